Context: an optimization exercise on an open-source flow, tuned for small area. The choices shown serve that exercise and are no tape-out recipe.
RTL that was checked went through simulation tests only; none was proved equivalent to the original.
Runs are listed by start time; runs that overlapped did not see each other's results, and the first one shown may already differ from the original design.
Not every run is shown, and edits may drop behaviour that the tests do not exercise.
No functional check of the RTL was part of runs 1 and 2.
Power is estimated from default activity; no workload was simulated.

==> design.v <==
module source (
  input  wire         wr_en,        
  input  wire         rd_en,     
  input  wire  [32-1:0] wr_data,     
  input  wire         rstn,   
  input  wire         clk,
  input wire         source_ready,
  output reg [32-1:0]  source_data,
  output reg          source_valid,
  output wire         fifo_full,    
  output wire         fifo_empty);   
  integer i ;
  	reg  [32-1:0] fifo [32-1:0]; 
  	reg  [5-1:0] rd_addr,wr_addr;
	reg  [5-1:0] cnt;
  	always @ (posedge clk or negedge rstn)
    begin : cnt_judge
      if (rstn == 1'b0) begin
        cnt <= 'b0;
	  end
      else if(wr_en && !fifo_full && !(rd_en && !fifo_empty && source_ready)) begin
        cnt <= cnt +1;
      end
      else if(!(wr_en && !fifo_full) && rd_en && !fifo_empty && source_ready) begin
        cnt <= cnt -1;
      end
      else begin
        cnt <= cnt;
      end
    end                                      
  	always @ (posedge clk or negedge rstn)
    begin : write
      if (rstn == 1'b0) begin
	    for(i=0;i<32;i=i+1) fifo[i] <= 'b0;
        wr_addr <= 1'b0;
	  end
      else if (wr_en && !fifo_full) begin
	      fifo[wr_addr] <= wr_data;
          wr_addr <= wr_addr + 1;
      end
      else begin
	  	  wr_addr <= wr_addr;
	      fifo[wr_addr] <= fifo[wr_addr];
	  end
    end                         
    always @ (posedge clk or negedge rstn)
    begin : read
      if (rstn == 1'b0) begin
        rd_addr <= 1'b0;
	    source_valid <= 0; 
	  end
      else if (rd_en && !fifo_empty && source_ready) begin
	      source_data <= fifo[rd_addr];
	      rd_addr <= rd_addr + 1;
	      source_valid <= 1;
      end
      else begin
	  	  rd_addr <= rd_addr;
	      source_valid <= source_valid && !source_ready;
	  end
    end
   	assign fifo_full = (cnt==32-1)? 1 : 0;
  	assign fifo_empty = (cnt==0)? 1 : 0;
endmodule
module terminal (
  input  wire         wr_en,        
  input  wire         rd_en,     
  input  wire  [32-1:0] wr_data, 
  input  wire 	 	  terminal_valid,
  input  wire         rstn,   
  input  wire         clk,
  output reg [32-1:0]  rd_data,       
  output wire   	  terminal_ready,
  output wire         fifo_full,      
  output wire         fifo_empty);     
  integer i ;
  	reg  [32-1:0] fifo [32-1:0]; 
  	reg  [5-1:0] rd_addr,wr_addr;
	reg  [5-1:0] cnt;
  	always @ (posedge clk or negedge rstn)
    begin : cnt_judge
      if (rstn == 1'b0) begin
        cnt <= 'b0;
	  end
      else if(wr_en && terminal_valid && !fifo_full && !(rd_en && !fifo_empty)) begin
        cnt <= cnt +1;
      end
      else if(!(wr_en && terminal_valid && !fifo_full) && rd_en && !fifo_empty) begin
        cnt <= cnt -1;
      end
      else begin
        cnt <= cnt;
      end
    end                                      
  	always @ (posedge clk or negedge rstn)
    begin : write
      if (rstn == 1'b0) begin
	    for(i=0;i<32;i=i+1) fifo[i] <= 'b0;
        wr_addr <= 1'b0;
	  end
      else if (wr_en && terminal_valid && !fifo_full) begin
	      fifo[wr_addr] <= wr_data;
          wr_addr <= wr_addr + 1;
      end
      else begin
	  	  wr_addr <= wr_addr;
	      fifo[wr_addr] <= fifo[wr_addr];
	  end
    end                         
    always @ (posedge clk or negedge rstn)
    begin : read
      if (rstn == 1'b0) begin
        rd_addr <= 1'b0;
	  end
      else if (rd_en && !fifo_empty) begin
	      rd_data <= fifo[rd_addr];
          rd_addr <= rd_addr + 1;
      end
      else begin
	  	  rd_addr <= rd_addr;
	  end
    end
   	assign fifo_full = (cnt==32-1)? 1 : 0;
    assign terminal_ready = !fifo_full && wr_en;
  	assign fifo_empty = (cnt==0)? 1 : 0;
endmodule
module handshake (
  input  wire         source_wr_en,        
  input  wire         source_rd_en, 
  input  wire         terminal_wr_en,        
  input  wire         terminal_rd_en, 
  input  wire  [32-1:0] wr_data,     
  input  wire         rstn,   
  input  wire         clk,
  output wire [32-1:0]  rd_data,
  output wire         source_fifo_full,    
  output wire         source_fifo_empty,
  output wire         terminal_fifo_full,    
  output wire         terminal_fifo_empty
	); 
	wire ready,valid;
	wire [31:0]  data;
  source mst(
	  .wr_en(source_wr_en),
	  .rd_en(source_rd_en),
	  .source_data(data),
	  .wr_data(wr_data),
	  .clk(clk),
	  .rstn(rstn),
	  .fifo_full(source_fifo_full),
	  .fifo_empty(source_fifo_empty),
	  .source_valid(valid),
	  .source_ready(ready)
	  );
  terminal slv(
	  .wr_en(terminal_wr_en),
	  .rd_en(terminal_rd_en),
	  .wr_data(data),
	  .rd_data(rd_data),
	  .clk(clk),
	  .rstn(rstn),
	  .fifo_full(terminal_fifo_full),
	  .fifo_empty(terminal_fifo_empty),
	  .terminal_valid(valid),
	  .terminal_ready(ready)
	  );
endmodule
==> run.sh <==
#!/bin/bash
# synth_recipe.tcl (not shown) runs the flow's synth.tcl, then flattens the netlist and writes it again
# the make line also repeats each setting of config.mk as NAME=value (left out here)
make -C /OpenROAD-flow-scripts/flow DESIGN_CONFIG=/design/flow/config.mk WORK_HOME=/design/flow/orfs CLKGATE_MAP_FILE= SYNTH_SCRIPT=/design/flow/synth_recipe.tcl finish
==> config.mk <==
export PLATFORM = sky130hd
export DESIGN_NAME = handshake
export DESIGN_NICKNAME = handshake
export VERILOG_FILES = /design/flow/design.v
export SDC_FILE = /design/flow/constraint.sdc
export NUM_CORES = 8
export LEC_CHECK = 0
export CAP_MARGIN = 20
export CORE_MARGIN = 2
export CORE_UTILIZATION = 40
export SLEW_MARGIN = 20
==> constraint.sdc <==
create_clock -name core_clock -period 6.0 [get_ports {clk}]
set_input_delay 1.2000 -clock core_clock [delete_from_list [all_inputs] [get_ports {clk}]]
set_output_delay 1.2000 -clock core_clock [all_outputs]
set_load 0.01 [all_outputs]
==> reports/metrics.cfg, run 1 <==
[clock_tree]
clkSlewWorstSetupHoldPaths_ps = 60
clk_latency_ps = 1040
cts_hold_buffers = 0
cts_tree = built
cts_sinks = 2143
cts_root_buf = clkbuf_16
numCtsBuffers = 241
ctsResizeCount = 0
clockBufferDepth = 4
cts.htree.levels = 4
post-cts-setup-buffers = 0

[job]
maxCapViolations = 0

[floorplanning]
io_pins = 74
dieArea_mm2 = 0.271
die_h_um = 521
core_area_mm2 = 0.266
start_util_pct = 40.2
die_w_um = 521
std_cell_rows = 189

[setup_path]
end_kind = flip-flop
path_buf_inv = 2
path_class = flip-flop to flip-flop
crit_chain = buf_4 > nand2_1 > nor2_4 > buf_4 > a22oi_1 > nand3_1 > nor4_1 > a21oi_1
r2r_cells = 8
critPathMaxFanout = 34
worstReg2RegEnd = mst.source_data[12]
cp-start-kind = flip-flop
worst_ep_required_time_ps = 6620
critPathTopFamily = simple AND/OR/NAND/NOR gates
ff2ff_setup_slack_ps = 800
slowest_delay_ps = 950
rr_startpoint = mst.rd_addr[2]
cp_slowest_cell = dfrtp_4
worstPathArrival_ps = 5820
cpMostUsedCell = buf_4

[synth]
synth_edf_count = 64
netlist_area_mm2 = 0.107
synth.yosys.seq_area_share_pct = 50.5
ys_warn_count = 4
syn_nets = 11500
synth_top_cell_area_share_pct = 48.7
ys_types = 98
synth.avg_cell_area_um2 = 9.38
ys_top_cells_by_count = 2175 x nand2_1, 2079 x dfrtp_1, 1960 x o21ai_0
yosysMostFrequentCell = nand2_1
synthFlopType = dfrtp_1
async_flop_share_pct = 97.0
syn_inst = 11400
synthTopCellsByArea = dfrtp_1 49%, o21ai_0 9.2%, nand2_1 7.6%, a22oi_1 4.9%, mux2i_1 4.9%
yosysTopAreaCell = dfrtp_1
ys_ff_latch = 2143

[detailed_routing]
wl_met1_um = 228000
detail-route-antenna-nets = 0
firstDrtPassIters = 13
dr_total_vias = 113000
routed.top_layer = met5
wl_met2_um = 266000
drt-wirelength-per-cell_um = 46.0
drtIter0Drc = 22400
via_per_inst = 7.49
drc = 0
routed_wirelength_um = 693000
wl_met3_um = 111000

[cells_and_area]
area_delta_synth_final_pct = 14.8
fin_cells = 15100
fin_nets = 11300
layout-drive-gt1-share_pct = 12.9
postLayoutCoreUtil_pct = 46.2

[placed_design]
hpwlAfterDp_um = 442000
dp.cells = 14500
place_congestion = 1.08
portBuffers = 73

[sta]
worst_pin_slew_ps = 1390
maxSlewViolCount = 0
post-route-min-period_ps = 5200
fmax_ghz = 0.192
rsz0062_at_grt = no
finalSetupTns_ps = 0
fin_skew_ps = 110
fin_crit_sh_pct = 86.6
timing.slew.headroom_pct = 7.64
hold_viol = 0
whs_ps = 135
setup-violations-final = 0

[global_route]
grt_pass1_vias = 102000
antenna_found_initial = 121
grt_pass1_wl_um = 921000
track_usage_pct = 49.8
grt_max_degree = 162
grt_remaining_overflow = 0

[power_and_ir_drop]
power_density_mw_per_mm2 = 719
p_total_w = 0.0882
power_switching_w = 0.0456
p_int_w = 0.0426
seq_power_share_pct = 33.3
ir_worst_vdd_uv = 342
sw_frac_of_total_pct = 51.7
p_clk_share_pct = 18.2
power.leakage_nw = 52.9
pwr-share-comb_pct = 48.4

[worst_hold_path]
hold_class = input port to asynchronous set/reset pin

[run_status]
outcome = no timing/DRC/antenna violations

## routing by layer
layer,GRT usage [%],up-vias
li1,-,41600
met1,56.4,54400
met2,66.6,12200
met3,25.5,4681
met4,47.7,67
met5,1.12,-
## power groups by stage
stage | sequential [W] | clock [W] | combinational (W)
floorplan | 0.0252 | 0 | 0.0224
global placement | 0.0287 | 0 | 0.0384
detailed placement | 0.0289 | 0 | 0.0390
CTS | 0.0287 | 0.0160 | 0.0391
global route | 0.0296 | 0.0166 | 0.0429
finish | 0.0294 | 0.0161 | 0.0427
## through the flow
step                setup WS (ps)  cell area, um^2
finish                        803           123000
floorplan                    2380           107000
detailed placement           1560           114000
global placement             1630           114000
CTS                          1570           122000
global route                 1280           122000
## registers in the layout, summed over array words and instances, names as in the netlist, named ones only
signal,cells
mst.fifo,1024
slv.fifo,1024
mst.source_data,32
slv.rd_data,32
mst.cnt,5
mst.rd_addr,5
mst.wr_addr,5
slv.cnt,5
slv.rd_addr,5
slv.wr_addr,5
## cell families after synthesis
group | synth area share, %
flip-flops | 50.5
multiplexers | 6.55
adder cells (fa/ha/maj) | 0.389
buffers and inverters | 4.79
AND/OR/NAND/NOR | 13.1
AO/OA/AOI/OAI | 24.5
XOR/XNOR | 0.164
## worst reg2reg max path: stages, from the launching register on
cell and delay, ps:
dfrtp_4 950, buf_4 670, nand2_1 570, nor2_4 810
buf_4 670, a22oi_1 210, nand3_1 100, nor4_1 60
a21oi_1 810
## final cells by class
class	instances	area (um^2)
Fill cell	25100	143000
Multi-Input combinational cell	8061	49600
Inverter	97	364
Antenna cell	135	338
Clock inverter	126	1510
Sequential cell	2143	54000
Clock buffer	324	6840
Timing Repair Buffer	656	5680
Tap cell	3533	4420
## worst max path at each step
stage              startpoint                  end  depth (start not counted)
2_1_floorplan  mst.wr_addr[3]     mst.fifo[15][15]                         15
3_3_place_gp   mst.rd_addr[2]   mst.source_data[7]                          8
6_report       mst.rd_addr[2]  mst.source_data[12]                          8
4_1_cts        mst.rd_addr[2]   mst.source_data[7]                          8
5_1_grt        mst.rd_addr[2]  mst.source_data[12]                          8
3_5_place_dp   mst.rd_addr[2]   mst.source_data[7]                          8
## layout by cell type (no fill, tap or decap), types with 26 or more instances in the layout
cell,synthesis,routed
buf_4,29,531
a222oi_1,125,125
nor2_1,377,313
inv_1,91,91
o21ai_0,1960,1944
clkbuf_16,0,245
nor3_1,115,103
nand2_4,0,33
nand3_1,108,89
a21oi_1,266,265
nand2b_1,35,32
clkinv_2,0,47
clkbuf_1,832,38
a22o_1,163,163
a2111oi_0,27,26
bufinv_16,0,28
and3_1,29,29
o21ai_1,56,56
a22oi_1,702,702
buf_12,0,33
diode_2,0,135
o2111ai_1,38,38
dfrtp_1,2079,2067
nand2_1,2175,2128
clkdlybuf4s50_1,0,72
clkbuf_8,0,41
nor4_1,47,47
nand3b_1,30,30
nor2_2,1,47
o22ai_1,174,169
a221oi_1,185,185
edfxtp_1,64,64
o32ai_1,32,32
o21ai_2,28,32
mux2i_1,524,519
mux2_2,120,120
o211ai_1,31,31
nand4_1,135,135
a32oi_1,52,52
==> run 2: changes to the inputs <==
==> design.v (replaced) <==
module handshake (
  input  wire         source_wr_en,
  input  wire         source_rd_en,
  input  wire         terminal_wr_en,
  input  wire         terminal_rd_en,
  input  wire  [31:0] wr_data,
  input  wire         rstn,
  input  wire         clk,
  output wire [31:0]  rd_data,
  output wire         source_fifo_full,
  output wire         source_fifo_empty,
  output wire         terminal_fifo_full,
  output wire         terminal_fifo_empty
  );
  reg  [5:0]  wp;      
  reg  [5:0]  lp;      
  reg  [4:0]  scnt;    
  reg  [4:0]  tcnt;    
  reg         lv;      
  wire s_full  = &scnt;
  wire s_empty = ~|scnt;
  wire t_full  = &tcnt;
  wire t_empty = ~|tcnt;
  wire ready = terminal_wr_en & ~t_full;
  wire spush = source_wr_en & ~s_full;
  wire spop  = source_rd_en & ~s_empty & ready;
  wire tpush = ready & lv;
  wire tpop  = terminal_rd_en & ~t_empty;
  always @(posedge clk or negedge rstn) begin
    if (!rstn) begin
      wp   <= 6'd0;
      lp   <= 6'd63;
      scnt <= 5'd0;
      tcnt <= 5'd0;
      lv   <= 1'b0;
    end else begin
      wp   <= wp + {5'd0, spush};
      lp   <= lp + {5'd0, tpop};
      scnt <= scnt + {4'd0, spush} - {4'd0, spop};
      tcnt <= tcnt + {4'd0, tpush} - {4'd0, tpop};
      lv   <= spop | (lv & ~ready);
    end
  end
  wire full63 = s_full & t_full & lv;
  wire [63:0] wsel, wkeep;
  wire [31:0] rd_w [0:63];
  genvar i;
  generate
    for (i = 0; i < 64; i = i + 1) begin : word
      reg [31:0] m;
      assign wsel[i]  = spush & (wp == i);
      assign wkeep[i] = (wp != i) | full63;
      always @(posedge clk)
        m <= ({32{wsel[i]}} & wr_data) | ({32{wkeep[i]}} & m);
      assign rd_w[i] = m;
    end
  endgenerate
  assign rd_data = rd_w[lp];
  assign source_fifo_full    = s_full;
  assign source_fifo_empty   = s_empty;
  assign terminal_fifo_full  = t_full;
  assign terminal_fifo_empty = t_empty;
endmodule
==> reports/metrics.cfg, run 2 <==
[floorplanning]
die_h_um = 443  ; -15%
io_pins = 74  ; unchanged
std_cell_rows = 161  ; -15%
core_area_mm2 = 0.192  ; -28%
die_w_um = 443  ; -15%
start_util_pct = 40.2  ; -0.049 points
dieArea_mm2 = 0.197  ; -28%

[clock_tree]
clk_latency_ps = 910  ; -130 ps
cts_root_buf = clkbuf_16
clkSlewWorstSetupHoldPaths_ps = 70  ; about the same
clockBufferDepth = 3  ; -1
cts_sinks = 2071  ; -3.4%
cts_tree = built
numCtsBuffers = 211  ; -12%
cts.htree.levels = 4  ; unchanged

[setup_path]
slowest_delay_ps = 820  ; -130 ps
path_buf_inv = 2  ; unchanged
critPathMaxFanout = 24  ; -29%
end_kind = output pin
crit_chain = buf_6 > mux2_2 > a32oi_1 > nand4_1 > and3_1 > or4_1 > o22a_1 > clkdlybuf4s50_1
r2r_cells = 8  ; unchanged
critPathTopFamily = simple AND/OR/NAND/NOR gates
cp-start-kind = flip-flop
worst_ep_required_time_ps = 4800  ; -1820 ps
cp_slowest_cell = dfstp_4
path_class = flip-flop to output pin
cp_num_cells = 8  ; unchanged
worstPathArrival_ps = 5050  ; -770 ps

[cells_and_area]
fin_area_mm2 = 0.0900  ; -27%
area_delta_synth_final_pct = 16.5
fin_nets = 6911  ; -39%
reg_top3 = word.m: 2048 flops, lp: 6 flops, wp: 6 flops
postLayoutCoreUtil_pct = 46.8  ; +0.61 points
layout_commonest_cell = a22o_1
layout-drive-gt1-share_pct = 15.7  ; +2.8 points
largest_register = word.m
final_cell_mix = 2146 x a22o_1, 2048 x dfxtp_1, 618 x a22oi_1
largest_reg_flops = 2048

[synth]
synth.yosys.seq_area_share_pct = 53.8  ; +3.4 points
ys_warn_count = 1  ; -3
synth_edf_count = 0  ; -100%
synth.avg_cell_area_um2 = 11.0  ; +17%
synth_top_cell_area_share_pct = 53.1  ; +4.4 points
ys_types = 81  ; -17%
synthTopCellsByArea = dfxtp_1 53%, a22o_1 24%, a22oi_1 6.0%, clkbuf_1 2.7%, and3_1 1.7%
ys_ff_latch = 2071  ; -3.4%
syn_inst = 7024  ; -38%
async_flop_share_pct = 1.11  ; -96 points
netlist_area_mm2 = 0.0773  ; -28%
yosysMostFrequentCell = a22o_1
yosysTopAreaCell = dfxtp_1
ys_top_cells_by_count = 2146 x a22o_1, 2048 x dfxtp_1, 619 x a22oi_1
syn_nets = 7082  ; -38%
synthFlopType = dfxtp_1

[power_and_ir_drop]
power_density_mw_per_mm2 = 529  ; -26%
power_switching_w = 0.0163  ; -64%
p_int_w = 0.0313  ; -27%
seq_power_share_pct = 42.8  ; +9.5 points
sw_frac_of_total_pct = 34.3  ; -17 points
pwr-share-comb_pct = 27.8  ; -21 points
ir_worst_vdd_uv = 440  ; +28%
p_total_w = 0.0476  ; -46%
power.leakage_nw = 35.4  ; -33%
p_clk_share_pct = 29.4  ; +11 points

[placed_design]
placed_area_mm2 = 0.0817  ; -28%
portBuffers = 73  ; unchanged
hpwlAfterDp_um = 246000  ; -44%
place_congestion = 0.996  ; -8.0%
place_ws_ps = 278  ; -1280 ps

[global_route]
track_usage_pct = 41.3  ; -8.5 points
antenna_found_initial = 51  ; -58%
grt_remaining_overflow = 0  ; unchanged
grt_pass1_vias = 66100  ; -35%
grt_pass1_wl_um = 569000  ; -38%
grt_max_degree = 65  ; -60%

[sta]
fmax_ghz = 0.160  ; -17%
hold_viol = 0  ; unchanged
rsz0062_at_grt = yes
whs_ps = 472  ; +337 ps
post-route-min-period_ps = 6250  ; +1050 ps
worst_pin_slew_ps = 1390  ; +1.68 ps
fin_skew_ps = 56.0  ; -53.8 ps
timing.slew.headroom_pct = 7.53  ; -0.11 points
maxSlewViolCount = 0  ; unchanged
fin_crit_sh_pct = 104  ; +17 points
layout_setup_ws_ps = -247  ; -1050 ps
setup-violations-final = 24  ; +24

[job]
maxCapViolations = 0  ; unchanged

[detailed_routing]
routed_wirelength_um = 425000  ; -39%
drc = 0  ; unchanged
drtIter0Drc = 15600  ; -30%
detail-route-antenna-nets = 0  ; unchanged
drt-wirelength-per-cell_um = 44.2  ; -3.8%
via_per_inst = 7.66  ; +2.2%
dr_total_vias = 73500  ; -35%
firstDrtPassIters = 9  ; -4

[run_status]
so_faults = setup timing
outcome = failed layout checks

[worst_hold_path]
hold_class = flip-flop to flip-flop
holdPathStages = 1

[run 2: cell count changes after synthesis, moves of 155 or more]
| cell | delta |
|---|---|
| a22o_1 | +1983 |
| dfxtp_1 | +2048 |
| o21ai_0 | -1951 |
| a21oi_1 | -206 |
| mux2i_1 | -514 |
| nor2_1 | -250 |
| clkbuf_1 | -269 |
| and3_1 | +180 |
| o22ai_1 | -155 |
| nand2_1 | -2014 |
| dfrtp_1 | -2062 |
[run 2: final timing paths]
path                                     start        endpoint  slack (ps)
worst max register to register         scnt[2]  word[12].m[15]        2120
worst min register to register  word[43].m[18]  word[43].m[18]         470
worst min-delay path            word[43].m[18]  word[43].m[18]         470
max in group asynchronous                 rstn           lp[5]        4950
worst max-delay path                     lp[4]      rd_data[4]        -250
min in group asynchronous                 rstn         tcnt[4]         690
[run 2: kinds of logic after synthesis]
kind of cell / count (synthesis) / share of synthesized area, %
flip-flops: 2071 / 53.8
buffers and inverters: 912 / 5.19
XOR/XNOR: 16 / 0.181
multiplexers: 25 / 0.348
AND/OR/NAND/NOR: 883 / 6.40
adder cells (fa/ha/maj): 20 / 0.343
AO/OA/AOI/OAI: 3097 / 33.7
[run 2: area by class of cell]
type | count | area [um^2]
Multi-Input combinational cell | 4042 | 33200
Timing Repair Buffer | 508 | 4540
Clock inverter | 76 | 1030
Sequential cell | 2071 | 41600
Tap cell | 2526 | 3160
Antenna cell | 51 | 128
Fill cell | 17400 | 102000
Inverter | 19 | 71.3
Clock buffer | 310 | 6290
[run 2: worst reg2reg max path, stage by stage (launching register included)]
cell and delay (ps):
dfrtp_1 400, ha_1 200, and4_1 210, nor2b_1 500
inv_1 190, or3_2 850, nor2_4 440, buf_4 700
a22o_1 330
[run 2: power by group through the flow]
stage	clock [W]	sequential, W	combinational [W]
after floorplan	0	0.0196	0.00707
after global placement	0	0.0203	0.0119
after detailed placement	0	0.0204	0.0121
after CTS	0.0139	0.0202	0.0124
after global routing	0.0144	0.0207	0.0133
final	0.0140	0.0204	0.0132
[run 2: routing by layer]
layer | vias to the layer above | track usage (%) | routed length, um
met2 | 7662 | 55.5 | 164000
met1 | 36400 | 50.8 | 150000
li1 | 27300 | - | -
met4 | 24 | 30.5 | 39100
met3 | 2138 | 19.3 | 71400
met5 | - | 0.904 | 603
[run 2: stage by stage]
| step | cells | setup TNS (ps) |
|---|---|---|
| 2_1_floorplan | 7024 | 0 |
| 3_3_place_gp | 9135 | 0 |
| 3_5_place_dp | 9140 | 0 |
| 4_1_cts | 9544 | -155 |
| 5_1_grt | 9567 | -219 |
| 6_report | 9603 | -2210 |
[run 2: repair_timing]
item                                   4_1_cts  5_1_grt
pin swaps                                    9       11
gates cloned                                 2        0
setup buffers                               16        8
gates resized for setup                     85       39
hold buffers                                 0        0
setup endpoints to repair                   32       26
endpoints found under the hold margin        0        0
==> run 3: changes to the inputs <==
--- a/design.v
+++ b/design.v
@@ -7,5 +7,5 @@
   input  wire         rstn,
   input  wire         clk,
-  output wire [31:0]  rd_data,
+  output reg  [31:0]  rd_data,
   output wire         source_fifo_full,
   output wire         source_fifo_empty,
@@ -13,6 +13,7 @@
   output wire         terminal_fifo_empty
   );
+  localparam N = 63;
   reg  [5:0]  wp;      
-  reg  [5:0]  lp;      
+  reg  [5:0]  rp;      
   reg  [4:0]  scnt;    
   reg  [4:0]  tcnt;    
@@ -30,11 +31,11 @@
     if (!rstn) begin
       wp   <= 6'd0;
-      lp   <= 6'd63;
+      rp   <= 6'd0;
       scnt <= 5'd0;
       tcnt <= 5'd0;
       lv   <= 1'b0;
     end else begin
-      wp   <= wp + {5'd0, spush};
-      lp   <= lp + {5'd0, tpop};
+      if (spush) wp <= (wp == N - 1) ? 6'd0 : wp + 6'd1;
+      if (tpop)  rp <= (rp == N - 1) ? 6'd0 : rp + 6'd1;
       scnt <= scnt + {4'd0, spush} - {4'd0, spop};
       tcnt <= tcnt + {4'd0, tpush} - {4'd0, tpop};
@@ -43,18 +44,18 @@
   end
   wire full63 = s_full & t_full & lv;
-  wire [63:0] wsel, wkeep;
-  wire [31:0] rd_w [0:63];
+  wire [31:0] rd_or [0:N-1];
   genvar i;
   generate
-    for (i = 0; i < 64; i = i + 1) begin : word
-      reg [31:0] m;
-      assign wsel[i]  = spush & (wp == i);
-      assign wkeep[i] = (wp != i) | full63;
+    for (i = 0; i < N; i = i + 1) begin : word
+      reg  [31:0] m;
+      wire wsel  = spush & (wp == i);
+      wire wkeep = (wp != i) | full63;
       always @(posedge clk)
-        m <= ({32{wsel[i]}} & wr_data) | ({32{wkeep[i]}} & m);
-      assign rd_w[i] = m;
+        m <= ({32{wsel}} & wr_data) | ({32{wkeep}} & m);
+      assign rd_or[i] = m;
     end
   endgenerate
-  assign rd_data = rd_w[lp];
+  always @(posedge clk)
+    if (tpop) rd_data <= rd_or[rp];
   assign source_fifo_full    = s_full;
   assign source_fifo_empty   = s_empty;
==> flow/run.sh (new file) <==
#!/bin/bash
# Own layout flow: the standard flow (standard.sh), changed in four ways:
#  - synthesis maps with flow/abc_speed.script, which leaves out ABC's fanout
#    buffering and gate sizing (OpenROAD repairs slew and load later); the
#    flip-flop mapping and all other synthesis steps are unchanged;
#  - ports are buffered with buf_1;
#  - CTS uses clkbuf_8 in clusters of up to 20 sinks, without dummy loads;
#  - after global routing, gates with slack to spare are downsized.
# Each tool's output goes to a log file in the work folder (flow_*.log) and
# ORFS's own logs under orfs/logs/.
set -euo pipefail
W=$PWD
rm -rf "$W/scripts_abc"
cp -r "$FLOW_HOME/scripts" "$W/scripts_abc"
cp "$W/flow/abc_speed.script" "$W/scripts_abc/abc_speed.script"
bash standard.sh synth "SCRIPTS_DIR=$W/scripts_abc" > "$W/flow_synth.log" 2>&1
bash standard.sh ${FLOW_TARGET:-finish} \
  "CTS_ARGS=-sink_clustering_enable -repair_clock_nets -dont_use_dummy_load -buf_list sky130_fd_sc_hd__clkbuf_8 -sink_clustering_size 20 -sink_clustering_max_diameter 50" \
  "BUFFER_PORTS_ARGS=-buffer_cell sky130_fd_sc_hd__buf_1" \
  RECOVER_POWER=100 > "$W/flow_layout.log" 2>&1
==> flow/abc_speed.script (new file) <==
&get -n
&st
&dch
&nf -R 1000
&put
topo
==> standard.sh (new file) <==
#!/bin/bash
# synth_recipe.tcl (not shown) runs the flow's synth.tcl, then flattens the netlist and writes it again
# the make line also repeats each setting of config.mk as NAME=value (left out here)
make -C /OpenROAD-flow-scripts/flow DESIGN_CONFIG=/design/flow/config.mk WORK_HOME=/design/flow/orfs CLKGATE_MAP_FILE= SYNTH_SCRIPT=/design/flow/synth_recipe.tcl "${@:-finish}"
--- a/config.mk
+++ b/config.mk
@@ -8,4 +8,4 @@
 export CAP_MARGIN = 20
 export CORE_MARGIN = 2
-export CORE_UTILIZATION = 40
+export CORE_UTILIZATION = 65
 export SLEW_MARGIN = 20
removed: run.sh
==> reports/metrics.cfg, run 3 <==
[sta]
hold_viol = 0  ; unchanged
fmax_ghz = 0.208  ; +30%
setup-violations-final = 0  ; -100%
maxSlewViolCount = 1431  ; +1431
timing.slew.headroom_pct = -46.1  ; -54 points
rsz0062_at_grt = no
worst_pin_slew_ps = 2190  ; +804 ps
finalSetupTns_ps = 0  ; +2210 ps
post-route-min-period_ps = 4800  ; -1450 ps
fin_skew_ps = 95.8  ; +39.8 ps
fin_crit_sh_pct = 80.0  ; -24 points

[placed_design]
dp.cells = 7560  ; -17%
hpwlAfterDp_um = 144000  ; -41%
portBuffers = 73  ; unchanged
place_congestion = 1.06  ; +6.4%

[cells_and_area]
nFillCells = 8167  ; -53%
reg_top3 = word.m: 2016 flops, rd_data: 32 flops
largest_register = word.m
largest_reg_flops = 2016  ; -1.6%
fin_cells = 7717  ; -20%
area_delta_synth_final_pct = 8.83
fin_nets = 6363  ; -7.9%
final_cell_mix = 2016 x a22o_1, 2016 x dfxtp_1, 992 x a22oi_1
postLayoutCoreUtil_pct = 71.3  ; +24 points
layout-drive-gt1-share_pct = 7.51  ; -8.2 points

[power_and_ir_drop]
p_total_w = 0.0349  ; -27%
power.leakage_nw = 28.8  ; -19%
ir_worst_vdd_uv = 362  ; -18%
power_density_mw_per_mm2 = 449  ; -15%

[setup_path]
worst_ep_required_time_ps = 6820  ; +2020 ps
critPathMaxFanout = 32  ; +33%
cp-start-kind = flip-flop
path_class = flip-flop to flip-flop
ff2ff_setup_slack_ps = 1200  ; -920 ps
worstPathArrival_ps = 5620  ; +570 ps
end_kind = flip-flop

[clock_tree]
ctsResizeCount = 0  ; -100%
cts_tree = built
clkSlewWorstSetupHoldPaths_ps = 100  ; +30 ps
cts_root_buf = clkbuf_8
cts.htree.levels = 4  ; unchanged
clk_latency_ps = 930  ; +20 ps
clockBufferDepth = 3  ; unchanged
numCtsBuffers = 152  ; -28%
cts_hold_buffers = 0  ; unchanged
post-cts-setup-buffers = 0  ; -16
cts_sinks = 2071  ; unchanged

[floorplanning]
io_pins = 74  ; unchanged
std_cell_rows = 121  ; -25%
die_w_um = 335  ; -24%
dieArea_mm2 = 0.112  ; -43%
start_util_pct = 65.5  ; +25 points
die_h_um = 335  ; -24%
core_area_mm2 = 0.109  ; -43%

[global_route]
track_usage_pct = 43.7  ; +2.4 points
grt_pass1_wl_um = 373000  ; -34%
grt_remaining_overflow = 0  ; unchanged
antenna_found_initial = 7  ; -86%
grt_pass1_vias = 57300  ; -13%
grt_max_degree = 64  ; -1.5%

[job]
maxCapViolations = 46  ; +46

[detailed_routing]
routed_wirelength_um = 254000  ; -40%
drc = 0  ; unchanged
drtIter0Drc = 9216  ; -41%
dr_total_vias = 60600  ; -18%
detail-route-antenna-nets = 0  ; unchanged
drt-wirelength-per-cell_um = 32.9  ; -26%
via_per_inst = 7.85  ; +2.5%
firstDrtPassIters = 7  ; -2

[synth]
synth.yosys.seq_area_share_pct = 58.7  ; +4.9 points
ys_types = 35  ; -57%
synthFlopType = dfxtp_1
ys_ff_latch = 2071  ; unchanged
ys_top_cells_by_count = 2016 x a22o_1, 2016 x dfxtp_1, 992 x a22oi_1
async_flop_share_pct = 1.11  ; unchanged
synthTopCellsByArea = dfxtp_1 57%, a22o_1 25%, a22oi_1 10%, nand4_1 2.0%, edfxtp_1 1.3%
synth_edf_count = 32  ; +32
syn_inst = 5854  ; -17%
synth_top_cell_area_share_pct = 56.6  ; +3.5 points
yosysTopAreaCell = dfxtp_1
netlist_area_mm2 = 0.0713  ; -7.7%
synth.avg_cell_area_um2 = 12.2  ; +11%
syn_nets = 5916  ; -16%
ys_warn_count = 1  ; unchanged

[run_status]
so_faults = capacitance limit, slew limit
outcome = failed layout checks

[worst_hold_path]
hold_class = flip-flop to flip-flop

-- run 3: cells by family (layout without fill, tap and decap cells) --
logic type / after synthesis / in the layout / synth area share [%]
xor gates and xnor gates: 9 / 9 / 0.111
DFF: 2071 / 2071 / 58.7
buffers and inverters: 25 / 470 / 0.132
adders and majority gates: 24 / 24 / 0.442
other: 0 / 4 / 0
AOI/OAI and AO/OA: 3031 / 3031 / 35.4
and+or+nand+nor: 694 / 694 / 5.18
-- run 3: worst paths after layout --
| kind | start | depth (start not counted) | to |
|---|---|---|---|
| max in group asynchronous | rstn | 2 | wp[2] |
| min | word[38].m[10] | 1 | word[38].m[10] |
| max | scnt[2] | 8 | word[46].m[16] |
| min in group asynchronous | rstn | 2 | tcnt[4] |
| max reg2reg | scnt[2] | 8 | word[46].m[16] |
| min reg2reg | word[38].m[10] | 1 | word[38].m[10] |
-- run 3: routing by layer --
metal	up-vias	share of wire (%)	GRT usage (%)
met2	4147	41	61.4
li1	25400	-	-
met5	-	0.086	1.39
met3	527	15	15.5
met1	30500	40	60.6
met4	6	4.2	18.4
-- run 3: metrics by stage --
stage          hold WS (ps)  cell area (um^2)  setup WS, ps
2_1_floorplan           449             71300          1260
3_3_place_gp            461             75800          2120
3_5_place_dp            464             75900          2120
4_1_cts                 272             77900          2190
5_1_grt                 492             77600          1150
6_report                483             77600          1200
-- run 3: power by group --
group | leakage [nW] | switching [W] | internal (W) | total [W]
clock | 1.09 | 0.00425 | 0.00227 | 0.00652
combinational | 10.7 | 0.00441 | 0.00377 | 0.00818
sequential | 17.0 | 0.00230 | 0.0179 | 0.0202
-- run 3: critical path, cell delays in order, from the launching register on --
cell and delay [ps]:
dfrtp_1 420, ha_1 220, nand4_1 150, and2_0 650
inv_1 180, or2_0 920, nor2_2 290, clkbuf_1 1570
a22o_1 310
-- run 3: final cells by class --
cell class                      instances  area, um^2  share of cell area, %
Tap cell                             1414        1770                   2.28
Multi-Input combinational cell       3758       30000                   38.6
Sequential cell                      2071       41900                   54.0
Antenna cell                            4        10.0                 0.0129
Inverter                               25        93.8                  0.121
Timing Repair Buffer                  293        1800                   2.32
Clock buffer                          152        2090                   2.69
==> run 4: changes to the inputs <==
==> run.sh (new file) <==
#!/bin/bash
# synth_recipe.tcl (not shown) runs the flow's synth.tcl, then flattens the netlist and writes it again
# the make line also repeats each setting of config.mk as NAME=value (left out here)
make -C /OpenROAD-flow-scripts/flow DESIGN_CONFIG=/design/flow/config.mk WORK_HOME=/design/flow/orfs CLKGATE_MAP_FILE= SYNTH_SCRIPT=/design/flow/synth_recipe.tcl finish
removed: flow/run.sh
removed: flow/abc_speed.script
removed: standard.sh
==> reports/metrics.cfg, run 4 <==
[run_status]
outcome = no timing/DRC/antenna violations

[sta]
worst_pin_slew_ps = 1340  ; -856 ps
finalSetupTns_ps = 0  ; unchanged
hold_viol = 0  ; unchanged
rsz0062_at_grt = no
fmax_ghz = 0.201  ; -3.7%
fin_crit_sh_pct = 83.1  ; +3.1 points
layout_setup_ws_ps = 1010  ; -185 ps
maxSlewViolCount = 0  ; -100%
post-route-min-period_ps = 4990  ; +185 ps
setup-violations-final = 0  ; unchanged
fin_skew_ps = 26.4  ; -69.4 ps
timing.slew.headroom_pct = 11.0  ; +57 points

[placed_design]
hpwlAfterDp_um = 212000  ; +47%
place_ws_ps = 1330  ; -785 ps
place_congestion = 1.04  ; -1.6%
portBuffers = 73  ; unchanged

[clock_tree]
clockBufferDepth = 3  ; unchanged
clk_latency_ps = 870  ; -60 ps
cts_tree = built
cts_root_buf = clkbuf_16
clkSlewWorstSetupHoldPaths_ps = 60  ; -40 ps
cts_hold_buffers = 0  ; unchanged
numCtsBuffers = 197  ; +30%
cts_sinks = 2071  ; unchanged
ctsResizeCount = 0  ; unchanged
post-cts-setup-buffers = 0  ; unchanged
cts.htree.levels = 4  ; unchanged

[floorplanning]
start_util_pct = 65.5  ; about the same
core_area_mm2 = 0.116  ; +6.6%
io_pins = 74  ; unchanged
die_w_um = 346  ; +3.2%
die_h_um = 346  ; +3.2%
dieArea_mm2 = 0.120  ; +6.4%
std_cell_rows = 125  ; +3.3%

[setup_path]
slowest_delay_ps = 1090  ; -480 ps
worstPathArrival_ps = 5550  ; -70 ps
path_buf_inv = 1  ; -1
r2r_cells = 7  ; -1
end_kind = flip-flop
critPathTopFamily = simple AND/OR/NAND/NOR gates
path_class = flip-flop to flip-flop
cp_num_cells = 7  ; -1
critPathMaxFanout = 44  ; +38%
cp_slowest_cell = nor4_1
crit_chain = nand2_1 > nor2_4 > buf_4 > a221oi_1 > nand4_1 > nor4_1 > a31oi_1
startpoint = rp[3]
rr_startpoint = rp[3]
worst_ep_required_time_ps = 6560  ; -260 ps
cp-start-kind = flip-flop

[global_route]
grt_max_degree = 64  ; unchanged
met2_usage_pct = 73.4  ; +12 points
top_usage_layer = met2
antenna_found_initial = 31  ; +24
track_usage_pct = 56.9  ; +13 points
grt_remaining_overflow = 0  ; unchanged
grt_use_met1_pct = 69.1  ; +8.5 points
grt_pass1_wl_um = 487000  ; +31%
grt_pass1_vias = 64000  ; +12%
grt_use_met3_pct = 31.1  ; +16 points

[detailed_routing]
routed_wirelength_um = 354000  ; +39%
firstDrtPassIters = 16  ; +9
drt-wirelength-per-cell_um = 42.6  ; +30%
dr_total_vias = 70100  ; +16%
drtIter0Drc = 15500  ; +68%
detail-route-antenna-nets = 0  ; unchanged
drc = 0  ; unchanged
via_per_inst = 8.44  ; +7.6%

[cells_and_area]
multi_input_area_mm2 = 0.0315  ; +5.1%
seqCellArea_mm2 = 0.0419  ; about the same
fin_nets = 6663  ; +4.7%
layout_commonest_cell = a22o_1
nFillCells = 8233  ; +0.81%
layout-drive-gt1-share_pct = 12.0  ; +4.5 points
postLayoutCoreUtil_pct = 73.3  ; +1.9 points
largest_reg_flops = 2016  ; unchanged
area_delta_synth_final_pct = 11.9
final_cell_mix = 2123 x a22o_1, 2016 x dfxtp_1, 699 x a22oi_1
largest_register = word.m
reg_top3 = word.m: 2016 flops, rd_data: 32 flops

[synth]
synth.yosys.seq_area_share_pct = 55.1  ; -3.6 points
synth_edf_count = 32  ; unchanged
ys_ff_latch = 2071  ; unchanged
syn_inst = 6888  ; +18%
synthFlopType = dfxtp_1
yosysTopAreaCell = dfxtp_1
ys_top_cells_by_count = 2123 x a22o_1, 2016 x dfxtp_1, 699 x a22oi_1
synth_top_cell_area_share_pct = 53.1  ; -3.5 points
ys_types = 64  ; +83%
yosysMostFrequentCell = a22o_1
syn_nets = 6950  ; +17%
async_flop_share_pct = 1.11  ; unchanged
synth.avg_cell_area_um2 = 11.0  ; -9.5%
ys_warn_count = 1  ; unchanged
synthTopCellsByArea = dfxtp_1 53%, a22o_1 24%, a22oi_1 6.9%, clkbuf_1 3.0%, edfxtp_1 1.3%
netlist_area_mm2 = 0.0760  ; +6.5%

[power_and_ir_drop]
p_total_w = 0.0449  ; +29%
power.leakage_nw = 32.7  ; +14%
power_density_mw_per_mm2 = 528  ; +18%
sw_frac_of_total_pct = 32.3  ; +0.87 points
power_switching_w = 0.0145  ; +32%
p_int_w = 0.0304  ; +27%
ir_worst_vdd_uv = 421  ; +16%
p_clk_share_pct = 28.6  ; +9.9 points
pwr-share-comb_pct = 24.1  ; +0.6 points
seq_power_share_pct = 47.3  ; -10 points

[worst_hold_path]
hold_class = flip-flop to flip-flop
holdPathStages = 1  ; unchanged
worstHoldStart = word[8].m[26]

[job]
maxCapViolations = 0  ; -100%

==> run 4: cell count changes after synthesis, moves of 100 or more <==
cell / previous run / this run
clkbuf_1: 0 / 616
a22oi_1: 992 / 699
nand4_1: 231 / 112
buf_1: 0 / 118
a22o_1: 2016 / 2123
nor2_1: 95 / 198
buf_2: 0 / 100
==> run 4: final timing paths <==
path / endpoint / slack (ps)
setup / recovery: rd_data[28] / 1010
setup reg to reg: rd_data[28] / 1010
min in group asynchronous: tcnt[3] / 740
max in group asynchronous: rp[2] / 4940
hold / removal: word[8].m[26] / 480
hold reg to reg: word[8].m[26] / 480
==> run 4: kinds of logic after synthesis <==
group / count (synthesis) / share of synthesized area, %
AOI/OAI and AO/OA: 3117 / 34.3
DFF: 2071 / 55.1
buffers and inverters: 878 / 4.58
and+or+nand+nor: 738 / 4.79
muxes: 51 / 0.690
adders and majority gates: 24 / 0.415
xor gates and xnor gates: 9 / 0.104
==> run 4: final cells by class <==
cell class	instances	share of cell area, %
flip-flops and latches	2071	49.3
clock buffers	297	6.96
inverters	31	0.137
diodes	15	0.0442
repair buffers	361	3.45
multi-input cells	3939	37.1
well taps	1524	2.24
clock inverters	64	0.815
==> run 4: per-stage QoR <==
| step | area, um^2 | cells | hold WS (ps) |
|---|---|---|---|
| floorplan | 76000 | 6888 | 441 |
| global placement | 78100 | 7912 | 456 |
| detailed placement | 78100 | 7916 | 462 |
| CTS | 84800 | 8277 | 480 |
| global route | 85000 | 8288 | 488 |
| finish | 85000 | 8302 | 476 |
==> run 4: metal layers <==
metal | vias up | routed length, um
met3 | 2136 | 65300
met1 | 34000 | 120000
met2 | 7479 | 132000
met4 | 54 | 35200
li1 | 26500 | -
met5 | - | 1210
==> run 4: power by group through the flow <==
stage	Sequential (W)	Combinational, W	Clock (W)
after floorplan	0.0203	0.00687	0
after global placement	0.0211	0.00982	0
after detailed placement	0.0212	0.0101	0
after CTS	0.0210	0.0102	0.0127
after global routing	0.0215	0.0110	0.0132
final	0.0212	0.0108	0.0128
==> run 5: changes to the inputs <==
--- a/design.v
+++ b/design.v
@@ -40,9 +40,11 @@
       scnt <= scnt + {4'd0, spush} - {4'd0, spop};
       tcnt <= tcnt + {4'd0, tpush} - {4'd0, tpop};
-      lv   <= spop | (lv & ~ready);
+      if (spop | ready) lv <= spop;    
     end
   end
   wire full63 = s_full & t_full & lv;
-  wire [31:0] rd_or [0:N-1];
+  wire [N-1:0]    rsel;
+  wire [32*N-1:0] words;
+  wire [31:0]     rd_word;
   genvar i;
   generate
@@ -53,9 +55,11 @@
       always @(posedge clk)
         m <= ({32{wsel}} & wr_data) | ({32{wkeep}} & m);
-      assign rd_or[i] = m;
+      assign rsel[i] = (rp == i);
+      assign words[32*i +: 32] = m;
     end
   endgenerate
+  rdmux #(.N(N)) rdm (.sel(rsel), .d(words), .y(rd_word));
   always @(posedge clk)
-    if (tpop) rd_data <= rd_or[rp];
+    if (tpop) rd_data <= rd_word;
   assign source_fifo_full    = s_full;
   assign source_fifo_empty   = s_empty;
@@ -63,2 +67,14 @@
   assign terminal_fifo_empty = t_empty;
 endmodule
+module rdmux #(parameter N = 63) (
+  input  wire [N-1:0]    sel,
+  input  wire [32*N-1:0] d,
+  output reg  [31:0]     y
+  );
+  integer k;
+  always @* begin
+    y = 32'd0;
+    for (k = 0; k < N; k = k + 1)
+      y = y | ({32{sel[k]}} & d[32*k +: 32]);
+  end
+endmodule
==> flow/run.sh (new file) <==
#!/bin/bash
# Own layout flow: the standard flow (standard.sh), changed in these ways:
#  - the read multiplexer (module rdmux) is synthesized from a gate-level
#    version that flow/gen_rdmux.py writes (a222oi and NAND/NOR cells); the
#    rest of design.v is synthesized as standard.sh does;
#  - synthesis maps with flow/abc_speed.script, which leaves out ABC's fanout
#    buffering and gate sizing (OpenROAD repairs slew and load later); the
#    flip-flop mapping and all other synthesis steps are unchanged;
#  - its flip-flops are then renamed to the standard synthesis's names
#    (flow/regnames.py), matched by the register each one drives;
#  - ports are buffered with buf_1;
#  - CTS uses clkbuf_8 in clusters of up to 20 sinks, without dummy loads;
# Each tool's output goes to a log file in the work folder (flow_*.log) and
# ORFS's own logs under orfs/logs/.
set -euo pipefail
W=$PWD
python3 "$W/flow/gen_rdmux.py" "$W/rdmux_cells.v" > "$W/flow_gen.log" 2>&1
python3 - "$W/design.v" "$W/rdmux_cells.v" "$W/design_own.v" <<'PY' >> "$W/flow_gen.log" 2>&1
import re, sys
d = open(sys.argv[1]).read()
cells = open(sys.argv[2]).read()
m = re.search(r'^module rdmux\b.*?^endmodule\b', d, re.S | re.M)
assert m, 'module rdmux not found'
open(sys.argv[3], 'w').write(d[:m.start()] + cells + d[m.end():])
print('replaced rdmux')
PY
rm -rf "$W/scripts_abc"
cp -r "$FLOW_HOME/scripts" "$W/scripts_abc"
cp "$W/flow/abc_speed.script" "$W/scripts_abc/abc_speed.script"
R=$W/orfs/results/sky130hd/handshake/base
# The standard synthesis, kept only for its flip-flop names.
bash standard.sh synth > "$W/flow_refsynth.log" 2>&1
cp "$R/1_2_yosys.v" "$W/ref_1_2_yosys.v"
rm -rf "$W/orfs"
OWN=("SCRIPTS_DIR=$W/scripts_abc" "VERILOG_FILES=$W/design_own.v")
bash standard.sh synth "${OWN[@]}" > "$W/flow_synth.log" 2>&1
# Name each flip-flop as the standard synthesis does, then rebuild 1_synth.odb.
python3 "$W/flow/regnames.py" "$W/ref_1_2_yosys.v" "$R/1_2_yosys.v" "$W/own_1_2_yosys.v" > "$W/flow_regnames.log" 2>&1
cp "$W/own_1_2_yosys.v" "$R/1_2_yosys.v"
rm -f "$R/1_synth.odb"
bash standard.sh synth "${OWN[@]}" >> "$W/flow_synth.log" 2>&1
bash standard.sh ${FLOW_TARGET:-finish} \
  "CTS_ARGS=-sink_clustering_enable -repair_clock_nets -dont_use_dummy_load -buf_list sky130_fd_sc_hd__clkbuf_8 -sink_clustering_size 20 -sink_clustering_max_diameter 50" \
  "BUFFER_PORTS_ARGS=-buffer_cell sky130_fd_sc_hd__buf_1" \
  > "$W/flow_layout.log" 2>&1
==> flow/abc_speed.script (new file) <==
&get -n
&st
&dch
&nf -R 1000
&put
topo
==> flow/gen_rdmux.py (new file) <==
#!/usr/bin/env python3
# Writes flow/rdmux_cells.v: module rdmux (see rtl/handshake.v) for N = 63,
# built from sky130_fd_sc_hd cells: per bit 21 a222oi, then nand4/nand3/nand2,
# two nor3 and a final nand2.
import sys
N = 63
P = 'sky130_fd_sc_hd__'
o = []
o.append('// Generated by gen/gen_rdmux.py: gate-level rdmux for the own flow.')
o.append('module rdmux #(parameter N = 63) (')
o.append('  input  wire [N-1:0]    sel,')
o.append('  input  wire [32*N-1:0] d,')
o.append('  output wire [31:0]     y')
o.append('  );')
for b in range(32):
    o.append(f'  wire [20:0] g{b};')
    o.append(f'  wire [5:0] p{b};')
    o.append(f'  wire [1:0] n{b};')
    for g in range(21):
        e = [3*g, 3*g+1, 3*g+2]
        pins = []
        for pn, k in zip('ABC', e):
            pins.append(f'.{pn}1(sel[{k}]), .{pn}2(d[{32*k+b}])')
        o.append(f'  {P}a222oi_1 m{b}_{g} ({", ".join(pins)}, .Y(g{b}[{g}]));')
    groups = [(0,4),(4,8),(8,12),(12,16),(16,19),(19,21)]
    for j,(lo,hi) in enumerate(groups):
        n = hi-lo
        cell = {4:'nand4_1',3:'nand3_1',2:'nand2_1'}[n]
        pins = ', '.join(f'.{pn}(g{b}[{lo+i}])' for i,pn in enumerate('ABCD'[:n]))
        o.append(f'  {P}{cell} o{b}_{j} ({pins}, .Y(p{b}[{j}]));')
    o.append(f'  {P}nor3_1 r{b}_0 (.A(p{b}[0]), .B(p{b}[1]), .C(p{b}[2]), .Y(n{b}[0]));')
    o.append(f'  {P}nor3_1 r{b}_1 (.A(p{b}[3]), .B(p{b}[4]), .C(p{b}[5]), .Y(n{b}[1]));')
    o.append(f'  {P}nand2_1 f{b} (.A(n{b}[0]), .B(n{b}[1]), .Y(y[{b}]));')
o.append('endmodule')
open(sys.argv[1] if len(sys.argv) > 1 else 'flow/rdmux_cells.v','w').write('\n'.join(o)+'\n')
==> flow/regnames.py (new file) <==
#!/usr/bin/env python3
# regnames.py REF.v MINE.v OUT.v
# Gives each flip-flop in MINE.v (the own flow's synthesis) the instance name
# that the flip-flop driving the same Q net has in REF.v (the standard
# synthesis), so the registers pair with the standard synthesis by name.
# Fails unless both netlists have the same flip-flops, Q nets and cell types.
import re, sys
INST = re.compile(r'^(\s*)(sky130_fd_sc_hd__(?:df|edf|sdf)\w+)\s+(\S+)\s*\((.*?)\);', re.S | re.M)
QPIN = re.compile(r'\.Q\(\s*(.*?)\s*\)', re.S)

def flops(text):
    out = {}
    for m in INST.finditer(text):
        q = QPIN.search(m.group(4))
        assert q, 'no Q pin on ' + m.group(3)
        net = q.group(1).strip()
        assert net not in out, 'two flip-flops drive ' + net
        out[net] = (m.group(3), re.sub(r'_\d+$', '', m.group(2)), m)
    return out

ref = flops(open(sys.argv[1]).read())
text = open(sys.argv[2]).read()
mine = flops(text)
assert set(ref) == set(mine), 'flip-flop Q nets differ: %s' % sorted(set(ref) ^ set(mine))[:10]
renames = {}
for net, (name, cell, _) in mine.items():
    rname, rcell, _ = ref[net]
    assert cell == rcell, '%s: %s here, %s in the standard synthesis' % (net, cell, rcell)
    if name != rname:
        renames[name] = rname
used = set(n for n, _, _ in mine.values())
clash = [r for r in renames.values() if r in used and r not in renames]
assert not clash, 'names already used: %s' % clash[:5]
def sub(m):
    name = m.group(3)
    if name in renames:
        new = renames[name]
        return m.group(0).replace(m.group(2) + ' ' + name, m.group(2) + ' ' + new, 1)
    return m.group(0)
out = INST.sub(sub, text)
open(sys.argv[3], 'w').write(out)
print('flip-flops: %d, renamed: %d' % (len(mine), len(renames)))
for a, b in sorted(renames.items())[:20]:
    print('  %s -> %s' % (a, b))
==> standard.sh (new file) <==
#!/bin/bash
# synth_recipe.tcl (not shown) runs the flow's synth.tcl, then flattens the netlist and writes it again
# the make line also repeats each setting of config.mk as NAME=value (left out here)
make -C /OpenROAD-flow-scripts/flow DESIGN_CONFIG=/design/flow/config.mk WORK_HOME=/design/flow/orfs CLKGATE_MAP_FILE= SYNTH_SCRIPT=/design/flow/synth_recipe.tcl "${@:-finish}"
removed: run.sh
==> reports/metrics.cfg, run 5 <==
[sta]
layout_setup_ws_ps = 1770  ; +752 ps
timing.slew.headroom_pct = 17.6  ; +6.6 points
post-route-min-period_ps = 4230  ; -752 ps
worst_pin_slew_ps = 1230  ; -108 ps
fmax_ghz = 0.236  ; +18%
maxSlewViolCount = 0  ; unchanged
finalSetupTns_ps = 0  ; unchanged
setup-violations-final = 0  ; unchanged
rsz0062_at_grt = no
fin_crit_sh_pct = 70.6  ; -13 points
hold_viol = 0  ; unchanged
fin_skew_ps = 76.7  ; +50.3 ps

[global_route]
grt_pass1_vias = 56500  ; -12%
track_usage_pct = 44.3  ; -13 points
grt_max_degree = 66  ; +3.1%
grt_pass1_wl_um = 372000  ; -24%
antenna_found_initial = 9  ; -71%
grt_remaining_overflow = 0  ; unchanged

[setup_path]
path_class = flip-flop to flip-flop
worstPathArrival_ps = 5010  ; -540 ps
critPathMaxFanout = 38  ; -14%
worst_ep_required_time_ps = 6770  ; +210 ps
cp-start-kind = flip-flop
end_kind = flip-flop

[cells_and_area]
fin_area_mm2 = 0.0761  ; -10%
layout_commonest_cell = a22o_1
largest_register = word.m
area_delta_synth_final_pct = 9.11
seqCellArea_mm2 = 0.0419  ; about the same
multi_input_area_mm2 = 0.0284  ; -9.8%
final_cell_mix = 2017 x a22o_1, 2016 x dfxtp_1, 672 x a222oi_1
largest_reg_flops = 2016  ; unchanged
nFillCells = 7759  ; -5.8%
postLayoutCoreUtil_pct = 71.3  ; -1.9 points
fin_nets = 5914  ; -11%
fin_cells = 7258  ; -13%
layout-drive-gt1-share_pct = 9.26  ; -2.8 points
reg_top3 = word.m: 2016 flops, rd_data: 32 flops

[run_status]
outcome = no timing/DRC/antenna violations

[power_and_ir_drop]
power_density_mw_per_mm2 = 472  ; -11%
ir_worst_vdd_uv = 317  ; -25%
power.leakage_nw = 28.7  ; -12%

[clock_tree]
clk_latency_ps = 920  ; +50 ps
cts_sinks = 2071  ; unchanged
cts_tree = built
cts_root_buf = clkbuf_8
ctsResizeCount = 0  ; unchanged
clockBufferDepth = 3  ; unchanged
cts.htree.levels = 4  ; unchanged
post-cts-setup-buffers = 0  ; unchanged
cts_hold_buffers = 0  ; unchanged
clkSlewWorstSetupHoldPaths_ps = 110  ; +50 ps
numCtsBuffers = 144  ; -27%

[floorplanning]
core_area_mm2 = 0.107  ; -8.0%
dieArea_mm2 = 0.110  ; -8.1%
start_util_pct = 65.4  ; -0.10 points
io_pins = 74  ; unchanged
die_h_um = 332  ; -4.1%
die_w_um = 332  ; -4.1%
std_cell_rows = 120  ; -4.0%

[placed_design]
hpwlAfterDp_um = 140000  ; -34%
portBuffers = 73  ; unchanged
dp.cells = 7107  ; -10%
placed_area_mm2 = 0.0741  ; -5.2%
place_ws_ps = 1900  ; +566 ps
place_congestion = 1.01  ; -3.2%

[synth]
synthTopCellsByArea = dfxtp_1 58%, a22o_1 25%, a222oi_1 9.6%, edfxtp_1 1.4%, nand4_1 1.2%
netlist_area_mm2 = 0.0698  ; -8.2%
syn_inst = 5413  ; -21%
ys_warn_count = 1  ; unchanged
ys_types = 28  ; -56%
ys_top_cells_by_count = 2017 x a22o_1, 2016 x dfxtp_1, 672 x a222oi_1
async_flop_share_pct = 1.11  ; unchanged
yosysMostFrequentCell = a22o_1
synth.avg_cell_area_um2 = 12.9  ; +17%
synth_top_cell_area_share_pct = 57.8  ; +4.7 points
syn_nets = 5475  ; -21%
synth.yosys.seq_area_share_pct = 60.0  ; +4.9 points
yosysTopAreaCell = dfxtp_1
synthFlopType = dfxtp_1
ys_ff_latch = 2071  ; unchanged
synth_edf_count = 32  ; unchanged

[job]
maxCapViolations = 0  ; unchanged

[detailed_routing]
drtIter0Drc = 12300  ; -20%
routed_wirelength_um = 254000  ; -28%
drc = 0  ; unchanged
via_per_inst = 8.23  ; -2.5%
firstDrtPassIters = 13  ; -3
drt-wirelength-per-cell_um = 35.1  ; -18%
detail-route-antenna-nets = 0  ; unchanged
dr_total_vias = 59700  ; -15%

[worst_hold_path]
hold_class = input port to asynchronous set/reset pin

run 5: changes by cell type after synthesis, sizes merged, moves of 31 or more:
| cell | change |
|---|---|
| a22oi | -699 |
| a222oi | +646 |
| clkbuf | -617 |
| buf | -230 |
| nor2 | -124 |
| nor3 | +114 |
| a22o | -106 |
| a221oi | -91 |
| nand2 | -74 |
| nor4 | -52 |
| mux2i | -40 |
| a21oi | -36 |
| o21ai | -32 |
| inv | -31 |
run 5: through the flow:
step                      hold slack, ps  total power [W]
final                                300           0.0359
after global routing                 298           0.0372
after CTS                            268           0.0355
after detailed placement             463           0.0293
after global placement               460           0.0289
after floorplan                      449           0.0259
run 5: where the power goes:
group	total (W)	switching, W	internal, W	leakage [nW]
sequential	0.0212	0.00275	0.0184	17.1
clock	0.00639	0.00422	0.00216	1.04
combinational	0.00837	0.00433	0.00404	10.6
total	0.0359	0.0113	0.0246	28.7
run 5: cell families after synthesis:
family	share of synthesized area, %
AO/OA/AOI/OAI	35.1
flip-flops	60.0
AND/OR/NAND/NOR	4.12
buffers and inverters	0.129
adder cells (fa/ha/maj)	0.452
XOR/XNOR	0.151
run 5: worst max-delay path, stage by stage (launching register included):
cell	delay (ps)
dfrtp_1	430
clkinv_1	80
ha_1	150
nor4b_1	300
nand2b_1	460
clkinv_2	940
ha_1	650
clkinv_1	50
ha_1	150
clkinv_1	80
fa_1	440
clkinv_1	60
a21oi_1	60
nor2_1	90
nor2_1	60
xnor2_1	110
run 5: per-layer routing:
layer | vias to the layer above | routed length (um) | track usage, % | part of all wire, %
li1 | 24500 | - | - | -
met1 | 29700 | 97200 | 60.9 | 38
met2 | 4796 | 105000 | 63.0 | 41
met3 | 645 | 40000 | 14.7 | 16
met4 | 11 | 11500 | 20.5 | 4.5
met5 | - | 226 | 1.13 | 0.089
run 5: worst paths after layout:
path	start	end	slack (ps)	cells after the start
max in group asynchronous	rstn	rp[0]	5360	2
worst min register to register	word[52].m[31]	word[52].m[31]	480	1
worst max-delay path	tcnt[3]	tcnt[4]	1770	15
min in group core_clock	word[52].m[31]	word[52].m[31]	480	1
worst min-delay path	rstn	scnt[4]	300	2
worst max register to register	tcnt[3]	tcnt[4]	1770	15
run 5: area by class of cell:
cell class	instances	area share, %
Clock buffer	144	2.60
Sequential cell	2071	55.0
Multi-Input combinational cell	3318	37.3
Tap cell	1403	2.31
Inverter	24	0.122
Timing Repair Buffer	293	2.62
Antenna cell	5	0.0164
==> run 6: changes to the inputs <==
--- a/design.v
+++ b/design.v
@@ -44,5 +44,5 @@
   end
   wire full63 = s_full & t_full & lv;
-  wire [N-1:0]    rsel;
+  wire [N-1:0]    rsel, wsel, wkeep;
   wire [32*N-1:0] words;
   wire [31:0]     rd_word;
@@ -51,12 +51,11 @@
     for (i = 0; i < N; i = i + 1) begin : word
       reg  [31:0] m;
-      wire wsel  = spush & (wp == i);
-      wire wkeep = (wp != i) | full63;
       always @(posedge clk)
-        m <= ({32{wsel}} & wr_data) | ({32{wkeep}} & m);
-      assign rsel[i] = (rp == i);
+        m <= ({32{wsel[i]}} & wr_data) | ({32{wkeep[i]}} & m);
       assign words[32*i +: 32] = m;
     end
   endgenerate
+  rowdec #(.N(N)) rdec (.wp(wp), .rp(rp), .spush(spush), .full63(full63),
+                        .wsel(wsel), .wkeep(wkeep), .rsel(rsel));
   rdmux #(.N(N)) rdm (.sel(rsel), .d(words), .y(rd_word));
   always @(posedge clk)
@@ -79,2 +78,20 @@
   end
 endmodule
+module rowdec #(parameter N = 63) (
+  input  wire [5:0]   wp,
+  input  wire [5:0]   rp,
+  input  wire         spush,
+  input  wire         full63,
+  output wire [N-1:0] wsel,
+  output wire [N-1:0] wkeep,
+  output wire [N-1:0] rsel
+  );
+  genvar i;
+  generate
+    for (i = 0; i < N; i = i + 1) begin : row
+      assign wsel[i]  = spush & (wp == i);
+      assign wkeep[i] = (wp != i) | full63;
+      assign rsel[i]  = (rp == i);
+    end
+  endgenerate
+endmodule
--- a/flow/run.sh
+++ b/flow/run.sh
@@ -1,7 +1,8 @@
 #!/bin/bash
 # Own layout flow: the standard flow (standard.sh), changed in these ways:
-#  - the read multiplexer (module rdmux) is synthesized from a gate-level
-#    version that flow/gen_rdmux.py writes (a222oi and NAND/NOR cells); the
-#    rest of design.v is synthesized as standard.sh does;
+#  - the read multiplexer (module rdmux) and the row selects (module rowdec)
+#    are synthesized from gate-level versions that flow/gen_rdmux.py and
+#    flow/gen_rowdec.py write; the rest of design.v is synthesized as
+#    standard.sh does;
 #  - synthesis maps with flow/abc_speed.script, which leaves out ABC's fanout
 #    buffering and gate sizing (OpenROAD repairs slew and load later); the
@@ -16,12 +17,16 @@
 W=$PWD
 python3 "$W/flow/gen_rdmux.py" "$W/rdmux_cells.v" > "$W/flow_gen.log" 2>&1
-python3 - "$W/design.v" "$W/rdmux_cells.v" "$W/design_own.v" <<'PY' >> "$W/flow_gen.log" 2>&1
+python3 "$W/flow/gen_rowdec.py" "$W/rowdec_cells.v" >> "$W/flow_gen.log" 2>&1
+python3 - "$W/design.v" "$W/design_own.v" "$W/rdmux_cells.v" "$W/rowdec_cells.v" <<'PY' >> "$W/flow_gen.log" 2>&1
 import re, sys
 d = open(sys.argv[1]).read()
-cells = open(sys.argv[2]).read()
-m = re.search(r'^module rdmux\b.*?^endmodule\b', d, re.S | re.M)
-assert m, 'module rdmux not found'
-open(sys.argv[3], 'w').write(d[:m.start()] + cells + d[m.end():])
-print('replaced rdmux')
+for f in sys.argv[3:]:
+    cells = open(f).read()
+    name = re.search(r'^module (\w+)', cells, re.M).group(1)
+    m = re.search(r'^module ' + name + r'\b.*?^endmodule\b', d, re.S | re.M)
+    assert m, 'module %s not found' % name
+    d = d[:m.start()] + cells + d[m.end():]
+    print('replaced', name)
+open(sys.argv[2], 'w').write(d)
 PY
 rm -rf "$W/scripts_abc"
==> flow/abc_speed.script (replaced) <==
&get -n
&st
&syn2
&dch
&nf -R 1000
&put
topo
==> flow/gen_rowdec.py (new file) <==
#!/usr/bin/env python3
# Writes the gate-level module rowdec (see rtl/handshake.v) for N = 63 from
# sky130_fd_sc_hd cells: 3-bit predecoders, then one strong 2-input gate per
# row select (and2_2 for wsel and rsel, or2_2 for wkeep).
import sys
N = 63
P = 'sky130_fd_sc_hd__'
o = ['// Generated by flow/gen_rowdec.py: gate-level rowdec for the own flow.',
     'module rowdec #(parameter N = 63) (',
     '  input  wire [5:0]   wp,', '  input  wire [5:0]   rp,',
     '  input  wire         spush,', '  input  wire         full63,',
     '  output wire [N-1:0] wsel,', '  output wire [N-1:0] wkeep,', '  output wire [N-1:0] rsel',
     '  );',
     '  wire [5:0] wpn, rpn;', '  wire nfull;',
     '  wire [7:0] rl, rh, wls, wh, wln, whfn;']
for b in range(6):
    o.append(f'  {P}inv_1 iw{b} (.A(wp[{b}]), .Y(wpn[{b}]));')
    o.append(f'  {P}inv_1 ir{b} (.A(rp[{b}]), .Y(rpn[{b}]));')
o.append(f'  {P}inv_1 inf (.A(full63), .Y(nfull));')
def lits(v, vn, base, j):
    return [f'{v}[{base+t}]' if (j >> t) & 1 else f'{vn}[{base+t}]' for t in range(3)]
for j in range(8):
    a = lits('rp', 'rpn', 0, j); o.append(f'  {P}and3_1 prl{j} (.A({a[0]}), .B({a[1]}), .C({a[2]}), .X(rl[{j}]));')
    a = lits('rp', 'rpn', 3, j); o.append(f'  {P}and3_1 prh{j} (.A({a[0]}), .B({a[1]}), .C({a[2]}), .X(rh[{j}]));')
    a = lits('wp', 'wpn', 0, j); o.append(f'  {P}and4_1 pwl{j} (.A({a[0]}), .B({a[1]}), .C({a[2]}), .D(spush), .X(wls[{j}]));')
    a = lits('wp', 'wpn', 3, j); o.append(f'  {P}and3_1 pwh{j} (.A({a[0]}), .B({a[1]}), .C({a[2]}), .X(wh[{j}]));')
    a = lits('wp', 'wpn', 0, j); o.append(f'  {P}nand3_1 pwln{j} (.A({a[0]}), .B({a[1]}), .C({a[2]}), .Y(wln[{j}]));')
    a = lits('wp', 'wpn', 3, j); o.append(f'  {P}nand4_1 pwhf{j} (.A({a[0]}), .B({a[1]}), .C({a[2]}), .D(nfull), .Y(whfn[{j}]));')
for i in range(N):
    j, k = i % 8, i // 8
    o.append(f'  {P}and2_2 ws{i} (.A(wls[{j}]), .B(wh[{k}]), .X(wsel[{i}]));')
    o.append(f'  {P}or2_2 wk{i} (.A(wln[{j}]), .B(whfn[{k}]), .X(wkeep[{i}]));')
    o.append(f'  {P}and2_2 rs{i} (.A(rl[{j}]), .B(rh[{k}]), .X(rsel[{i}]));')
o.append('endmodule')
open(sys.argv[1], 'w').write('\n'.join(o) + '\n')
==> reports/metrics.cfg, run 6 <==
[cells_and_area]
area_delta_synth_final_pct = 6.52
nFillCells = 7892  ; +1.7%
reg_top3 = word.m: 2016 flops, rd_data: 32 flops
fin_nets = 5750  ; -2.8%
seqCellArea_mm2 = 0.0419  ; unchanged
multi_input_area_mm2 = 0.0282  ; -0.60%
layout-drive-gt1-share_pct = 7.52  ; -1.7 points
final_cell_mix = 2016 x a22o_1, 2016 x dfxtp_1, 672 x a222oi_1
largest_register = word.m
fin_cells = 7108  ; -2.1%
largest_reg_flops = 2016  ; unchanged

[sta]
timing.slew.headroom_pct = 22.4  ; +4.8 points
worst_pin_slew_ps = 1160  ; -71.6 ps
fin_skew_ps = 70.6  ; -6.06 ps
finalSetupTns_ps = 0  ; unchanged
rsz0062_at_grt = no
maxSlewViolCount = 0  ; unchanged
setup-violations-final = 0  ; unchanged
hold_viol = 0  ; unchanged
fmax_ghz = 0.236  ; about the same
post-route-min-period_ps = 4230  ; -3.93 ps
fin_crit_sh_pct = 70.5  ; about the same

[setup_path]
worstPathArrival_ps = 4860  ; -150 ps
cp-start-kind = flip-flop
crit_chain = inv_1 > and3_1 > and2_2 > a222oi_1 > nand4_1 > nor3_1 > nand2_1
ff2ff_setup_slack_ps = 1770  ; about the same
end_kind = flip-flop
slowest_delay_ps = 920  ; -20 ps
critPathMaxFanout = 32  ; -16%
worst_ep_required_time_ps = 6630  ; -140 ps
cp_slowest_cell = a222oi_1
path_class = flip-flop to flip-flop

[detailed_routing]
routed_wirelength_um = 257000  ; +1.0%
drtIter0Drc = 11500  ; -6.4%
drt-wirelength-per-cell_um = 36.2  ; +3.2%
detail-route-antenna-nets = 0  ; unchanged
dr_total_vias = 58900  ; -1.3%
firstDrtPassIters = 17  ; +4
drc = 0  ; unchanged
via_per_inst = 8.29  ; +0.74%

[clock_tree]
numCtsBuffers = 148  ; +2.8%
ctsResizeCount = 0  ; unchanged
cts_hold_buffers = 0  ; unchanged
cts.htree.levels = 4  ; unchanged
clk_latency_ps = 920  ; about the same
clkSlewWorstSetupHoldPaths_ps = 110  ; about the same
cts_sinks = 2071  ; unchanged
clockBufferDepth = 3  ; unchanged
post-cts-setup-buffers = 0  ; unchanged
cts_root_buf = clkbuf_8
cts_tree = built

[synth]
synthTopCellsByArea = dfxtp_1 57%, a22o_1 25%, a222oi_1 9.6%, edfxtp_1 1.4%, and2_2 1.3%
synth.yosys.seq_area_share_pct = 59.6  ; -0.40 points
syn_inst = 5411  ; -0.037%
async_flop_share_pct = 1.11  ; unchanged
ys_types = 30  ; +7.1%
ys_warn_count = 1  ; unchanged
syn_nets = 5469  ; -0.11%
synth_edf_count = 32  ; unchanged
yosysTopAreaCell = dfxtp_1
synth.avg_cell_area_um2 = 13.0  ; +0.71%
synthFlopType = dfxtp_1
ys_ff_latch = 2071  ; unchanged
netlist_area_mm2 = 0.0703  ; +0.68%
synth_top_cell_area_share_pct = 57.4  ; -0.39 points
ys_top_cells_by_count = 2016 x a22o_1, 2016 x dfxtp_1, 672 x a222oi_1

[global_route]
track_usage_pct = 44.4  ; about the same
grt_pass1_vias = 53800  ; -4.8%
antenna_found_initial = 26  ; +17
grt_remaining_overflow = 0  ; unchanged
grt_max_degree = 64  ; -3.0%
grt_pass1_wl_um = 372000  ; -0.19%

[floorplanning]
die_h_um = 333  ; +0.33%
die_w_um = 333  ; +0.33%
dieArea_mm2 = 0.111  ; +0.67%
io_pins = 74  ; unchanged
core_area_mm2 = 0.107  ; +0.42%
std_cell_rows = 120  ; unchanged
start_util_pct = 65.5  ; +0.17 points

[power_and_ir_drop]
ir_worst_vdd_uv = 294  ; -7.1%
power_density_mw_per_mm2 = 413  ; -12%
power.leakage_nw = 28.7  ; about the same

[placed_design]
place_congestion = 0.912  ; -9.7%
portBuffers = 73  ; unchanged
dp.cells = 6945  ; -2.3%
hpwlAfterDp_um = 146000  ; +3.9%

[run_status]
outcome = no timing/DRC/antenna violations

[worst_hold_path]
hold_class = input port to asynchronous set/reset pin

[job]
maxCapViolations = 0  ; unchanged

## run 6: per-layer routing
metal,up-vias,wire (um),GRT usage (%)
met2,4680,103000,60.1
met5,-,274,0.304
met4,36,16600,25.9
met1,29300,98100,60.3
met3,758,38700,16.4
li1,24100,-,-
## run 6: per-stage QoR
stage	setup slack, ps	instance area [um^2]	power [W]	hold WS [ps]	util (%)
floorplan	2180	70300	0.0220	439	-
global placement	2110	72800	0.0242	451	67.9
detailed placement	2090	72800	0.0244	452	67.9
CTS	2280	74800	0.0306	216	69.8
global route	1880	74800	0.0319	268	69.8
finish	1770	74800	0.0309	274	69.8
## run 6: final timing paths
kind | cells after the start | end | start
max in group asynchronous | 2 | wp[3] | rstn
worst max-delay path | 7 | rd_data[29] | rp[1]
worst max register to register | 7 | rd_data[29] | rp[1]
worst min-delay path | 2 | tcnt[4] | rstn
min in group core_clock | 1 | word[30].m[8] | word[30].m[8]
worst min register to register | 1 | word[30].m[8] | word[30].m[8]
## run 6: layout make-up
class,instances,area share (%)
repair buffers,131,1.00
inverters,35,0.176
multi-input cells,3305,37.7
flip-flops and latches,2071,56.0
diodes,15,0.0502
clock buffers,148,2.72
well taps,1403,2.35
## run 6: cells by family after synthesis
family / share of synthesized area (%)
xor+xnor: 0.137
flops: 59.6
buf+inv: 0.187
simple gates: 4.81
compound gates: 34.9
fa+ha+maj: 0.378
## run 6: power by group
group | switching [W] | total [W] | internal (W) | leakage [nW]
Sequential | 0.00182 | 0.0186 | 0.0168 | 17.0
Clock | 0.00426 | 0.00648 | 0.00222 | 1.06
Combinational | 0.00331 | 0.00587 | 0.00256 | 10.6
Total | 0.00939 | 0.0309 | 0.0216 | 28.7
## run 6: critical path, delay by kind of cell, from the launching register on
kind,cells,cell delay (ps)
and+or+nand+nor,5,2430
AOI/OAI and AO/OA,1,920
DFF,1,500
buffers and inverters,1,120
==> run 7: changes to the inputs <==
--- a/flow/run.sh
+++ b/flow/run.sh
@@ -11,5 +11,5 @@
 #    (flow/regnames.py), matched by the register each one drives;
 #  - ports are buffered with buf_1;
-#  - CTS uses clkbuf_8 in clusters of up to 20 sinks, without dummy loads;
+#  - CTS uses clkbuf_8 in clusters of up to 16 sinks, without dummy loads;
 # Each tool's output goes to a log file in the work folder (flow_*.log) and
 # ORFS's own logs under orfs/logs/.
@@ -46,5 +46,5 @@
 bash standard.sh synth "${OWN[@]}" >> "$W/flow_synth.log" 2>&1
 bash standard.sh ${FLOW_TARGET:-finish} \
-  "CTS_ARGS=-sink_clustering_enable -repair_clock_nets -dont_use_dummy_load -buf_list sky130_fd_sc_hd__clkbuf_8 -sink_clustering_size 20 -sink_clustering_max_diameter 50" \
+  "CTS_ARGS=-sink_clustering_enable -repair_clock_nets -dont_use_dummy_load -buf_list sky130_fd_sc_hd__clkbuf_8 -sink_clustering_size 16 -sink_clustering_max_diameter 45" \
   "BUFFER_PORTS_ARGS=-buffer_cell sky130_fd_sc_hd__buf_1" \
   > "$W/flow_layout.log" 2>&1
==> reports/metrics.cfg, run 7 <==
[run_status]
outcome = no timing/DRC/antenna violations

[synth]
async_flop_share_pct = 1.11  ; unchanged
yosys.area_share.xor_xnor_pct = 0.137  ; unchanged
netlist_area_mm2 = 0.0703  ; unchanged
ys_top_cells_by_count = 2016 x a22o_1, 2016 x dfxtp_1, 672 x a222oi_1
synth_edf_count = 32  ; unchanged
synth_compound_area_share_pct = 34.9  ; unchanged
synth_top_family_by_area = compound AO/OA/AOI/OAI gates
ys_warn_count = 1  ; unchanged
syn_inst = 5411  ; unchanged
synth.avg_cell_area_um2 = 13.0  ; unchanged
ys_ff_latch = 2071  ; unchanged
synthTopCellsByArea = dfxtp_1 57%, a22o_1 25%, a222oi_1 9.6%, edfxtp_1 1.4%, and2_2 1.3%
yosysTopAreaCell = dfxtp_1
syn_nets = 5469  ; unchanged
synth.yosys.seq_area_share_pct = 59.6  ; unchanged
ys_types = 30  ; unchanged
synth-simple-area-share_pct = 4.81  ; unchanged
synthFlopType = dfxtp_1
synth_top_cell_area_share_pct = 57.4  ; unchanged
muxShareOfSynthArea_pct = 0  ; unchanged
synth_fa_ha_area_share_pct = 0.378  ; unchanged

[cells_and_area]
final_cell_mix = 2016 x a22o_1, 2016 x dfxtp_1, 672 x a222oi_1
area_delta_synth_final_pct = 7.12
postLayoutCoreUtil_pct = 70.2  ; +0.39 points
fin_area_mm2 = 0.0753  ; +0.56%
fin_cells = 7141  ; +0.46%
layout-drive-gt1-share_pct = 8.01  ; +0.49 points
fin_nets = 5780  ; +0.52%
reg_top3 = word.m: 2016 flops, rd_data: 32 flops
largest_register = word.m
largest_reg_flops = 2016  ; unchanged

[setup_path]
slowest_delay_ps = 870  ; -50 ps
critPathTopFamily = simple AND/OR/NAND/NOR gates
path_buf_inv = 1  ; unchanged
path_class = flip-flop to flip-flop
cp-start-kind = flip-flop
end_kind = flip-flop
worst_ep_required_time_ps = 6630  ; about the same
ff2ff_setup_slack_ps = 1780  ; about the same
crit_chain = inv_1 > and3_1 > and2_2 > a222oi_1 > nand4_1 > nor3_1 > nand2_1
worstPathArrival_ps = 4850  ; about the same
critPathMaxFanout = 32  ; unchanged
cp_slowest_cell = a222oi_1

[power_and_ir_drop]
power.leakage_nw = 28.9  ; +0.75%
ir_worst_vdd_uv = 325  ; +10%
power_density_mw_per_mm2 = 418  ; +1.2%

[detailed_routing]
dr_total_vias = 59200  ; +0.40%
drt-wirelength-per-cell_um = 36.1  ; -0.32%
detail-route-antenna-nets = 0  ; unchanged
firstDrtPassIters = 14  ; -3
via_per_inst = 8.28  ; about the same
drtIter0Drc = 11300  ; -1.7%
routed_wirelength_um = 258000  ; +0.15%
drc = 0  ; unchanged

[sta]
post-route-min-period_ps = 4220  ; -6.27 ps
rsz0062_at_grt = no
worst_pin_slew_ps = 1110  ; -42.8 ps
layout_setup_ws_ps = 1780  ; +6.27 ps
fin_crit_sh_pct = 70.4  ; -0.10 points
maxSlewViolCount = 0  ; unchanged
setup-violations-final = 0  ; unchanged
fmax_ghz = 0.237  ; +0.15%
finalSetupTns_ps = 0  ; unchanged
fin_skew_ps = 72.6  ; +1.99 ps
hold_viol = 0  ; unchanged
timing.slew.headroom_pct = 25.8  ; +3.4 points

[clock_tree]
cts_sinks = 2071  ; unchanged
cts_root_buf = clkbuf_8
cts_tree = built
ctsResizeCount = 0  ; unchanged
numCtsBuffers = 178  ; +20%
clk_latency_ps = 950  ; +30 ps
clockBufferDepth = 3  ; unchanged
cts.htree.levels = 4  ; unchanged
clkSlewWorstSetupHoldPaths_ps = 90  ; -20 ps
post-cts-setup-buffers = 0  ; unchanged
cts_hold_buffers = 0  ; unchanged

[floorplanning]
die_h_um = 333  ; unchanged
core_area_mm2 = 0.107  ; unchanged
dieArea_mm2 = 0.111  ; unchanged
std_cell_rows = 120  ; unchanged
die_w_um = 333  ; unchanged
start_util_pct = 65.5  ; unchanged
io_pins = 74  ; unchanged

[global_route]
grt_remaining_overflow = 0  ; unchanged
grt_pass1_vias = 54200  ; +0.78%
antenna_found_initial = 26  ; unchanged
track_usage_pct = 44.5  ; +0.19 points
grt_pass1_wl_um = 373000  ; +0.44%
grt_max_degree = 64  ; unchanged

[placed_design]
place_congestion = 0.912  ; unchanged
dp.cells = 6945  ; unchanged
portBuffers = 73  ; unchanged
hpwlAfterDp_um = 146000  ; unchanged
place_ws_ps = 2090  ; unchanged
placed_area_mm2 = 0.0728  ; unchanged

[job]
maxCapViolations = 0  ; unchanged

[worst_hold_path]
hold_class = input port to asynchronous set/reset pin

run 7: report_power, final:
| group | internal [W] | total (W) | switching, W |
|---|---|---|---|
| logic | 0.00256 | 0.00588 | 0.00332 |
| registers | 0.0168 | 0.0186 | 0.00183 |
| clock network | 0.00264 | 0.00701 | 0.00437 |
run 7: kinds of logic after synthesis:
family / after synthesis
XOR/XNOR: 11
AO/OA/AOI/OAI: 2707
adder cells (fa/ha/maj): 20
flip-flops: 2071
AND/OR/NAND/NOR: 567
buffers and inverters: 35
run 7: cell type report:
type | instances | area [um^2]
fillers | 7840 | 31900
inverters | 35 | 131
flip-flops and latches | 2071 | 41900
repair buffers | 131 | 749
well taps | 1403 | 1760
multi-input cells | 3305 | 28200
diodes | 18 | 45.0
clock buffers | 178 | 2450
run 7: through the flow:
stage               power, W  hold slack [ps]
CTS                   0.0311              234
global route          0.0325              269
finish                0.0315              282
floorplan             0.0220              439
detailed placement    0.0244              452
global placement      0.0242              451
run 7: worst reg2reg max path, cell delays in order, from the launching register on:
cell and delay [ps]:
dfrtp_1 510, inv_1 130, and3_1 380, and2_2 500, a222oi_1 880, nand4_1 740
nor3_1 730, nand2_1 100
run 7: path summary, 6_finish.rpt:
check                                   start            end  depth (start not counted)
worst max-delay path                    rp[1]    rd_data[29]                          7
worst min-delay path                     rstn        tcnt[4]                          2
worst max register to register          rp[1]    rd_data[29]                          7
worst min register to register  word[33].m[2]  word[33].m[2]                          1
max in group asynchronous                rstn          wp[2]                          2
min in group core_clock         word[33].m[2]  word[33].m[2]                          1
run 7: per-layer routing:
metal  part of all wire [%]  vias to the layer above  GRT usage, %
met5                  0.067                        -         0.304
met3                     16                      757          17.4
li1                       -                    24200             -
met4                    6.2                       24          25.3
met1                     38                    29400          60.2
met2                     40                     4766          60.5
==> run 8: changes to the inputs <==
--- a/flow/run.sh
+++ b/flow/run.sh
@@ -11,5 +11,5 @@
 #    (flow/regnames.py), matched by the register each one drives;
 #  - ports are buffered with buf_1;
-#  - CTS uses clkbuf_8 in clusters of up to 16 sinks, without dummy loads;
+#  - CTS uses clkbuf_8 in clusters of up to 18 sinks, without dummy loads;
 # Each tool's output goes to a log file in the work folder (flow_*.log) and
 # ORFS's own logs under orfs/logs/.
@@ -46,5 +46,5 @@
 bash standard.sh synth "${OWN[@]}" >> "$W/flow_synth.log" 2>&1
 bash standard.sh ${FLOW_TARGET:-finish} \
-  "CTS_ARGS=-sink_clustering_enable -repair_clock_nets -dont_use_dummy_load -buf_list sky130_fd_sc_hd__clkbuf_8 -sink_clustering_size 16 -sink_clustering_max_diameter 45" \
+  "CTS_ARGS=-sink_clustering_enable -repair_clock_nets -dont_use_dummy_load -buf_list sky130_fd_sc_hd__clkbuf_8 -sink_clustering_size 18 -sink_clustering_max_diameter 45" \
   "BUFFER_PORTS_ARGS=-buffer_cell sky130_fd_sc_hd__buf_1" \
   > "$W/flow_layout.log" 2>&1
==> flow/gen_rdmux.py (replaced) <==
#!/usr/bin/env python3
# Writes flow/rdmux_cells.v: module rdmux (see rtl/handshake.v) for N = 63,
# built from sky130_fd_sc_hd cells: per bit 21 a222oi, five nand4, a nor3,
# a nor2 and a final nand3.
import sys
N = 63
P = 'sky130_fd_sc_hd__'
o = []
o.append('// Generated by gen/gen_rdmux.py: gate-level rdmux for the own flow.')
o.append('module rdmux #(parameter N = 63) (')
o.append('  input  wire [N-1:0]    sel,')
o.append('  input  wire [32*N-1:0] d,')
o.append('  output wire [31:0]     y')
o.append('  );')
for b in range(32):
    o.append(f'  wire [20:0] g{b};')
    o.append(f'  wire [4:0] p{b};')
    o.append(f'  wire [1:0] n{b};')
    for g in range(21):
        e = [3*g, 3*g+1, 3*g+2]
        pins = []
        for pn, k in zip('ABC', e):
            pins.append(f'.{pn}1(sel[{k}]), .{pn}2(d[{32*k+b}])')
        o.append(f'  {P}a222oi_1 m{b}_{g} ({", ".join(pins)}, .Y(g{b}[{g}]));')
    for j in range(5):
        pins = ', '.join(f'.{pn}(g{b}[{4*j+i}])' for i, pn in enumerate('ABCD'))
        o.append(f'  {P}nand4_1 o{b}_{j} ({pins}, .Y(p{b}[{j}]));')
    o.append(f'  {P}nor3_1 r{b}_0 (.A(p{b}[0]), .B(p{b}[1]), .C(p{b}[2]), .Y(n{b}[0]));')
    o.append(f'  {P}nor2_1 r{b}_1 (.A(p{b}[3]), .B(p{b}[4]), .Y(n{b}[1]));')
    o.append(f'  {P}nand3_1 f{b} (.A(n{b}[0]), .B(n{b}[1]), .C(g{b}[20]), .Y(y[{b}]));')
o.append('endmodule')
open(sys.argv[1] if len(sys.argv) > 1 else 'flow/rdmux_cells.v','w').write('\n'.join(o)+'\n')
==> reports/metrics.cfg, run 8 <==
[synth]
synthTopCellsByArea = dfxtp_1 58%, a22o_1 25%, a222oi_1 9.6%, nand4_1 1.5%, edfxtp_1 1.4%
ys_types = 30  ; unchanged
ys_warn_count = 1  ; unchanged
synth_top_cell_area_share_pct = 57.5  ; +0.066 points
synth.avg_cell_area_um2 = 13.0  ; +0.48%
synthFlopType = dfxtp_1
yosysTopAreaCell = dfxtp_1
syn_inst = 5379  ; -0.59%
syn_nets = 5437  ; -0.59%
synth.yosys.seq_area_share_pct = 59.7  ; +0.068 points
ys_ff_latch = 2071  ; unchanged
async_flop_share_pct = 1.11  ; unchanged
netlist_area_mm2 = 0.0702  ; -0.11%
synth_edf_count = 32  ; unchanged
ys_top_cells_by_count = 2016 x a22o_1, 2016 x dfxtp_1, 672 x a222oi_1

[clock_tree]
clk_latency_ps = 940  ; about the same
cts_hold_buffers = 0  ; unchanged
clockBufferDepth = 3  ; unchanged
cts_sinks = 2071  ; unchanged
cts_tree = built
clkSlewWorstSetupHoldPaths_ps = 100  ; about the same
cts_root_buf = clkbuf_8
post-cts-setup-buffers = 0  ; unchanged
cts.htree.levels = 4  ; unchanged
numCtsBuffers = 173  ; -2.8%
ctsResizeCount = 0  ; unchanged

[sta]
finalSetupTns_ps = 0  ; unchanged
setup-violations-final = 0  ; unchanged
maxSlewViolCount = 0  ; unchanged
post-route-min-period_ps = 4110  ; -110 ps
fin_skew_ps = 74.1  ; +1.55 ps
rsz0062_at_grt = no
whs_ps = 379  ; +97.2 ps
hold_viol = 0  ; unchanged
worst_pin_slew_ps = 1160  ; +46.1 ps
timing.slew.headroom_pct = 22.8  ; -3.1 points
fmax_ghz = 0.243  ; +2.7%
fin_crit_sh_pct = 68.6  ; -1.8 points

[run_status]
outcome = no timing/DRC/antenna violations

[setup_path]
path_class = flip-flop to flip-flop
worst_ep_required_time_ps = 6550  ; -80 ps
ff2ff_setup_slack_ps = 1890  ; +110 ps
critPathCapture = rd_data[18]
rr_startpoint = rp[2]
critPathMaxFanout = 32  ; unchanged
r2r_cells = 7  ; unchanged
end_kind = flip-flop
worstPathArrival_ps = 4660  ; -190 ps
worstReg2RegEnd = rd_data[18]
startpoint = rp[2]
cp-start-kind = flip-flop

[global_route]
grt_max_degree = 64  ; unchanged
grt_remaining_overflow = 0  ; unchanged
grt_pass1_vias = 53900  ; -0.49%
antenna_found_initial = 16  ; -38%
grt_pass1_wl_um = 373000  ; about the same
track_usage_pct = 44.4  ; -0.12 points

[floorplanning]
std_cell_rows = 120  ; unchanged
die_h_um = 333  ; about the same
dieArea_mm2 = 0.111  ; -0.11%
start_util_pct = 65.6  ; about the same
core_area_mm2 = 0.107  ; -0.14%
die_w_um = 333  ; about the same
io_pins = 74  ; unchanged

[cells_and_area]
final_cell_mix = 2016 x a22o_1, 2016 x dfxtp_1, 672 x a222oi_1
fin_nets = 5744  ; -0.62%
largest_reg_flops = 2016  ; unchanged
largest_register = word.m
layout-drive-gt1-share_pct = 7.99  ; -0.020 points
reg_top3 = word.m: 2016 flops, rd_data: 32 flops
area_delta_synth_final_pct = 6.99

[power_and_ir_drop]
power_density_mw_per_mm2 = 420  ; +0.26%
power.leakage_nw = 28.5  ; -1.2%
ir_worst_vdd_uv = 283  ; -13%

[detailed_routing]
drc = 0  ; unchanged
drt-wirelength-per-cell_um = 36.2  ; +0.50%
detail-route-antenna-nets = 0  ; unchanged
dr_total_vias = 59300  ; +0.26%
drtIter0Drc = 12100  ; +6.9%
via_per_inst = 8.36  ; +0.92%
firstDrtPassIters = 14  ; unchanged
routed_wirelength_um = 257000  ; -0.16%

[placed_design]
hpwlAfterDp_um = 145000  ; -0.78%
place_congestion = 0.975  ; +6.9%
portBuffers = 73  ; unchanged

[job]
maxCapViolations = 0  ; unchanged

[worst_hold_path]
hold_class = input port to asynchronous set/reset pin

==> run 8: changes by cell type in the layout (fill, tap and decap cells not counted), moves of 3 or more <==
cell and change:
nand2_1 -64, buf_4 -3, nand4_1 +32, nor3_1 -31, diode_2 -11, clkbuf_8 -5, buf_2 +4, nor2_1 +32
==> run 8: where the power goes <==
part | total [W] | switching [W] | internal (W)
clock | 0.00688 | 0.00430 | 0.00257
sequential | 0.0187 | 0.00196 | 0.0168
combinational | 0.00588 | 0.00330 | 0.00258
total | 0.0315 | 0.00957 | 0.0219
==> run 8: worst min-delay path by stage <==
stage	start	to	slack (ps)
after global placement	word[57].m[31]	word[57].m[31]	450
after floorplan	word[0].m[31]	word[0].m[31]	440
after detailed placement	word[57].m[30]	word[57].m[30]	450
after global routing	rstn	rp[2]	380
after CTS	rstn	rp[2]	350
final	rstn	wp[0]	380
==> run 8: per-stage QoR <==
stage	cell area [um^2]	power, W	std cells	util (%)	setup slack, ps
2_1_floorplan	70200	0.0220	5379	-	2180
3_5_place_dp	72700	0.0245	6911	67.9	2160
3_3_place_gp	72600	0.0243	6904	67.8	2200
6_report	75100	0.0315	7094	70.1	1890
5_1_grt	75100	0.0325	7090	70.1	1960
4_1_cts	75000	0.0311	7084	70.1	2150
==> run 8: kinds of logic (layout without fill, tap and decap cells) <==
logic type | Yosys count | count (layout) | synth area share (%)
AOI/OAI and AO/OA | 2707 | 2707 | 34.9
xor gates and xnor gates | 11 | 11 | 0.137
adders and majority gates | 20 | 20 | 0.378
buffers and inverters | 35 | 340 | 0.187
DFF | 2071 | 2071 | 59.7
other | 0 | 7 | 0
and+or+nand+nor | 535 | 535 | 4.71
==> run 8: cell type report <==
class	count	area, um^2
Timing Repair Buffer	132	748
Clock buffer	173	2380
Inverter	35	131
Tap cell	1403	1760
Multi-Input combinational cell	3273	28200
Antenna cell	7	17.5
Sequential cell	2071	41900
Fill cell	7713	32000
==> run 8: metal layers <==
layer | vias to the layer above | GRT usage [%] | part of all wire, %
met3 | 650 | 16.4 | 16
met5 | - | 1.30 | 0.14
met2 | 5029 | 59.6 | 40
met4 | 18 | 20.9 | 5.2
li1 | 24100 | - | -
met1 | 29500 | 62.9 | 38
==> run 8: worst max-delay path: stages, from the launching register on <==
cell	delay [ps]
dfrtp_1	560
inv_1	140
and3_1	460
and2_2	540
a222oi_1	720
nand4_1	460
nor2_1	470
nand3_1	370
==> run 9: changes to the inputs <==
--- a/flow/run.sh
+++ b/flow/run.sh
@@ -11,5 +11,5 @@
 #    (flow/regnames.py), matched by the register each one drives;
 #  - ports are buffered with buf_1;
-#  - CTS uses clkbuf_8 in clusters of up to 18 sinks, without dummy loads;
+#  - CTS uses clkbuf_4 in clusters of up to 9 sinks, without dummy loads;
 # Each tool's output goes to a log file in the work folder (flow_*.log) and
 # ORFS's own logs under orfs/logs/.
@@ -46,5 +46,5 @@
 bash standard.sh synth "${OWN[@]}" >> "$W/flow_synth.log" 2>&1
 bash standard.sh ${FLOW_TARGET:-finish} \
-  "CTS_ARGS=-sink_clustering_enable -repair_clock_nets -dont_use_dummy_load -buf_list sky130_fd_sc_hd__clkbuf_8 -sink_clustering_size 18 -sink_clustering_max_diameter 45" \
+  "CTS_ARGS=-sink_clustering_enable -repair_clock_nets -dont_use_dummy_load -buf_list sky130_fd_sc_hd__clkbuf_4 -sink_clustering_size 9 -sink_clustering_max_diameter 40" \
   "BUFFER_PORTS_ARGS=-buffer_cell sky130_fd_sc_hd__buf_1" \
   > "$W/flow_layout.log" 2>&1
==> reports/metrics.cfg, run 9 <==
[synth]
synth_edf_count = 32  ; unchanged
syn_nets = 5437  ; unchanged
ys_ff_latch = 2071  ; unchanged
synth_top_cell_area_share_pct = 57.5  ; unchanged
ys_top_cells_by_count = 2016 x a22o_1, 2016 x dfxtp_1, 672 x a222oi_1
synthTopCellsByArea = dfxtp_1 58%, a22o_1 25%, a222oi_1 9.6%, nand4_1 1.5%, edfxtp_1 1.4%
synth.yosys.seq_area_share_pct = 59.7  ; unchanged
netlist_area_mm2 = 0.0702  ; unchanged
ys_types = 30  ; unchanged
synthFlopType = dfxtp_1
async_flop_share_pct = 1.11  ; unchanged
yosysTopAreaCell = dfxtp_1
syn_inst = 5379  ; unchanged
ys_warn_count = 1  ; unchanged
synth.avg_cell_area_um2 = 13.0  ; unchanged

[placed_design]
dp.cells = 6911  ; unchanged
portBuffers = 73  ; unchanged
hpwlAfterDp_um = 145000  ; unchanged
place_congestion = 0.975  ; unchanged

[run_status]
outcome = no timing/DRC/antenna violations

[power_and_ir_drop]
p_int_w = 0.0216  ; -1.7%
ir_worst_vdd_uv = 266  ; -5.9%
p_clk_share_pct = 21.3  ; -0.5 points
sw_frac_of_total_pct = 31.1  ; +0.73 points
pwr-share-comb_pct = 18.8  ; about the same
power_density_mw_per_mm2 = 418  ; -0.38%
seq_power_share_pct = 59.9  ; +0.4 points
power_switching_w = 0.00973  ; +1.7%
power.leakage_nw = 28.6  ; +0.24%

[floorplanning]
start_util_pct = 65.6  ; unchanged
io_pins = 74  ; unchanged
dieArea_mm2 = 0.111  ; unchanged
die_h_um = 333  ; unchanged
die_w_um = 333  ; unchanged
core_area_mm2 = 0.107  ; unchanged
std_cell_rows = 120  ; unchanged

[clock_tree]
clkSlewWorstSetupHoldPaths_ps = 100  ; about the same
ctsResizeCount = 0  ; unchanged
clockBufferDepth = 4  ; +1
cts.htree.levels = 5  ; +1
cts_root_buf = clkbuf_4
post-cts-setup-buffers = 0  ; unchanged
numCtsBuffers = 285  ; +65%
cts_sinks = 2071  ; unchanged
cts_tree = built
clk_latency_ps = 1260  ; +320 ps

[cells_and_area]
layout-drive-gt1-share_pct = 9.75  ; +1.8 points
postLayoutCoreUtil_pct = 69.9  ; -0.22 points
final_cell_mix = 2016 x a22o_1, 2016 x dfxtp_1, 672 x a222oi_1
largest_reg_flops = 2016  ; unchanged
largest_register = word.m
reg_top3 = word.m: 2016 flops, rd_data: 32 flops
area_delta_synth_final_pct = 6.66
fin_nets = 5856  ; +1.9%
fin_cells = 7208  ; +1.6%

[sta]
fmax_ghz = 0.246  ; +1.1%
fin_skew_ps = 98.8  ; +24.6 ps
worst_pin_slew_ps = 1300  ; +136 ps
maxSlewViolCount = 0  ; unchanged
rsz0062_at_grt = no
fin_crit_sh_pct = 67.8  ; -0.73 points
timing.slew.headroom_pct = 13.7  ; -9.1 points
setup-violations-final = 0  ; unchanged
hold_viol = 0  ; unchanged
post-route-min-period_ps = 4070  ; -44.0 ps
whs_ps = 287  ; -92.7 ps
finalSetupTns_ps = 0  ; unchanged

[setup_path]
cp_slowest_cell = nor2_1
ff2ff_setup_slack_ps = 1930  ; +40 ps
end_kind = flip-flop
critPathMaxFanout = 32  ; unchanged
worstPathArrival_ps = 4970  ; +310 ps
path_class = flip-flop to flip-flop
slowest_delay_ps = 750  ; +30 ps
worst_ep_required_time_ps = 6900  ; +350 ps
crit_chain = inv_1 > and3_1 > and2_2 > a222oi_1 > nand4_1 > nor2_1 > nand3_1
cp-start-kind = flip-flop

[detailed_routing]
drc = 0  ; unchanged
routed_wirelength_um = 259000  ; +0.77%
drtIter0Drc = 12600  ; +3.6%
detail-route-antenna-nets = 0  ; unchanged
drt-wirelength-per-cell_um = 35.9  ; -0.82%
via_per_inst = 8.33  ; -0.37%
dr_total_vias = 60000  ; +1.2%
firstDrtPassIters = 14  ; unchanged

[global_route]
antenna_found_initial = 18  ; +2
grt_remaining_overflow = 0  ; unchanged
track_usage_pct = 44.9  ; +0.45 points
grt_pass1_vias = 55100  ; +2.1%
grt_pass1_wl_um = 377000  ; +1.0%
grt_max_degree = 64  ; unchanged

[job]
maxCapViolations = 0  ; unchanged

[worst_hold_path]
hold_class = input port to flip-flop

## run 9: cell counts after synthesis
No cell type changed its count.
## run 9: logic make-up after synthesis
kind of cell,synth area share [%]
xor gates and xnor gates,0.137
adders and majority gates,0.378
and+or+nand+nor,4.71
buffers and inverters,0.187
DFF,59.7
AOI/OAI and AO/OA,34.9
## run 9: path summary, 6_finish.rpt
path,startpoint,endpoint,cells after the start
worst max-delay path,rp[2],rd_data[24],7
worst min-delay path,terminal_wr_en,lv,3
worst max register to register,rp[2],rd_data[24],7
worst min register to register,word[42].m[14],word[42].m[14],1
max in group asynchronous,rstn,scnt[4],2
min in group asynchronous,rstn,wp[0],2
## run 9: through the flow
step	total power (W)	instance area, um^2	setup WS, ps
floorplan	0.0220	70200	2180
global placement	0.0243	72600	2200
detailed placement	0.0245	72700	2160
CTS	0.0309	74800	2160
global route	0.0324	74800	1870
finish	0.0313	74800	1930
## run 9: final cells by class
class	instances	area (um^2)
sequential	2071	41900
multi-input combinational	3273	28200
antenna	9	22.5
inverter	35	131
tap	1403	1760
fill	7756	32200
timing repair buffer	132	753
clock buffer	285	2140
## run 9: power groups by stage
stage	Clock, W	Combinational [W]	Sequential (W)
final	0.00665	0.00589	0.0187
after global routing	0.00722	0.00618	0.0190
after CTS	0.00666	0.00567	0.0186
after detailed placement	0	0.00566	0.0188
after global placement	0	0.00544	0.0189
after floorplan	0	0.00370	0.0183
## run 9: timing repair
item                                    in CTS  in global routing
hold buffers                                 1                  0
hold endpoints to repair                    15                  0
endpoints found under the setup margin       0                  0
## run 9: per-layer routing
layer	global-route usage [%]	vias to the layer above	wire (um)
met1	62.9	29600	98900
li1	-	24400	-
met2	59.6	5221	102000
met5	0	-	123
met3	17.1	792	43200
met4	23.6	18	14500
## run 9: worst max-delay path: cells and delay by family (launching register included)
| family | cells | cell delay (ps) |
|---|---|---|
| AOI/OAI and AO/OA | 1 | 520 |
| buffers and inverters | 1 | 140 |
| DFF | 1 | 560 |
| and+or+nand+nor | 5 | 2540 |

static timing again, ports no longer ideal:
The results above use ideal ports. As a check the final layouts listed here were re-extracted and re-timed, cells and wires unchanged. Step 1 sets driving cells, clkbuf_16 on the clock port and buf_2 on the other inputs (assumed; they add their load-dependent delay and slew). Step 2 also shifts input and output timing later by t, the mid clock arrival at the registers, as if the neighbouring blocks saw the same clock. a / b / c = ideal / step 1 / step 2; a / b = the first two.
| run | t, ns | setup slack, ns | slew at the worst register clock pin (ns) | worst data-port slew with drivers (ns) |
|---|---|---|---|---|
| run 1 | 1.084 | 0.803 / 0.803 / 0.803 | 0.07 / 0.07 | 0.08 |
| run 2 | 0.974 | -0.247 / -0.340 / 0.634 | 0.07 / 0.07 | 0.11 |
| run 3 | 0.965 | 1.199 / 1.199 / 0.724 | 0.12 / 0.12 | 0.04 |
| run 4 | 0.940 | 1.014 / 1.014 / 1.014 | 0.07 / 0.07 | 0.06 |
| run 5 | 0.961 | 1.766 / 1.766 / 1.545 | 0.12 / 0.12 | 0.03 |
| run 6 | 0.957 | 1.770 / 1.770 / 1.770 | 0.12 / 0.12 | 0.03 |
| run 7 | 0.982 | 1.776 / 1.776 / 1.776 | 0.10 / 0.10 | 0.03 |
| run 8 | 0.966 | 1.886 / 1.886 / 1.886 | 0.11 / 0.11 | 0.03 |
| run 9 | 1.288 | 1.931 / 1.931 / 1.931 | 0.12 / 0.12 | 0.03 |
For run 3, which loses most, drivers alone change the setup slack by 0.000 ns; drivers and shift together by -0.475 ns.
